This is an optimization exercise on Yosys and OpenROAD, whose aim is small area, not a production implementation. At most, simulation tests tie the RTL to the original design; equivalence was not proved. Runs are listed by start time; runs that overlapped did not see each other's results, and the first one shown may already differ from the original design. Some runs may be left out. An edit can pass the tests and still lose a function that they never use. For runs 1 and 7, only the layout was checked, not whether the RTL still works.

[flow/design.v]
`timescale 1ns / 1ps
module Buzzer(input clk, input rst, input en, output reg speaker);
    parameter clkdivider = 12;
    reg [7:0] tone;
    always @(posedge clk, posedge rst) if (rst) tone <= 0; else tone <= tone+1;
    reg [14:0] counter;
    always @(posedge clk, posedge rst) if (rst) counter <= 0; else if (counter == 0) counter <= (tone[7] ? clkdivider-1 : clkdivider/2-1); else counter <= counter-1;
    always @(posedge clk, posedge rst) begin
        if (rst) speaker <= 0;
        else if (!en) speaker <= 0;
        else if (counter == 0) speaker <= ~speaker;
    end
endmodule
`timescale 1ns / 1ps
module ClockDivider #(parameter n = 50000000) (input clk, rst, output reg clk_out, output tick);
    reg [31:0] count;  
    always @ (posedge clk, posedge rst) begin
        if (rst == 1'b1)  
            count <= 32'b0;
        else if (count == n-1)
            count <= 32'b0;
        else
            count <= count + 1;
    end
    always @ (posedge clk, posedge rst) begin
        if (rst)  
            clk_out <= 0;
        else if (count == n-1)
            clk_out <= ~clk_out;    
    end
    assign tick = (count == n-1) & ~clk_out;
endmodule
`timescale 1ns / 1ps
module CounterModN #(parameter x = 3,parameter  n = 5) (input clk, rst, ce, clr, enable, load, input[x-1:0] data, output reg [x-1:0] count);
  always @(posedge clk, posedge rst) begin
    if (rst)
        count <= 0;
    else if (!ce)
        count <= count;
    else if (clr)
        count <= 0;
    else if (load) 
        count <= data;
    else if (enable & count == n-1)    
        count <= 0;
    else if (enable) 
        count <= count + 1;
  end
endmodule
`timescale 1ns / 1ps
module CounterModNUpDown #(parameter x = 3,parameter  n = 5) (input clk, reset, up, down, load, input[x-1:0] data, output reg [x-1:0] count);
  always @(posedge clk, posedge reset) begin
    if (reset)
        count <= 0;
    else if (load) 
        count <= data;
    else if (up & count == n-1)  
        count <= 0;
    else if (down & count == 0)  
        count <= n-1;
    else if (up) 
        count <= count + 1;
    else if (down)
        count <= count - 1;
  end
endmodule
`timescale 1ns / 1ps
module DeBouncer(input clk, reset, in, output out);
    reg q1,q2,q3;
    always@(posedge clk, posedge reset) begin
        if(reset == 1'b1) begin
            q1 <= 0;
            q2 <= 0;
            q3 <= 0;
        end
        else begin
            q1 <= in;
            q2 <= q1;
            q3 <= q2;
        end
    end
    assign out = (reset) ? 0 : q1 & q2 & q3;
endmodule
`timescale 1ns / 1ps
module Synchronizer(input clk, reset, in, output reg out);
    reg q1;
    always@(posedge clk, posedge reset) begin
         if(reset == 1'b1) begin
            q1 <= 0;
            out <= 0;
         end
         else begin
             q1 <= in;
             out <= q1;
         end
    end
endmodule
`timescale 1ns / 1ps
module RisingEdgeDetector(input clk, rst, w, output z);
  reg[1:0] state, nextState;
  parameter[1:0] A = 2'b00, B = 2'b01, C = 2'b10;
  always @(w or state)
    case(state)
      A: if (w==0) nextState = A;
          else nextState = B;
      B: if (w==0) nextState = A;
          else nextState = C;
      C: if (w==0) nextState = A;
          else nextState = C;
      default: nextState = A;
  endcase
  always @ (posedge clk or posedge rst) begin
    if(rst) state <= A;
    else state <= nextState;
  end
  assign z = (state == B);
endmodule
`timescale 1ns / 1ps
module PushButtonDetector(input clk, rst, in, output out);
    wire debouncer_out, sync_out;
    DeBouncer deb(clk, rst, in, debouncer_out);
    Synchronizer syn(clk, rst, debouncer_out, sync_out);
    RisingEdgeDetector rising(clk, rst, sync_out, out);  
endmodule
`timescale 1ns / 1ps
module RisingEdgeDetectorExt #(parameter n = 2) (input clk, rst, in, output reg out);
    reg[1:0] shiftReg;
    reg[31:0] count;
    always @(posedge clk) begin
        if (rst) begin 
            shiftReg <= 0;
            count <= 0;
            out <= 0;
        end
        else begin 
            shiftReg <= (shiftReg << 1) + in;
            if (count == n - 1) begin
                count <= 0;
                out <= 0;
            end
            else count <= count + 1;
            if (shiftReg == 1) begin
                count <= 0;
                out <= 1;
            end
        end
    end    
endmodule
`timescale 1ns / 1ps
module SegmentDisplay(input[3:0] x, input[1:0] sw, input dec, input enable, output reg[0:6] segment, output reg[3:0] anodes, output reg decimal_point);  
    always @ (x, sw, enable, dec) 
    begin
        if (sw == 2'b10) decimal_point = dec;
        else decimal_point = 1;
        if(!enable) anodes = 4'b1111;
        else if (sw == 2'b00) anodes = 4'b1110;
        else if (sw == 2'b01) anodes = 4'b1101;
        else if (sw == 2'b10) anodes = 4'b1011;
        else anodes = 4'b0111;
        case(x)
            0: segment = 7'b0000001;
            1: segment = 7'b1001111;
            2: segment = 7'b0010010;
            3: segment = 7'b0000110;
            4: segment = 7'b1001100;
            5: segment = 7'b0100100;
            6: segment = 7'b0100000;
            7: segment = 7'b0001111;
            8: segment = 7'b0000000;
            9: segment = 7'b0000100;
            default: segment = 7'b0110000;  
        endcase
    end
endmodule
`timescale 1ns / 1ps
module SystemCounter #(parameter div = 50) (input clk, reset, enable, load, input [5:0] time_minutes, input [4:0] time_hours, output [3:0] sec_units, min_units, hour_units, output [2:0] sec_tens, min_tens, hour_tens);
    wire clk_out;  
    wire tick;     
    reg reset_counter;
    wire wrap = (sec_units == 9 && sec_tens == 5 && min_units == 9 && min_tens == 5 && hour_units == 3 && hour_tens == 2);
    ClockDivider #(div) ck(clk, reset, clk_out, tick);
    always @(posedge clk, posedge reset) begin
        if (reset) reset_counter <= 0;
        else if (tick) reset_counter <= wrap;
    end
    wire clr = wrap | reset_counter;
    CounterModN #(4, 10) sec_mod_10(clk, reset, tick, clr, enable, 1'b0, 4'd0, sec_units);
    CounterModN #(3, 6) sec_mod_6(clk, reset, tick, clr, sec_units == 9, 1'b0, 3'd0, sec_tens);
    CounterModN #(4, 10) min_mod_10(clk, reset, tick, clr, (sec_units == 9 && sec_tens == 5), load, time_minutes % 10 ,min_units);
    CounterModN #(3, 6) min_mod_6(clk, reset, tick, clr, (sec_units == 9 && sec_tens == 5 && min_units == 9), load, time_minutes / 10, min_tens);
    CounterModN #(4, 10) hour_mod_10(clk, reset, tick, clr, (sec_units == 9 && sec_tens == 5 && min_units == 9 && min_tens == 5), load, time_hours % 10, hour_units);
    CounterModN #(3, 3) hour_mod_6(clk, reset, tick, clr, (sec_units == 9 && sec_tens == 5 && min_units == 9 && min_tens == 5 && hour_units == 9), load, time_hours / 10, hour_tens);
endmodule
`timescale 1ns / 1ps
module SystemAdjust( input clk, reset, enable, input[4:0] button_out, 
                     input[4:0] input_time_hours, input_alarm_hours, input[5:0] input_time_minutes, input_alarm_minutes,
                     output[3:0] adj_minutes_units, adj_hours_units, output[2:0] adj_minutes_tens, adj_hours_tens, output[1:0] adjusted,
                     output[4:0] time_hours_out, alarm_hours_out, output[5:0] time_minutes_out, alarm_minutes_out, output reg[3:0] LED);   
    wire[5:0] clk_time[1:0], alarm_time[1:0];  
    reg[5:0] adj_time[1:0];
    wire[4:0] clk_hours, alarm_hours;  
    reg[2:0] state, nextstate;
    parameter[2:0] Initial = 3'b000, TimeHours = 3'b001, TimeMin = 3'b010, AlarmHours = 3'b011, AlarmMin = 3'b100;
    integer i;
    always @(*) begin
        LED = 4'b0000;
        case(state)
            Initial: nextstate = TimeHours;
            TimeHours:
                begin
                    LED = 4'b1000; 
                    if(button_out[2]) nextstate = TimeMin;  
                    else if(button_out[1]) nextstate = AlarmMin;  
                    else nextstate = TimeHours;  
                end   
            TimeMin:
                begin
                    LED = 4'b0100; 
                    if(button_out[2]) nextstate = AlarmHours;  
                    else if(button_out[1]) nextstate = TimeHours;  
                    else nextstate = TimeMin;  
                end
            AlarmHours:
                begin
                    LED = 4'b0010;
                    if(button_out[2]) nextstate = AlarmMin;  
                    else if(button_out[1]) nextstate = TimeMin;  
                    else nextstate = AlarmHours;  
                end
            AlarmMin:
                begin
                    LED = 4'b0001;
                    if(button_out[2]) nextstate = TimeHours;  
                    else if(button_out[1]) nextstate = AlarmHours;  
                    else nextstate = AlarmMin;  
                end
            default: nextstate = TimeHours;
        endcase
        if (state == AlarmHours || state == AlarmMin) 
            for (i = 0; i < 2; i = i + 1)
                adj_time[i] = alarm_time[i];
        else
            for (i = 0; i < 2; i = i + 1)
                adj_time[i] = clk_time[i];
    end
    always @(posedge clk, posedge reset) begin
        if(reset) state <= Initial;
        else if(button_out[0]) state <= Initial;
        else state <= nextstate;    
    end
    CounterModNUpDown #(6, 60) time_min_mod_10(clk, reset, (state == TimeMin && button_out[3]==1), (state == TimeMin && button_out[4]==1), 
                                              (state == Initial), input_time_minutes , clk_time[0]);
    CounterModNUpDown #(5, 24) time_hour_mod_10(clk, reset, (state == TimeHours && button_out[3]==1), (state == TimeHours  && button_out[4]==1),
                                               (state == Initial), input_time_hours, clk_hours);
    CounterModNUpDown #(6, 60) alarm_min_mod_10(clk, reset, (state == AlarmMin && button_out[3]==1), (state == AlarmMin && button_out[4]==1), 
                                               (state == Initial), input_alarm_minutes, alarm_time[0]);
    CounterModNUpDown #(5, 24) alarm_hour_mod_10(clk, reset, (state == AlarmHours  && button_out[3]==1), (state == AlarmHours  && button_out[4]==1),
                                                (state == Initial), input_alarm_hours, alarm_hours);
    assign clk_time[1] = {1'b0, clk_hours};
    assign alarm_time[1] = {1'b0, alarm_hours};
    assign adj_minutes_units = adj_time[0] % 10;
    assign adj_minutes_tens = adj_time[0] / 10;
    assign adj_hours_units = adj_time[1] % 10;
    assign adj_hours_tens = adj_time[1] / 10;
    assign time_hours_out = clk_time[1];
    assign time_minutes_out = clk_time[0];
    assign alarm_hours_out = alarm_time[1];
    assign alarm_minutes_out = alarm_time[0];
    assign adjusted = {(input_alarm_hours != alarm_hours_out || input_alarm_minutes != alarm_minutes_out), 
                       (input_time_hours != time_hours_out || input_time_minutes != time_minutes_out)};
endmodule
`timescale 1ns / 1ps
module System(input clk, rst, enable, input[4:0] button_in, output[0:6] segment, output[3:0] anodes, output decimal_point, output [3:0] LEDs, output mode_led, output alarm_led, output speaker);
    reg load, mode, nextMode, alarm, alarm_flag;  
    reg[3:0] num_displayed;
    reg[4:0] alarm_hours, clk_load_time_hours;
    reg[5:0] alarm_minutes, clk_load_time_minutes; 
    wire[4:0] adjusted_alarm_hours, adjusted_time_hours, button_out; 
    wire[5:0] adjusted_alarm_minutes, adjusted_time_minutes;
    wire[1:0] adjusted, sw;
    wire[3:0] adj_leds;
    wire clk_load_reset, clk_out, clk_sec, load_out;
    wire sec_tick, disp_tick;  
    wire[3:0] clk_time0, clk_time2, adj_time0, adj_time2;
    wire[2:0] clk_time1, clk_time3, adj_time1, adj_time3;
    wire[3:0] sec_time0;
    wire[2:0] sec_time1;
    wire[5:0] clk_minutes = clk_time1 * 10 + clk_time0;
    wire[4:0] clk_hours = clk_time3 * 10 + clk_time2;
    genvar i;
    generate for (i = 0; i < 5; i = i + 1) begin: block1
        PushButtonDetector btn(clk, rst, button_in[i], button_out[i]);
    end endgenerate
    ClockDivider #(50) ckDecimal(clk, rst, clk_sec, sec_tick);
    SystemCounter #(50) counter(clk, rst, enable, load_out, clk_load_time_minutes, clk_load_time_hours, sec_time0, clk_time0, clk_time2, sec_time1, clk_time1, clk_time3);
    SystemAdjust adjust(clk, rst, enable, button_out,
                        clk_hours, alarm_hours, clk_minutes, alarm_minutes,
                        adj_time0, adj_time2, adj_time1, adj_time3, adjusted, 
                        adjusted_time_hours, adjusted_alarm_hours, adjusted_time_minutes, adjusted_alarm_minutes, adj_leds);
    SegmentDisplay seg(num_displayed, sw, clk_sec, enable, segment, anodes, decimal_point);
    ClockDivider #(5) ck(clk, rst, clk_out, disp_tick);
    CounterModN #(2, 4) cntModN(clk, rst, disp_tick, 1'b0, enable, 1'b0, 2'd0, sw);
    wire[3:0] clk_digit = (sw == 2'd0) ? clk_time0 : (sw == 2'd1) ? {1'b0, clk_time1} : (sw == 2'd2) ? clk_time2 : {1'b0, clk_time3};
    wire[3:0] adj_digit = (sw == 2'd0) ? adj_time0 : (sw == 2'd1) ? {1'b0, adj_time1} : (sw == 2'd2) ? adj_time2 : {1'b0, adj_time3};
    always @(posedge clk) begin
        if (rst) begin
            {load, mode, alarm_hours, alarm_minutes} <= 0;
            num_displayed <= 0;
            {clk_load_time_minutes, clk_load_time_hours} <= 0;
        end
        else begin
            num_displayed <= mode ? adj_digit : clk_digit;
            mode <= nextMode;
            if(button_out[0]) begin
                if(mode) begin
                    if(adjusted[0]) 
                        {clk_load_time_minutes, clk_load_time_hours} <= {adjusted_time_minutes, adjusted_time_hours};
                    if(adjusted[1]) 
                        {alarm_minutes, alarm_hours} <= {adjusted_alarm_minutes, adjusted_alarm_hours};
                end
            end        
        end
    end
    always @(*) begin
        case(button_out[0])
            0: nextMode = mode;
            1: nextMode = ~mode;
            default: nextMode = mode;
        endcase
    end
    RisingEdgeDetectorExt #(100) rising1(clk, rst, button_out[0] && mode && adjusted[0], load_out);  
    always @(posedge clk) begin
        if (rst) alarm_flag <= 0;
        else if (button_out != 0) alarm_flag <= 0;
        else if (mode == 0 && clk_minutes == alarm_minutes && clk_hours == alarm_hours && {sec_time0, sec_time1} == 0) 
            alarm_flag <= 1;    
    end
    always @(posedge clk, posedge rst) begin
        if (rst) alarm <= 0;
        else if (sec_tick) alarm <= ~alarm;
    end
    Buzzer buz(clk, rst, (alarm_flag && alarm), speaker);
    assign LEDs = (mode == 0) ? 0 : adj_leds;
    assign mode_led = mode;
    assign alarm_led = (alarm_flag && alarm);
endmodule
[flow/run.sh]
#!/bin/bash
# synth_recipe.tcl (not shown) runs the flow's synth.tcl, then flattens the netlist and writes it again
# the make line also repeats each setting of config.mk as NAME=value (left out here)
make -C /OpenROAD-flow-scripts/flow DESIGN_CONFIG=/design/flow/config.mk WORK_HOME=/design/flow/orfs CLKGATE_MAP_FILE= SYNTH_SCRIPT=/design/flow/synth_recipe.tcl finish
[flow/config.mk]
export PLATFORM = sky130hd
export DESIGN_NAME = System
export DESIGN_NICKNAME = System
export VERILOG_FILES = /design/flow/design.v
export SDC_FILE = /design/flow/constraint.sdc
export NUM_CORES = 4
export LEC_CHECK = 0
export CAP_MARGIN = 20
export CORE_MARGIN = 2
export CORE_UTILIZATION = 40
export PLACE_DENSITY = 0.6
export SLEW_MARGIN = 20
[flow/constraint.sdc]
create_clock -name core_clock -period 10.0 [get_ports {clk}]
set_input_delay 2.0000 -clock core_clock [delete_from_list [all_inputs] [get_ports {clk}]]
set_output_delay 2.0000 -clock core_clock [all_outputs]
set_load 0.01 [all_outputs]
==> results of run 1 <==
## cells in the mapped netlist (9+ instances only)
cell        n
and4_1     16
mux2i_1    23
a21oi_1    95
and2_1     19
ha_1       81
dfxtp_1    66
nand2b_1    9
o21ai_0    49
or3_1      13
nor2_1    157
xor2_1     59
xnor2_1   134
nand4_1    32
nor4_1     36
and3_1     36
dfrtp_1   208
nand2_1   138
nor3_1     43
inv_1      54
buf_2       9
nor2b_1    16
nor3b_1    11
clkbuf_1   40
a21o_1     11
a221o_1     9
nand3_1    71
## worst max-delay path, cell delays in order
cell and delay, ns:
clkdlybuf4s50_1 0.58, nand2_1 0.15, clkdlybuf4s50_1 0.54
## layout make-up
type | instances | area (µm²)
clock inverter | 18 | 278
clock buffer | 38 | 811
tap | 468 | 586
inverter | 57 | 221
timing repair buffer | 34 | 320
fill | 3443 | 20000
sequential | 274 | 6530
multi-input combinational | 1192 | 7950
## flip-flops by register name, summed over array words and instances (netlist names), 6 cells and up
name,flops
ck.count,32
ckDecimal.count,32
counter.ck.count,32
rising1.count,32
buz.counter,15
block1.btn.rising.state,10
buz.tone,8
segment,7
adjust.alarm_min_mod_10.count,6
adjust.time_min_mod_10.count,6
alarm_minutes,6
clk_load_time_minutes,6
## through the flow
| stage | util | worst slack, ns | cells |
|---|---|---|---|
| detailed placement | 0.425 | 4.70 | 2025 |
| CTS | 0.455 | 4.70 | 2081 |
| finish | 0.455 | 4.73 | 2081 |
| floorplan | - | 2.07 | 1579 |
| global placement | 0.425 | 4.72 | 2025 |
| global route | 0.455 | 4.65 | 2081 |
## cells in the final DEF, fill, tap and decap left out, types with 42 or more instances in the layout
master / count
xnor2_1: 134
dfrtp_1: 208
ha_1: 81
a21oi_1: 95
dfxtp_1: 66
inv_1: 53
xor2_1: 59
nand2_1: 138
nor3_1: 42
o21ai_0: 49
nand3_1: 71
nor2_1: 157
## metal layers
metal / part of all wire / wire length [µm] / up-vias / track usage
met3: 0.044 / 1410 / 67 / 0.0256
met5: 0.00040 / 13 / - / 0
met2: 0.44 / 14300 / 214 / 0.269
li1: - / - / 5563 / -
met1: 0.49 / 15700 / 5375 / 0.236
met4: 0.025 / 809 / 2 / 0.0529
## cell families (layout without fill, tap and decap cells)
logic type               after synthesis  count (layout)  share of synthesized area
adder cells (fa/ha/maj)               89              89                     0.0773
XOR/XNOR                             193             193                      0.113
flip-flops                           274             274                      0.438
AO/OA/AOI/OAI                        248             248                      0.107
AND/OR/NAND/NOR                      636             636                      0.216
multiplexers                          26              26                     0.0180
buffers and inverters                113             147                     0.0304
## final timing paths
| path | start | cells after the start | slack [ns] | to |
|---|---|---|---|---|
| max | enable | 3 | 4.73 | anodes[0] |
| min | block1[2].btn.syn.q1$_DFF_PP0_ | 0 | 0.35 | block1[2].btn.syn.out$_DFF_PP0_ |
| max reg2reg | adjust.state[0]$_DFF_PP0_ | 15 | 5.27 | segment[3]$_SDFF_PP0_ |
| min reg2reg | block1[2].btn.syn.q1$_DFF_PP0_ | 0 | 0.35 | block1[2].btn.syn.out$_DFF_PP0_ |
| max in group asynchronous | rst | 4 | 6.53 | buz.tone[1]$_DFF_PP0_ |
| min in group asynchronous | rst | 3 | 2.19 | counter.ck.count[3]$_DFF_PP0_ |
==> out/qor.txt, run 1 <==
Die ar.: 38900 µm²
placed cell areas: 15600 µm²
post-synthesis cell count: 1579
Worst Clk Skew: 0.00988 ns
outcome: timing/DRC/antenna clean
WP data required: 8.00 ns
drt drc: 0
vias per cell: 5.39
DIE HEIGHT: 197 µm
layout net count: 1684
Post-Syn Area: 14900 µm²
Hold-fix buffers, CTS: 0
CP max FO: 9
vias in the first global route: 11000
Synth Flop Type: dfrtp_1
max_slew headroom: 0.340
Ant. Diodes: 0
I/O pin total: 27
WL/cell: 15.5 µm
min cycle time layout: 5.27 ns
global-route wire length before repair: 54700 µm
post-CTS resize count: 0
Initial Util: 0.406
Root Buffer: clkbuf_16
Antenna Nets Post-Route: 0
final slew viol count: 0
fmax: 0.190 GHz
Clock Tree Buf Depth: 3
RSZ-0062 raised after global routing: no
Hold Path Class: reg -> reg
Critical Path AT: 3.27 ns
die width: 197 µm
type of origin of the critical path: input pin
CP Class: in -> out
Row Count: 70
Post-synth EDFFs: 0
DRT iter0 DRCs: 849
synth warn: 23
WHS: 0.346 ns
TritonCTS clock tree: done
H-tree depth: 1
Worst setup EP type: output pin
area leader, netlist: dfrtp_1
Post-CTS Setup Bufs: 0
Synth top area share: 0.349
vias post-DR: 11200
Synth cell types: 86
GRT overflow: 0
setup_tns: 0 ns
Syn Nets: 1674
CTS buffer count: 30
register area share after synthesis: 0.438
DRT Wirelength: 32300 µm
Maximum Capacitance Violations: 0
share of layout cells above drive strength 1: 0.0527
worst slew pin tran: 0.988 ns
Overall Global Routing Usage: 0.169
gpl congestion: 0.836
top area cells in the synthesized netlist: dfrtp_1 35%, dfxtp_1 8.9%, xnor2_1 7.9%, ha_1 6.8%, nor2_1 4.0%
fraction of registers with async set/reset: 0.759
Worst-path clk slew: 0.06 ns
largest net degree at the start of global routing: 112
Clock Sinks: 274
Area Overhead vs Synth: 11.9%
worst skew pair latency: 0.57 ns
total core area: 36700 µm²
1st-pass router iterations: 7
hpwl dp: 22100 µm
Fin. Hold Viols: 0
Design Area, Final: 16700 µm²
initial antenna violation count: 1
I/O Buffers: 26
synthesized area per cell: 9.45 µm²
Yosys reg bits: 274
# setup viols final: 0
Period Utilization, post-route: 0.527
Power of run 1 is not shown: the default activity estimate is doubtful for this run.
==> run 2: changes to the inputs <==
==> flow/design.v (replaced) <==
`timescale 1ns / 1ps
`timescale 1ns / 1ps
`timescale 1ns / 1ps
`timescale 1ns / 1ps
`timescale 1ns / 1ps
`timescale 1ns / 1ps
`timescale 1ns / 1ps
`timescale 1ns / 1ps
`timescale 1ns / 1ps
`timescale 1ns / 1ps
`timescale 1ns / 1ps
`timescale 1ns / 1ps
`timescale 1ns / 1ps
module System(input clk, rst, enable, input[4:0] button_in, output[0:6] segment, output[3:0] anodes,
              output decimal_point, output [3:0] LEDs, output mode_led, output alarm_led, output speaker);
    reg [7:0] tone;    
    reg [2:0] d5;      
    reg [2:0] a5;      
    reg csec;          
    reg alarm;         
    wire m10_9 = tone[0] & d5[2];         
    wire disp_tick = ~tone[0] & d5[2];    
    wire m50 = m10_9 & a5[2];             
    wire tick = m50 & ~csec;              
    always @(posedge clk) begin
        if (rst) begin
            tone <= 0; d5 <= 0; a5 <= 0; csec <= 0; alarm <= 0;
        end else begin
            tone <= tone + 1'b1;
            d5 <= d5[2] ? 3'd0 : d5 + 1'b1;
            if (m10_9) a5 <= a5[2] ? 3'd0 : a5 + 1'b1;
            if (m50) csec <= ~csec;
            if (tick) alarm <= ~alarm;
        end
    end
    wire [4:0] press;
    genvar i;
    generate for (i = 0; i < 5; i = i + 1) begin: btn
        reg [1:0] r, T;
        wire x = button_in[i];
        wire special = (r == 2'd2) & (T == 2'd3);
        wire ev = x & (r == 2'd2) & ~T[1];
        always @(posedge clk) begin
            if (rst) begin
                r <= 0; T <= 0;
            end else if (ev) begin
                r <= 2'd2; T <= 2'd3;
            end else if (special) begin
                r <= x ? 2'd3 : 2'd0; T <= 2'd3;
            end else begin
                r <= x ? ((r == 2'd3) ? 2'd3 : r + 1'b1) : 2'd0;
                T <= (T == 2'd0) ? 2'd0 : T - 1'b1;
            end
        end
        assign press[i] = (T == 2'd1);
    end endgenerate
    reg [3:0] su, mu, hu;
    reg [2:0] sn, mt;      
    reg [1:0] ht;
    reg p;                 
    reg [3:0] Emu, Ehu;    
    reg [2:0] Emt;
    reg [1:0] Eht;
    wire rcs = sn[2] & sn[1];
    wire c_s = (su == 4'd9);
    wire c_st = c_s & (sn == 3'd5);
    wire c_m = c_st & (mu == 4'd9);
    wire c_mt = c_m & (mt == 3'd5);
    wire c_h = c_mt & (hu == 4'd9);
    wire wrap = c_mt & (hu == 4'd3) & (ht == 2'd2);
    always @(posedge clk) begin
        if (rst) begin
            su <= 0; sn <= 0; mu <= 0; mt <= 0; hu <= 0; ht <= 0;
        end else if (tick) begin
            if (wrap | rcs) begin
                su <= 0; mu <= 0; mt <= 0; hu <= 0; ht <= 0;
                sn <= wrap ? 3'd6 : 3'd0;
            end else begin
                if (enable) su <= c_s ? 4'd0 : su + 1'b1;
                if (c_s) sn <= (sn == 3'd5) ? 3'd0 : sn + 1'b1;
                if (p) begin
                    mu <= Emu; mt <= Emt; hu <= Ehu; ht <= Eht;
                end else begin
                    if (c_st) mu <= (mu == 4'd9) ? 4'd0 : mu + 1'b1;
                    if (c_m) mt <= (mt == 3'd5) ? 3'd0 : mt + 1'b1;
                    if (c_mt) hu <= (hu == 4'd9) ? 4'd0 : hu + 1'b1;
                    if (c_h) ht <= ht + 1'b1;
                end
            end
        end
    end
    localparam [2:0] S_INIT = 3'd0, S_TH = 3'd1, S_TM = 3'd2, S_AH = 3'd3, S_AM = 3'd4;
    reg mode;
    reg [2:0] st;
    reg [3:0] Amu, Ahu, Lmu, Lhu;    
    reg [2:0] Amt, Lmt;
    reg [1:0] Aht, Lht;
    reg sr, alarm_flag;
    wire up = press[3], dn = press[4];
    wire s_th = (st == S_TH), s_tm = (st == S_TM), s_ah = (st == S_AH), s_am = (st == S_AM);
    wire adjusted = ({mu, mt, hu, ht} != {Amu, Amt, Ahu, Aht});
    wire trig = press[0] & mode & adjusted;
    always @(posedge clk) begin
        if (rst) begin
            mode <= 0; st <= S_INIT; sr <= 0; p <= 0;
        end else begin
            mode <= mode ^ press[0];
            if (press[0]) st <= S_INIT;
            else case (st)
                S_TH: st <= press[2] ? S_TM : press[1] ? S_AM : S_TH;
                S_TM: st <= press[2] ? S_AH : press[1] ? S_TH : S_TM;
                S_AH: st <= press[2] ? S_AM : press[1] ? S_TM : S_AH;
                S_AM: st <= press[2] ? S_TH : press[1] ? S_AH : S_AM;
                default: st <= S_TH;
            endcase
            sr <= trig;
            p <= sr | (p & ~tick);
        end
    end
    always @(posedge clk) if (trig) {Emu, Emt, Ehu, Eht} <= {Amu, Amt, Ahu, Aht};
    function [6:0] min_next(input [6:0] m, input u, input d);
        reg [2:0] t; reg [3:0] o;
        begin
            {t, o} = m;
            if (u & (m == {3'd5, 4'd9})) min_next = 0;
            else if (d & (m == 0)) min_next = {3'd5, 4'd9};
            else if (u) min_next = (o == 4'd9) ? {t + 3'd1, 4'd0} : {t, o + 4'd1};
            else if (d) min_next = (o == 4'd0) ? {t - 3'd1, 4'd9} : {t, o - 4'd1};
            else min_next = m;
        end
    endfunction
    function [5:0] hour_next(input [5:0] h, input u, input d);
        reg [1:0] t; reg [3:0] o;
        begin
            {t, o} = h;
            if (u & (h == {2'd2, 4'd3})) hour_next = 0;
            else if (d & (h == 0)) hour_next = {2'd2, 4'd3};
            else if (u) hour_next = (o == 4'd9) ? {t + 2'd1, 4'd0} : {t, o + 4'd1};
            else if (d) hour_next = (o == 4'd0) ? {t - 2'd1, 4'd9} : {t, o - 4'd1};
            else hour_next = h;
        end
    endfunction
    always @(posedge clk) begin
        if (st == S_INIT) begin
            {Amt, Amu} <= {mt, mu};
            {Aht, Ahu} <= {ht, hu};
        end else begin
            {Amt, Amu} <= min_next({Amt, Amu}, up & s_tm, dn & s_tm);
            {Aht, Ahu} <= hour_next({Aht, Ahu}, up & s_th, dn & s_th);
        end
    end
    wire l_en = mode & ~press[0];
    always @(posedge clk) begin
        if (rst) begin
            Lmu <= 0; Lmt <= 0; Lhu <= 0; Lht <= 0;
        end else begin
            {Lmt, Lmu} <= min_next({Lmt, Lmu}, up & s_am & l_en, dn & s_am & l_en);
            {Lht, Lhu} <= hour_next({Lht, Lhu}, up & s_ah & l_en, dn & s_ah & l_en);
        end
    end
    wire sec0 = (su == 4'd0) & ~sn[0] & (sn[2] == sn[1]);
    wire amatch = ({mu, mt, hu, ht} == {Lmu, Lmt, Lhu, Lht});
    always @(posedge clk) begin
        if (rst) alarm_flag <= 0;
        else if (press != 0) alarm_flag <= 0;
        else if (~mode & amatch & sec0) alarm_flag <= 1;
    end
    wire buz_en = alarm_flag & alarm;
    reg [3:0] bz;
    reg spk;
    always @(posedge clk) begin
        if (rst) begin
            bz <= 0; spk <= 0;
        end else begin
            if (bz == 0) bz <= tone[7] ? 4'd11 : 4'd5;
            else bz <= bz - 1'b1;
            if (!buz_en) spk <= 0;
            else if (bz == 0) spk <= ~spk;
        end
    end
    reg [1:0] sw;
    reg [3:0] num;
    wire alm = s_ah | s_am;
    wire [3:0] vmu = ~mode ? mu : alm ? Lmu : Amu;
    wire [2:0] vmt = ~mode ? mt : alm ? Lmt : Amt;
    wire [3:0] vhu = ~mode ? hu : alm ? Lhu : Ahu;
    wire [1:0] vht = ~mode ? ht : alm ? Lht : Aht;
    wire [3:0] digit = (sw == 2'd0) ? vmu : (sw == 2'd1) ? {1'b0, vmt} : (sw == 2'd2) ? vhu : {2'b0, vht};
    always @(posedge clk) begin
        if (rst) sw <= 0;
        else if (disp_tick & enable) sw <= sw + 1'b1;
        num <= digit;
    end
    reg [0:6] seg;
    always @(*) begin
        case (num)
            4'd0: seg = 7'b0000001;
            4'd1: seg = 7'b1001111;
            4'd2: seg = 7'b0010010;
            4'd3: seg = 7'b0000110;
            4'd4: seg = 7'b1001100;
            4'd5: seg = 7'b0100100;
            4'd6: seg = 7'b0100000;
            4'd7: seg = 7'b0001111;
            4'd8: seg = 7'b0000000;
            4'd9: seg = 7'b0000100;
            default: seg = 7'b0110000;
        endcase
    end
    assign segment = seg;
    assign anodes = ~enable ? 4'b1111 : ~(4'b0001 << sw);
    assign decimal_point = (sw == 2'd2) ? csec : 1'b1;
    assign LEDs = mode ? {s_th, s_tm, s_ah, s_am} : 4'b0000;
    assign mode_led = mode;
    assign alarm_led = buz_en;
    assign speaker = spk;
endmodule
==> run 2 against run 1 <==
  * Register-to-register slack gained 1.8 ns
  * Clock-buffer cell count shrank 14
  * Synthesized cell count shrank 45%
  * Via count shrank 47%
  * Critical path depth is the same
  * Worst hold slack gained 0.089 ns
  * Worst setup slack lost 0.036 ns
  * Sequential cell count shrank 158
  * Maximum frequency shrank 0.68%
  * Critical path type unchanged
  * Largest cell class unchanged
==> out/qor.txt, run 2 <==
Seq. cell area: 2580 µm² (-60%)
Worst-path clk slew: 0.05 ns (about the same)
vias per cell: 5.46 (+1.3%)
leading cell type in the layout, fill and taps excluded: nor2_1
H-tree depth: 4 (+3)
worst slew pin tran: 0.970 ns (-0.0182 ns)
share of layout cells above drive strength 1: 0.0680 (+0.0153)
worst skew pair latency: 0.43 ns (-0.14 ns)
Clock Tree Buf Depth: 2 (-1)
min cycle time layout: 5.30 ns (+0.0363 ns)
I/O pin total: 27 (unchanged)
most frequent cell after synthesis: nor2_1
vias post-DR: 5972 (-47%)
final slew viol count: 0 (unchanged)
Synth top area share: 0.253 (-0.0961)
post-CTS resize count: 0 (unchanged)
DIE HEIGHT: 137 µm (-30%)
I/O Buffers: 26 (unchanged)
DRT Wirelength: 16700 µm (-48%)
Yosys reg bits: 116 (-58%)
Antenna Nets Post-Route: 0 (unchanged)
gpl congestion: 0.844 (+1.1%)
vias in the first global route: 5390 (-51%)
hpwl dp: 11800 µm (-47%)
Period Utilization, post-route: 0.530 (+0.00363)
Syn Nets: 905 (-46%)
top area cells in the synthesized netlist: dfxtp_1 25%, edfxtp_1 11%, ha_1 5.8%, nor2_1 5.6%, a21oi_1 4.1%
Worst setup EP type: output pin
CTS buffer count: 17 (-43%)
layout net count: 896 (-47%)
Fin. Hold Viols: 0 (unchanged)
Commonest cells post-synth: 107 x nor2_1, 90 x dfxtp_1, 73 x nand2_1
DRT iter0 DRCs: 498 (-41%)
register area share after synthesis: 0.362 (-0.0751)
max_slew headroom: 0.349 (+0.00911)
Maximum Capacitance Violations: 0 (unchanged)
Initial Util: 0.410 (+0.00402)
Synth Flop Type: dfxtp_1
area leader, netlist: dfxtp_1
Synth cell types: 76 (-12%)
Critical Path AT: 3.30 ns (+0.03 ns)
Post-Syn Area: 7120 µm² (-52%)
GRT overflow: 0 (unchanged)
fmax: 0.189 GHz (-0.68%)
WP data required: 8.00 ns (about the same)
drt drc: 0 (unchanged)
outcome: timing/DRC/antenna clean
Post-synth EDFFs: 26 (+26)
Overall Global Routing Usage: 0.188 (+0.0199)
synthesized area per cell: 8.25 µm² (-13%)
Root Buffer: clkbuf_16
Row Count: 48 (-31%)
fillers: 1667 (-52%)
Area Overhead vs Synth: 12.6%
Ant. Diodes: 0 (unchanged)
global-route wire length before repair: 27600 µm (-50%)
Clock Sinks: 116 (-58%)
1st-pass router iterations: 5 (-2)
Hold-fix buffers, CTS: 0 (unchanged)
WL/cell: 15.3 µm (-1.4%)
CP Class: in -> out
most frequent cells in the layout: 107 x nor2_1, 90 x dfxtp_1, 73 x nand2_1
Top Registers: btn.T (10), btn.r (10), tone (8)
synth warn: 1 (-96%)
type of origin of the critical path: input pin
Hold Path Class: reg -> reg
RSZ-0062 raised after global routing: no
largest net degree at the start of global routing: 68 (-39%)
fraction of registers with async set/reset: 0 (-0.759)
TritonCTS clock tree: done
post-synthesis cell count: 864 (-45%)
# setup viols final: 0 (unchanged)
CP max FO: 11 (+2)
initial antenna violation count: 0 (-1)
die width: 137 µm (-30%)
Post-CTS Setup Bufs: 0 (unchanged)
Die ar.: 18900 µm² (-51%)
setup_tns: 0 ns (unchanged)
Multi-input gate area: 4160 µm² (-48%)
Worst Clk Skew: 0.0118 ns (+0.00188 ns)
total core area: 17400 µm² (-53%)
-- run 2: kinds of logic after synthesis --
| family | Yosys count | share of synthesized area |
|---|---|---|
| AND/OR/NAND/NOR | 363 | 0.265 |
| adder cells (fa/ha/maj) | 33 | 0.0580 |
| flip-flops | 116 | 0.362 |
| AO/OA/AOI/OAI | 198 | 0.175 |
| buffers and inverters | 90 | 0.0532 |
| XOR/XNOR | 45 | 0.0553 |
| multiplexers | 19 | 0.0313 |
-- run 2: worst paths after layout --
path	end	startpoint	cells past startpoint	slack [ns]
setup / recovery	anodes[2]	enable	3	4.70
hold / removal	d5[0]$_SDFF_PP0_	d5[0]$_SDFF_PP0_	1	0.43
setup reg to reg	segment[4]$_DFF_P_	sw[0]$_SDFFE_PP0P_	9	7.07
hold reg to reg	d5[0]$_SDFF_PP0_	d5[0]$_SDFF_PP0_	1	0.43
-- run 2: per-stage QoR --
step	util	setup slack [ns]	cells	hold slack, ns	cell area, µm²
finish	0.462	4.70	1093	0.434	8020
CTS	0.462	4.69	1093	0.440	8020
detailed placement	0.428	4.70	1061	0.428	7420
global route	0.462	4.59	1093	0.462	8020
floorplan	-	5.63	864	0.408	7120
global placement	0.428	4.69	1061	0.415	7420
-- run 2: area by class of cell --
| cell class | count | share of cell area |
|---|---|---|
| multi-input combinational | 658 | 0.519 |
| sequential | 116 | 0.322 |
| clock buffer | 24 | 0.0627 |
| tap | 225 | 0.0351 |
| timing repair buffer | 28 | 0.0337 |
| inverter | 34 | 0.0159 |
| clock inverter | 8 | 0.0120 |
-- run 2: layer usage --
layer,global-route usage,up-vias,share of wire
met1,0.257,2758,0.49
met4,0.0664,0,0.015
met3,0.0453,22,0.048
met2,0.291,146,0.45
met5,0,-,0
li1,-,3046,-
-- run 2: worst max-delay path, stage by stage --
cell	delay, ns
clkdlybuf4s50_1	0.71
nand2_1	0.10
clkdlybuf4s50_1	0.50
Power of run 2 is not shown: the default activity estimate is doubtful for this run.
==> run 3: changes to the inputs <==
==> flow/design.v (replaced) <==
`timescale 1ns / 1ps
`timescale 1ns / 1ps
`timescale 1ns / 1ps
`timescale 1ns / 1ps
`timescale 1ns / 1ps
`timescale 1ns / 1ps
`timescale 1ns / 1ps
`timescale 1ns / 1ps
`timescale 1ns / 1ps
`timescale 1ns / 1ps
`timescale 1ns / 1ps
`timescale 1ns / 1ps
`timescale 1ns / 1ps
module MinStep(input [2:0] t, input [3:0] o, input u, d, output [6:0] m);
    wire z = ~|{t, o};
    wire D = d & (~u | z);
    wire U = u & ~D;
    wire o9 = o[3] & o[0];
    wire o0 = ~|o;
    wire [3:0] ou = {o[0] & (o[3] | (o[1] & o[2])), o[0] & o[1], o[0] & ~o[3], 1'b1};
    wire [3:0] od = {~o[0] & ~o[1] & ~o[2], ~o[0] & ~o[1] & (o[2] | o[3]), ~o[0] & (o[1] | o[2] | o[3]), 1'b1};
    wire [2:0] tu = {t[0] & (t[1] | t[2]), t[0] & ~t[2], 1'b1};
    wire [2:0] td = {~t[0] & ~t[1], ~t[0] & (t[1] | t[2]), 1'b1};
    assign m[3:0] = ({4{U}} & ou) | ({4{D}} & od);
    assign m[6:4] = ({3{U & o9}} & tu) | ({3{D & o0}} & td);
endmodule
module HourStep(input [1:0] t, input [3:0] o, input u, d, output [5:0] m);
    wire z = ~|{t, o};
    wire D = d & (~u | z);
    wire U = u & ~D;
    wire h23 = t[1] & o[1] & o[0];
    wire o9 = o[3] & o[0];
    wire o0 = ~|o;
    wire [3:0] ou = h23 ? 4'b0011 : {o[0] & (o[3] | (o[1] & o[2])), o[0] & o[1], o[0] & ~o[3], 1'b1};
    wire [3:0] od = z ? 4'b0011 : {~o[0] & ~o[1] & ~o[2], ~o[0] & ~o[1] & (o[2] | o[3]), ~o[0] & (o[1] | o[2] | o[3]), 1'b1};
    wire [1:0] tu = h23 ? 2'b10 : o9 ? {t[0], 1'b1} : 2'b00;
    wire [1:0] td = z ? 2'b10 : o0 ? {t[1], 1'b1} : 2'b00;
    assign m[3:0] = ({4{U}} & ou) | ({4{D}} & od);
    assign m[5:4] = ({2{U}} & tu) | ({2{D}} & td);
endmodule
module Btn(input clk, rst, x, output press);
    reg [1:0] r, T;
    wire special = (r == 2'd2) & (T == 2'd3);
    wire ev = x & (r == 2'd2) & ~T[1];
    always @(posedge clk) begin
        if (rst) begin r <= 0; T <= 0; end
        else if (ev) begin r <= 2'd2; T <= 2'd3; end
        else if (special) begin r <= x ? 2'd3 : 2'd0; T <= 2'd3; end
        else begin r <= x ? ((r == 2'd3) ? 2'd3 : r + 1'b1) : 2'd0; T <= (T == 2'd0) ? 2'd0 : T - 1'b1; end
    end
    assign press = (T == 2'd1);
endmodule
module Tbase(input clk, rst, output reg [7:0] tone, output disp_tick, tick, output reg csec, alarm);
    reg [2:0] d5;      
    reg [2:0] a5;      
    wire m10_9 = tone[0] & d5[2];         
    assign disp_tick = ~tone[0] & d5[2];  
    wire m50 = m10_9 & a5[2];             
    assign tick = m50 & ~csec;            
    always @(posedge clk) begin
        if (rst) begin tone <= 0; d5 <= 0; a5 <= 0; csec <= 0; alarm <= 0; end
        else begin
            tone <= tone + 1'b1;
            d5 <= d5[2] ? 3'd0 : d5 + 1'b1;
            if (m10_9) a5 <= a5[2] ? 3'd0 : a5 + 1'b1;
            if (m50) csec <= ~csec;
            if (tick) alarm <= ~alarm;
        end
    end
endmodule
module Clk(input clk, rst, tick, enable, p, input [12:0] E, output reg [3:0] su, output reg [2:0] sn, output [12:0] R);
    wire T = tick;
    wire rcs = sn[2] & sn[1];
    wire c_s = su[3] & su[0];
    wire c_st = T & c_s & sn[2] & sn[0];
    wire c_m = c_st & mu[3] & mu[0];
    wire c_mt = c_m & mt[2] & mt[0];
    wire h23 = ht[1] & hu[1] & hu[0];
    wire wrap = c_mt & h23;
    wire ld = T & p & ~wrap & ~rcs;
    wire su_inc = T & ((enable & ~rcs) | wrap);
    wire [3:0] tsu = {su[0] & (su[3] | (su[1] & su[2])), su[0] & su[1], su[0] & ~su[3], 1'b1} & {4{su_inc}};
    wire [3:0] tmu = {mu[0] & (mu[3] | (mu[1] & mu[2])), mu[0] & mu[1], mu[0] & ~mu[3], 1'b1} & {4{c_st}};
    wire [2:0] tmt = {mt[0] & (mt[1] | mt[2]), mt[0] & ~mt[2], 1'b1} & {3{c_m}};
    wire [3:0] thu = {hu[0] & (hu[3] | (hu[1] & hu[2])), hu[0] & hu[1] & ~ht[1], hu[0] & ~hu[3], 1'b1} & {4{c_mt}};
    wire hu9 = hu[3] & hu[0];
    wire [1:0] tht = {(hu9 & ht[0]) | h23, hu9} & {2{c_mt}};
    reg [3:0] mu, hu; reg [2:0] mt; reg [1:0] ht;
    assign R = {mt, mu, ht, hu};
    always @(posedge clk) begin
        if (rst) begin su <= 0; sn <= 0; {mt, mu, ht, hu} <= 0; end
        else begin
            su <= su ^ tsu;
            if (T) sn <= rcs ? 3'd0 : wrap ? 3'd6 : c_s ? ((sn[2] & sn[0]) ? 3'd0 : sn + 1'b1) : sn;
            {mt, mu, ht, hu} <= ld ? E : {mt ^ tmt, mu ^ tmu, ht ^ tht, hu ^ thu};
        end
    end
endmodule
module System(input clk, rst, enable, input[4:0] button_in, output[0:6] segment, output[3:0] anodes,
              output decimal_point, output [3:0] LEDs, output mode_led, output alarm_led, output speaker);
    wire [7:0] tone;
    wire disp_tick, tick, csec, alarm;
    Tbase tb0(clk, rst, tone, disp_tick, tick, csec, alarm);
    wire [4:0] press;
    genvar i;
    generate for (i = 0; i < 5; i = i + 1) begin: btn
        Btn b(clk, rst, button_in[i], press[i]);
    end endgenerate
    reg p;               
    reg [12:0] E;        
    wire [3:0] su;
    wire [2:0] sn;
    wire [12:0] R;
    Clk ck(clk, rst, tick, enable, p, E, su, sn, R);
    localparam [2:0] S_INIT = 3'd0, S_TH = 3'd1, S_TM = 3'd2, S_AH = 3'd3, S_AM = 3'd4;
    reg mode, sr, alarm_flag;
    reg [2:0] st;
    reg [12:0] A, L;     
    wire s_init = (st == S_INIT), s_th = (st == S_TH), s_tm = (st == S_TM), s_ah = (st == S_AH), s_am = (st == S_AM);
    wire alm = s_ah | s_am;
    wire [12:0] dRA = R ^ A;
    wire trig = press[0] & mode & (|dRA);
    always @(posedge clk) begin
        if (rst) begin
            mode <= 0; st <= S_INIT; sr <= 0; p <= 0;
        end else begin
            mode <= mode ^ press[0];
            if (press[0]) st <= S_INIT;
            else case (st)
                S_TH: st <= press[2] ? S_TM : press[1] ? S_AM : S_TH;
                S_TM: st <= press[2] ? S_AH : press[1] ? S_TH : S_TM;
                S_AH: st <= press[2] ? S_AM : press[1] ? S_TM : S_AH;
                S_AM: st <= press[2] ? S_TH : press[1] ? S_AH : S_AM;
                default: st <= S_TH;
            endcase
            sr <= trig;
            p <= sr | (p & ~tick);
        end
    end
    always @(posedge clk) if (trig) E <= A;
    wire [12:0] v = alm ? L : A;
    wire ok = ~alm | (mode & ~press[0]);
    wire [6:0] mm;
    wire [5:0] hm;
    MinStep ms(v[12:10], v[9:6], press[3] & (s_tm | s_am) & ok, press[4] & (s_tm | s_am) & ok, mm);
    HourStep hs(v[5:4], v[3:0], press[3] & (s_th | s_ah) & ok, press[4] & (s_th | s_ah) & ok, hm);
    wire [12:0] msk = {mm, hm};
    always @(posedge clk) begin
        A <= A ^ (({13{s_init}} & dRA) | (msk & {13{~alm}}));    
        if (rst) L <= 0;
        else L <= L ^ (msk & {13{alm}});
    end
    wire sec0 = (su == 4'd0) & ~sn[0] & (sn[2] == sn[1]);
    always @(posedge clk) begin
        if (rst) alarm_flag <= 0;
        else if (press != 0) alarm_flag <= 0;
        else if (~mode & (R == L) & sec0) alarm_flag <= 1;
    end
    wire buz_en = alarm_flag & alarm;
    reg [3:0] bz;
    reg spk;
    always @(posedge clk) begin
        if (rst) begin
            bz <= 0; spk <= 0;
        end else begin
            if (bz == 0) bz <= tone[7] ? 4'd11 : 4'd5;
            else bz <= bz - 1'b1;
            if (!buz_en) spk <= 0;
            else if (bz == 0) spk <= ~spk;
        end
    end
    reg [1:0] g;    
    reg [3:0] n;
    wire p0 = ~g[1] & ~g[0], p1 = ~g[1] & g[0], p2 = g[1] & g[0], p3 = g[1] & ~g[0];
    wire [12:0] dv = mode ? v : R;
    wire [3:0] digit = ({4{p0}} & dv[9:6]) | ({4{p1}} & {1'b0, dv[12:10]}) | ({4{p2}} & dv[3:0]) | ({4{p3}} & {2'b0, dv[5:4]});
    always @(posedge clk) begin
        if (rst) g <= 0;
        else if (disp_tick & enable) g <= {g[0], ~g[1]};
        n <= digit;
    end
    assign segment[0] = (~n[3] & ~n[2] & ~n[1] & n[0]) | (n[2] & ~n[1] & ~n[0]);
    assign segment[1] = n[2] & (n[1] ^ n[0]);
    assign segment[2] = ~n[2] & n[1] & ~n[0];
    assign segment[3] = (~n[3] & ~n[2] & ~n[1] & n[0]) | (n[2] & ~n[1] & ~n[0]) | (n[2] & n[1] & n[0]);
    assign segment[4] = (n[2] & ~n[1]) | n[0];
    assign segment[5] = (~n[3] & ~n[2] & n[0]) | (~n[2] & n[1]) | (n[1] & n[0]);
    assign segment[6] = (~n[3] & ~n[2] & ~n[1]) | (n[2] & n[1] & n[0]);
    assign anodes = {~(enable & p3), ~(enable & p2), ~(enable & p1), ~(enable & p0)};
    assign decimal_point = ~p2 | csec;
    assign LEDs = mode ? {s_th, s_tm, s_ah, s_am} : 4'b0000;
    assign mode_led = mode;
    assign alarm_led = buz_en;
    assign speaker = spk;
endmodule
==> run 3 against run 2 <==
  * Clock-buffer cell count is 5 lower
  * Clock skew is 0.0023 ns lower
  * Highest routed layer unchanged
  * Still clean
  * Largest cell class unchanged
  * Global-route usage is 1.5 points higher
  * Critical endpoint is now anodes[0]
  * Final cell count is 11% lower
  * Sequential cell count is 3 lower
  * Critical path depth stayed put
  * Die area is 11% lower
  * Final area is 9.3% lower
  * Maximum frequency is 3.9% lower
  * Via count is 6.9% lower
  * Register-to-register slack worse by 0.34 ns
==> out/qor.txt, run 3 <==
# setup viols final: 0 (unchanged)
Synth top area share: 0.316 (+0.0634)
Area Overhead vs Synth: 14.9%
WL/cell: 16.9 µm (+11%)
WL met2: 7560 µm (+0.53%)
vias in the first global route: 5116 (-5.1%)
Fin. Hold Viols: 0 (unchanged)
wl on met1: 7650 µm (-5.8%)
largest net degree at the start of global routing: 82 (+21%)
Die ar.: 16800 µm² (-11%)
Design Area, Final: 7270 µm² (-9.3%)
Critical Path AT: 3.52 ns (+0.22 ns)
worst skew pair latency: 0.43 ns (about the same)
area leader, netlist: dfxtp_1
Worst setup EP type: output pin
pre-CTS WS: 4.48 ns (-0.218 ns)
hpwl dp: 11200 µm (-5.6%)
DRT Wirelength: 16400 µm (-1.7%)
die width: 130 µm (-5.6%)
TritonCTS clock tree: done
setup_tns: 0 ns (unchanged)
R2R depth: 7 (-2)
worst slew pin tran: 0.885 ns (-0.0855 ns)
CTS buffer count: 17 (unchanged)
H-tree depth: 4 (unchanged)
GRT overflow: 0 (unchanged)
CP dominant cell by count: clkdlybuf4s50_1
most frequent cell after synthesis: nor2_1
Period Utilization, post-route: 0.552 (+0.0214)
crit path to: anodes[0]
I/O pin total: 27 (unchanged)
total core area: 15300 µm² (-12%)
Row Count: 45 (-6.3%)
layout net count: 764 (-15%)
drt drc: 0 (unchanged)
type of origin of the critical path: input pin
WP data required: 8.00 ns (about the same)
vias per cell: 5.73 (+4.8%)
placed cell areas: 6640 µm² (-11%)
Post-Syn Area: 6330 µm² (-11%)
Hold Path Class: reg -> reg
global-route wire length before repair: 26600 µm (-3.7%)
I/O Buffers: 26 (unchanged)
min cycle time layout: 5.52 ns (+0.214 ns)
post-synthesis cell count: 751 (-13%)
Antenna Nets Post-Route: 0 (unchanged)
Top Registers: A (13), E (13), L (13)
Syn Nets: 768 (-15%)
share of layout cells above drive strength 1: 0.0829 (+0.0149)
Clock Sinks: 113 (-2.6%)
Worst Clk Skew: 0.00946 ns (-0.00230 ns)
RSZ-0062 raised after global routing: no
Routed met3 length: 858 µm (+6.7%)
DR top layer: met4
most frequent cells in the layout: 103 x nor2_1, 100 x dfxtp_1, 50 x nand2_1
gpl congestion: 0.901 (+6.7%)
outcome: timing/DRC/antenna clean
Ant. Diodes: 0 (unchanged)
FF-to-FF End: L[11]$_SDFF_PP0_
Worst-path clk slew: 0.06 ns (about the same)
DRT iter0 DRCs: 453 (-9.0%)
fmax: 0.181 GHz (-3.9%)
Clock Tree Buf Depth: 2 (unchanged)
Post-CTS Setup Bufs: 0 (unchanged)
synth warn: 4 (+3)
R2R setup slack: 6.73 ns (-0.34 ns)
DIE HEIGHT: 130 µm (-5.6%)
final slew viol count: 0 (unchanged)
synthesized area per cell: 8.43 µm² (+2.2%)
CP Class: in -> out
Overall Global Routing Usage: 0.203 (+0.0147)
Hold Crit Depth: 2 (+1)
vias post-DR: 5560 (-6.9%)
1st-pass router iterations: 5 (unchanged)
CP max FO: 6 (-5)
CP cell instances: clkdlybuf4s50_1 -> or3b_2 -> clkdlybuf4s50_1
Maximum Capacitance Violations: 0 (unchanged)
Post-synth EDFFs: 13 (-50%)
Commonest cells post-synth: 103 x nor2_1, 100 x dfxtp_1, 50 x nand2_1
slowest cell on the critical path: clkdlybuf4s50_1
Worst path max stage delay: 0.57 ns (-0.14 ns)
leading cell type in the layout, fill and taps excluded: nor2_1
reg2reg start: st[1]$_SDFF_PP0_
Hold-fix buffers, CTS: 0 (unchanged)
Root Buffer: clkbuf_16
Synth cell types: 72 (-5.3%)
register area share after synthesis: 0.378 (+0.0155)
fraction of registers with async set/reset: 0 (unchanged)
Initial Util: 0.413 (+0.00277)
crit path from: enable
Yosys reg bits: 113 (-2.6%)
WHS: 0.447 ns (+0.0123 ns)
Synth Flop Type: dfxtp_1
post-CTS resize count: 0 (unchanged)
top area cells in the synthesized netlist: dfxtp_1 32%, edfxtp_1 6.2%, nor2_1 6.1%, xnor2_1 3.7%, a21oi_1 3.6%
post-route setup slack: 4.48 ns (-0.214 ns)
initial antenna violation count: 0 (unchanged)
max_slew headroom: 0.410 (+0.0609)
run 3: cell types whose count changed after synthesis, moves of 8 or more:
cell	previous run	this run
nor3b_1	11	24
nor3_1	24	16
nand2_1	73	50
or3_1	4	12
a21oi_1	59	46
o21ai_0	55	35
ha_1	33	9
dfxtp_1	90	100
a211oi_1	6	15
inv_1	32	14
edfxtp_1	26	13
nand2b_1	28	16
run 3: routing by layer:
layer | track usage | up-vias
met5 | 0 | -
met4 | 0.0740 | 0
met3 | 0.0492 | 24
met2 | 0.315 | 160
met1 | 0.276 | 2678
li1 | - | 2698
run 3: layout make-up:
cell class | instances | area [µm²]
Multi-Input combinational cell | 569 | 3630
Clock inverter | 13 | 170
Timing Repair Buffer | 32 | 300
Fill cell | 1500 | 8040
Tap cell | 211 | 264
Clock buffer | 19 | 464
Sequential cell | 113 | 2390
Inverter | 14 | 52.6
run 3: worst min-delay path by stage:
stage          slack [ns]                 start                   end
2_1_floorplan        0.41         A[11]$_DFF_P_       E[11]$_DFFE_PP_
3_3_place_gp         0.42  tb0.d5[0]$_SDFF_PP0_  tb0.d5[0]$_SDFF_PP0_
3_5_place_dp         0.44         sr$_SDFF_PP0_          p$_SDFF_PP0_
4_1_cts              0.45         sr$_SDFF_PP0_          p$_SDFF_PP0_
5_1_grt              0.49  tb0.d5[0]$_SDFF_PP0_  tb0.d5[0]$_SDFF_PP0_
6_report             0.45         sr$_SDFF_PP0_          p$_SDFF_PP0_
run 3: cells by family after synthesis:
logic type | Yosys count | share of synthesized area
buf+inv | 69 | 0.0482
xor+xnor | 51 | 0.0706
mux | 16 | 0.0322
fa+ha+maj | 9 | 0.0178
simple gates | 320 | 0.264
compound gates | 173 | 0.189
flops | 113 | 0.378
run 3: through the flow:
| stage | cells | util |
|---|---|---|
| after floorplan | 751 | - |
| after global placement | 939 | 0.434 |
| after detailed placement | 939 | 0.434 |
| after CTS | 971 | 0.475 |
| after global routing | 971 | 0.475 |
| final | 971 | 0.475 |
run 3: critical path: cells and delay by family:
| kind | cells | cell delay [ns] |
|---|---|---|
| buf+inv | 2 | 1.06 |
| simple gates | 1 | 0.46 |
Power of run 3 is not shown: the default activity estimate is doubtful for this run.
==> run 4: changes to the inputs <==
--- a/flow/config.mk
+++ b/flow/config.mk
@@ -9,4 +9,7 @@
 export CORE_MARGIN = 2
 export CORE_UTILIZATION = 40
+export CTS_BUF_LIST = sky130_fd_sc_hd__clkbuf_4
+export CTS_CLUSTER_DIAMETER = 100
+export CTS_CLUSTER_SIZE = 30
 export PLACE_DENSITY = 0.6
 export SLEW_MARGIN = 20
==> run 4 against run 3 <==
  * Maximum frequency is 0.10% lower
  * Critical path depth is the same
  * Clock skew is 0.011 ns higher
  * Non-clock buffer count is the same
  * Critical endpoint unchanged
  * Worst setup slack worse by 0.0058 ns
  * Sequential cell count unchanged
  * Global-route usage fell by 0.33 points
  * Worst hold slack better by 0.017 ns
  * Final area down 4.1%
  * Critical path type unchanged
  * Still clean on timing, DRC and antenna
  * Wire length fell by 1.9%
  * Register-to-register slack hardly changed
  * Clock-buffer cell count decreased by 2
==> out/qor.txt, run 4 <==
WP buf/inv: 2 (unchanged)
Worst Clk Skew: 0.0202 ns (+0.0107 ns)
Finished Layout Cells: 972 (+0.10%)
GRT overflow: 0 (unchanged)
Clock Sinks: 113 (unchanged)
worst skew pair latency: 0.54 ns (+0.11 ns)
most frequent cells in the layout: 103 x nor2_1, 100 x dfxtp_1, 50 x nand2_1
max_slew headroom: 0.413 (+0.00249)
fillers: 1543 (+2.9%)
post-CTS resize count: 0 (unchanged)
Top Registers: A (13), E (13), L (13)
I/O Buffers: 26 (unchanged)
post-synthesis mux area share: 0.0322 (unchanged)
1st-pass router iterations: 5 (unchanged)
FF-to-FF End: L[11]$_SDFF_PP0_
TritonCTS clock tree: done
pre-CTS WS: 4.48 ns (unchanged)
Hold-fix buffers, CTS: 0 (unchanged)
Synth Area in Compound Gates: 0.189 (unchanged)
WP data required: 8.00 ns (about the same)
Post-CTS Setup Bufs: 0 (unchanged)
stages on the worst setup path: 3 (unchanged)
synthesized area per cell: 8.43 µm² (unchanged)
H-tree depth: 4 (unchanged)
CP Class: in -> out
Hold Crit Depth: 1 (-1)
die width: 130 µm (unchanged)
global-route wire length before repair: 26300 µm (-0.88%)
slowest cell on the critical path: clkdlybuf4s50_1
critical path's top delay family: buffers and inverters
gpl congestion: 0.901 (unchanged)
Hold Path Class: reg -> reg
final slew viol count: 0 (unchanged)
hpwl dp: 11200 µm (unchanged)
XOR/XNOR Fraction of Synth Area: 0.0706 (unchanged)
type of origin of the critical path: input pin
reg2reg start: st[1]$_SDFF_PP0_
Worst setup EP type: output pin
register area share after synthesis: 0.378 (unchanged)
layout net count: 764 (unchanged)
Fin. Hold Viols: 0 (unchanged)
vias per cell: 5.66 (-1.2%)
fraction of registers with async set/reset: 0 (unchanged)
Row Count: 45 (unchanged)
Synth Flop Type: dfxtp_1
Hold Startpoint: tb0.d5[0]$_SDFF_PP0_
outcome: timing/DRC/antenna clean
post-synthesis cell count: 751 (unchanged)
Clock Tree Buf Depth: 2 (unchanged)
Worst path max stage delay: 0.58 ns (about the same)
Area Overhead vs Synth: 10.2%
Synth Area in Adders: 0.0178 (unchanged)
vias post-DR: 5498 (-1.1%)
Period Utilization, post-route: 0.552 (+0.000578)
worst slew pin tran: 0.881 ns (-0.00374 ns)
leading cell type in the layout, fill and taps excluded: nor2_1
synth warn: 4 (unchanged)
Yosys reg bits: 113 (unchanged)
Commonest cells post-synth: 103 x nor2_1, 100 x dfxtp_1, 50 x nand2_1
share of layout cells above drive strength 1: 0.0816 (-0.00132)
Worst-path clk slew: 0.11 ns (+0.05 ns)
CP cell instances: clkdlybuf4s50_1 -> or3b_2 -> clkdlybuf4s50_1
largest net degree at the start of global routing: 82 (unchanged)
Critical Path AT: 3.52 ns (about the same)
fmax: 0.181 GHz (-0.10%)
WL/cell: 16.6 µm (-2.0%)
DIE HEIGHT: 130 µm (unchanged)
R2R setup slack: 6.74 ns (about the same)
post-route setup slack: 4.48 ns (-0.00578 ns)
Root Buffer: clkbuf_4
Initial Util: 0.413 (unchanged)
DRT Wirelength: 16100 µm (-1.9%)
total core area: 15300 µm² (unchanged)
Overall Global Routing Usage: 0.200 (-0.00328)
Maximum Capacitance Violations: 0 (unchanged)
top area cells in the synthesized netlist: dfxtp_1 32%, edfxtp_1 6.2%, nor2_1 6.1%, xnor2_1 3.7%, a21oi_1 3.6%
WHS: 0.463 ns (+0.0166 ns)
Placed Cells: 939 (unchanged)
vias in the first global route: 5112 (-0.078%)
Post-Syn Area: 6330 µm² (unchanged)
Post-synth EDFFs: 13 (unchanged)
Synth cell types: 72 (unchanged)
largest family of logic cells by synthesized area: simple AND/OR/NAND/NOR gates
DRT iter0 DRCs: 497 (+9.7%)
# setup viols final: 0 (unchanged)
I/O pin total: 27 (unchanged)
drt drc: 0 (unchanged)
CP dominant cell by count: clkdlybuf4s50_1
setup_tns: 0 ns (unchanged)
R2R depth: 7 (unchanged)
RSZ-0062 raised after global routing: no
area leader, netlist: dfxtp_1
initial antenna violation count: 1 (+1)
CTS buffer count: 17 (unchanged)
crit path from: enable
min cycle time layout: 5.52 ns (+0.00578 ns)
Die ar.: 16800 µm² (unchanged)
Syn Nets: 768 (unchanged)
most frequent cell after synthesis: nor2_1
Antenna Nets Post-Route: 0 (unchanged)
crit path to: anodes[0]
simple-gate area share of the yosys netlist: 0.264 (unchanged)
CP max FO: 6 (unchanged)
Synth top area share: 0.316 (unchanged)
-- run 4: cell counts after synthesis --
No cell type changed its count.
-- run 4: cells by family (layout without fill, tap and decap cells) --
family	count (synthesis)	count (layout)
compound gates	173	173
xor+xnor	51	51
fa+ha+maj	9	9
buf+inv	69	78
flops	113	113
mux	16	16
other cells	0	1
simple gates	320	320
-- run 4: worst min-delay path by stage --
stage	endpoint
floorplan	E[11]$_DFFE_PP_
global placement	tb0.d5[0]$_SDFF_PP0_
detailed placement	p$_SDFF_PP0_
CTS	p$_SDFF_PP0_
global route	tb0.d5[0]$_SDFF_PP0_
finish	tb0.d5[0]$_SDFF_PP0_
-- run 4: cell type report --
cell class                 count  area [µm²]  area share
clock buffer                  17         128      0.0183
antenna                        1        2.50    0.000359
clock inverter                15         204      0.0292
timing repair buffer          32         300      0.0431
multi-input combinational    569        3630       0.521
inverter                      14        52.6     0.00753
sequential                   113        2390       0.343
tap                          211         264      0.0379
-- run 4: through the flow --
step / utilization / instance area (µm²)
2_1_floorplan: - / 6330
3_3_place_gp: 0.434 / 6640
3_5_place_dp: 0.434 / 6640
4_1_cts: 0.455 / 6970
5_1_grt: 0.455 / 6970
6_report: 0.455 / 6970
-- run 4: layer usage --
layer | global-route usage | vias to the layer above | part of all wire
met5 | 0 | - | 0
met3 | 0.0451 | 21 | 0.050
li1 | - | 2707 | -
met2 | 0.315 | 144 | 0.46
met1 | 0.276 | 2626 | 0.47
met4 | 0.0582 | 0 | 0.014
Power of run 4 is not shown: the default activity estimate is doubtful for this run.
==> run 5: changes to the inputs <==
--- a/flow/config.mk
+++ b/flow/config.mk
@@ -9,7 +9,7 @@
 export CORE_MARGIN = 2
 export CORE_UTILIZATION = 40
-export CTS_BUF_LIST = sky130_fd_sc_hd__clkbuf_4
+export CTS_BUF_LIST = sky130_fd_sc_hd__clkbuf_8
 export CTS_CLUSTER_DIAMETER = 100
-export CTS_CLUSTER_SIZE = 30
+export CTS_CLUSTER_SIZE = 60
 export PLACE_DENSITY = 0.6
 export SLEW_MARGIN = 20
==> run 5 against run 4 <==
  * Still clean
  * Clock skew decreased by 0.0059 ns
  * Largest cell class unchanged
  * Global-route usage rose by 0.23 points
  * Wire length up 1.1%
  * Maximum frequency grew 0.15%
  * Core utilization increased by 0.74 points
  * Sequential cell count unchanged
  * Critical endpoint unchanged
  * Final area up 1.6%
  * Highest routed layer unchanged
==> out/qor.txt, run 5 <==
fillers: 1533 (-0.65%)
min cycle time layout: 5.52 ns (-0.00827 ns)
R2R depth: 7 (unchanged)
top area cells in the synthesized netlist: dfxtp_1 32%, edfxtp_1 6.2%, nor2_1 6.1%, xnor2_1 3.7%, a21oi_1 3.6%
Die ar.: 16800 µm² (unchanged)
area leader, netlist: dfxtp_1
Root Buffer: clkbuf_8
DRT iter0 DRCs: 481 (-3.2%)
layout net count: 764 (unchanged)
Synth cell types: 72 (unchanged)
Worst-path clk slew: 0.07 ns (-0.04 ns)
# setup viols final: 0 (unchanged)
Fin. Hold Viols: 0 (unchanged)
Hold Path Class: reg -> reg
Worst path max stage delay: 0.57 ns (about the same)
TritonCTS clock tree: done
I/O pin total: 27 (unchanged)
Critical Path AT: 3.52 ns (about the same)
Clock Tree Buf Depth: 2 (unchanged)
Overall Global Routing Usage: 0.202 (+0.00226)
RSZ-0062 raised after global routing: no
Synth Area in Compound Gates: 0.189 (unchanged)
fmax: 0.181 GHz (+0.15%)
DRT Wirelength: 16300 µm (+1.1%)
vias per cell: 5.70 (+0.83%)
Top Registers: A (13), E (13), L (13)
vias post-DR: 5538 (+0.73%)
synth warn: 4 (unchanged)
share of layout cells above drive strength 1: 0.0829 (+0.00132)
post-CTS resize count: 0 (unchanged)
largest family of logic cells by synthesized area: simple AND/OR/NAND/NOR gates
initial antenna violation count: 0 (-1)
Ant. Diodes: 0 (-1)
Post-CTS Setup Bufs: 0 (unchanged)
die width: 130 µm (unchanged)
stages on the worst setup path: 3 (unchanged)
XOR/XNOR Fraction of Synth Area: 0.0706 (unchanged)
1st-pass router iterations: 5 (unchanged)
vias in the first global route: 5094 (-0.35%)
max_slew headroom: 0.408 (-0.00443)
slowest cell on the critical path: clkdlybuf4s50_1
critical path's top delay family: buffers and inverters
Area Overhead vs Synth: 12.0%
worst skew pair latency: 0.46 ns (-0.08 ns)
Hold Crit Depth: 1 (unchanged)
Post-Syn Area: 6330 µm² (unchanged)
Finished Layout Cells: 971 (-0.10%)
largest net degree at the start of global routing: 82 (unchanged)
WL/cell: 16.8 µm (+1.2%)
Synth Area in Adders: 0.0178 (unchanged)
Hold-fix buffers, CTS: 0 (unchanged)
Row Count: 45 (unchanged)
outcome: timing/DRC/antenna clean
drt drc: 0 (unchanged)
Synth top area share: 0.316 (unchanged)
Clock Sinks: 113 (unchanged)
Syn Nets: 768 (unchanged)
Yosys reg bits: 113 (unchanged)
register area share after synthesis: 0.378 (unchanged)
gpl congestion: 0.901 (unchanged)
DIE HEIGHT: 130 µm (unchanged)
post-synthesis cell count: 751 (unchanged)
global-route wire length before repair: 26400 µm (+0.24%)
Initial Util: 0.413 (unchanged)
setup_tns: 0 ns (unchanged)
total core area: 15300 µm² (unchanged)
hpwl dp: 11200 µm (unchanged)
GRT overflow: 0 (unchanged)
CTS buffer count: 17 (unchanged)
Antenna Nets Post-Route: 0 (unchanged)
Period Utilization, post-route: 0.552 (-0.000827)
CP max FO: 6 (unchanged)
type of origin of the critical path: input pin
WP data required: 8.00 ns (about the same)
fraction of registers with async set/reset: 0 (unchanged)
CP Class: in -> out
simple-gate area share of the yosys netlist: 0.264 (unchanged)
Worst setup EP type: output pin
post-synthesis mux area share: 0.0322 (unchanged)
CP cell instances: clkdlybuf4s50_1 -> or3b_2 -> clkdlybuf4s50_1
most frequent cells in the layout: 103 x nor2_1, 100 x dfxtp_1, 50 x nand2_1
Commonest cells post-synth: 103 x nor2_1, 100 x dfxtp_1, 50 x nand2_1
Synth Flop Type: dfxtp_1
H-tree depth: 4 (unchanged)
Post-synth EDFFs: 13 (unchanged)
worst slew pin tran: 0.888 ns (+0.00665 ns)
Worst Clk Skew: 0.0143 ns (-0.00589 ns)
synthesized area per cell: 8.43 µm² (unchanged)
most frequent cell after synthesis: nor2_1
Maximum Capacitance Violations: 0 (unchanged)
Placed Cells: 939 (unchanged)
final slew viol count: 0 (unchanged)
leading cell type in the layout, fill and taps excluded: nor2_1
I/O Buffers: 26 (unchanged)
WP buf/inv: 2 (unchanged)
CP dominant cell by count: clkdlybuf4s50_1
-- run 5: cell counts after synthesis --
No cell type changed its count.
-- run 5: layout make-up --
class / count / area [µm²] / share of cell area
Clock buffer: 18 / 248 / 0.0350
Tap cell: 211 / 264 / 0.0372
Sequential cell: 113 / 2390 / 0.338
Timing Repair Buffer: 32 / 300 / 0.0424
Inverter: 14 / 52.6 / 0.00741
Clock inverter: 14 / 200 / 0.0282
Multi-Input combinational cell: 569 / 3630 / 0.512
-- run 5: final timing paths --
| check | startpoint | endpoint | slack, ns |
|---|---|---|---|
| worst max-delay path | enable | anodes[0] | 4.48 |
| worst max register to register | st[1]$_SDFF_PP0_ | A[9]$_DFF_P_ | 6.72 |
| worst min register to register | tb0.d5[0]$_SDFF_PP0_ | tb0.d5[0]$_SDFF_PP0_ | 0.46 |
| worst min-delay path | tb0.d5[0]$_SDFF_PP0_ | tb0.d5[0]$_SDFF_PP0_ | 0.46 |
-- run 5: kinds of logic (layout without fill, tap and decap cells) --
group	Yosys count	count (layout)
simple gates	320	320
compound gates	173	173
flops	113	113
buf+inv	69	78
xor+xnor	51	51
mux	16	16
fa+ha+maj	9	9
-- run 5: per-layer routing --
| metal | up-vias | routed length, µm | track usage |
|---|---|---|---|
| met2 | 161 | 7450 | 0.311 |
| met3 | 21 | 914 | 0.0525 |
| li1 | 2707 | - | - |
| met1 | 2649 | 7610 | 0.277 |
| met5 | - | 0 | 0 |
| met4 | 0 | 313 | 0.0670 |
-- run 5: stage by stage --
stage	setup slack (ns)	hold slack [ns]	instance area, µm²	util
floorplan	5.54	0.406	6330	-
global placement	4.50	0.417	6640	0.434
detailed placement	4.48	0.440	6640	0.434
CTS	4.48	0.456	7090	0.463
global route	4.43	0.488	7090	0.463
finish	4.48	0.461	7090	0.463
Power of run 5 is not shown: the default activity estimate is doubtful for this run.
==> run 6: changes to the inputs <==
--- a/flow/config.mk
+++ b/flow/config.mk
@@ -10,6 +10,6 @@
 export CORE_UTILIZATION = 40
 export CTS_BUF_LIST = sky130_fd_sc_hd__clkbuf_8
-export CTS_CLUSTER_DIAMETER = 100
-export CTS_CLUSTER_SIZE = 60
+export CTS_CLUSTER_DIAMETER = 200
+export CTS_CLUSTER_SIZE = 100
 export PLACE_DENSITY = 0.6
 export SLEW_MARGIN = 20
==> run 6 against run 5 <==
  * Maximum frequency unchanged
  * Highest routed layer unchanged
  * Largest cell class unchanged
  * Clock skew unchanged
  * Final area unchanged
  * Sequential cell count stayed put
  * Still clean
==> out/qor.txt, run 6 <==
setup_tns: 0 ns (unchanged)
fmax: 0.181 GHz (unchanged)
vias in the first global route: 5094 (unchanged)
Row Count: 45 (unchanged)
DRT iter0 DRCs: 481 (unchanged)
CP max FO: 6 (unchanged)
Top Registers: A (13), E (13), L (13)
CTS buffer count: 17 (unchanged)
Synth Area in Adders: 0.0178 (unchanged)
Initial Util: 0.413 (unchanged)
min cycle time layout: 5.52 ns (unchanged)
worst skew pair latency: 0.46 ns (about the same)
post-synthesis cell count: 751 (unchanged)
WL/cell: 16.8 µm (unchanged)
register area share after synthesis: 0.378 (unchanged)
simple-gate area share of the yosys netlist: 0.264 (unchanged)
Post-synth EDFFs: 13 (unchanged)
DIE HEIGHT: 130 µm (unchanged)
Root Buffer: clkbuf_8
WP data required: 8.00 ns (about the same)
final slew viol count: 0 (unchanged)
Period Utilization, post-route: 0.552 (unchanged)
CP Class: in -> out
XOR/XNOR Fraction of Synth Area: 0.0706 (unchanged)
Worst setup EP type: output pin
vias per cell: 5.70 (unchanged)
hpwl dp: 11200 µm (unchanged)
vias post-DR: 5538 (unchanged)
Fin. Hold Viols: 0 (unchanged)
worst slew pin tran: 0.888 ns (unchanged)
fillers: 1533 (unchanged)
# setup viols final: 0 (unchanged)
largest net degree at the start of global routing: 82 (unchanged)
synth warn: 4 (unchanged)
area leader, netlist: dfxtp_1
total core area: 15300 µm² (unchanged)
Synth Area in Compound Gates: 0.189 (unchanged)
1st-pass router iterations: 5 (unchanged)
Synth top area share: 0.316 (unchanged)
synthesized area per cell: 8.43 µm² (unchanged)
Yosys reg bits: 113 (unchanged)
fraction of registers with async set/reset: 0 (unchanged)
Syn Nets: 768 (unchanged)
Post-Syn Area: 6330 µm² (unchanged)
Maximum Capacitance Violations: 0 (unchanged)
Critical Path AT: 3.52 ns (about the same)
type of origin of the critical path: input pin
Die ar.: 16800 µm² (unchanged)
Synth Flop Type: dfxtp_1
RSZ-0062 raised after global routing: no
top area cells in the synthesized netlist: dfxtp_1 32%, edfxtp_1 6.2%, nor2_1 6.1%, xnor2_1 3.7%, a21oi_1 3.6%
Area Overhead vs Synth: 12.0% (unchanged)
layout net count: 764 (unchanged)
I/O Buffers: 26 (unchanged)
DRT Wirelength: 16300 µm (unchanged)
Commonest cells post-synth: 103 x nor2_1, 100 x dfxtp_1, 50 x nand2_1
drt drc: 0 (unchanged)
post-CTS resize count: 0 (unchanged)
Worst-path clk slew: 0.07 ns (about the same)
Antenna Nets Post-Route: 0 (unchanged)
Ant. Diodes: 0 (unchanged)
Worst Clk Skew: 0.0143 ns (unchanged)
Clock Sinks: 113 (unchanged)
max_slew headroom: 0.408 (unchanged)
most frequent cells in the layout: 103 x nor2_1, 100 x dfxtp_1, 50 x nand2_1
post-synthesis mux area share: 0.0322 (unchanged)
I/O pin total: 27 (unchanged)
global-route wire length before repair: 26400 µm (unchanged)
Clock Tree Buf Depth: 2 (unchanged)
outcome: timing/DRC/antenna clean
largest family of logic cells by synthesized area: simple AND/OR/NAND/NOR gates
Synth cell types: 72 (unchanged)
Hold-fix buffers, CTS: 0 (unchanged)
TritonCTS clock tree: done
share of layout cells above drive strength 1: 0.0829 (unchanged)
Hold Path Class: reg -> reg
gpl congestion: 0.901 (unchanged)
GRT overflow: 0 (unchanged)
Post-CTS Setup Bufs: 0 (unchanged)
initial antenna violation count: 0 (unchanged)
Overall Global Routing Usage: 0.202 (unchanged)
die width: 130 µm (unchanged)
leading cell type in the layout, fill and taps excluded: nor2_1
most frequent cell after synthesis: nor2_1
H-tree depth: 4 (unchanged)
-- run 6: critical path, cell delays in order --
cell,delay (ns)
clkdlybuf4s50_1,0.57
or3b_2,0.46
clkdlybuf4s50_1,0.49
-- run 6: kinds of logic (layout without fill, tap and decap cells) --
logic type,count (synthesis),count (layout)
AOI/OAI and AO/OA,173,173
xor gates and xnor gates,51,51
adders and majority gates,9,9
buffers and inverters,69,78
DFF,113,113
muxes,16,16
and+or+nand+nor,320,320
-- run 6: per-layer routing --
metal	vias up	track usage	wire length, µm
met2	161	0.311	7450
met3	21	0.0525	914
met1	2649	0.277	7610
li1	2707	-	-
met5	-	0	0
met4	0	0.0670	313
-- run 6: worst paths after layout --
check	startpoint	depth (start not counted)	slack (ns)	to
hold / removal	tb0.d5[0]$_SDFF_PP0_	1	0.46	tb0.d5[0]$_SDFF_PP0_
setup / recovery	enable	3	4.48	anodes[0]
hold reg to reg	tb0.d5[0]$_SDFF_PP0_	1	0.46	tb0.d5[0]$_SDFF_PP0_
setup reg to reg	st[1]$_SDFF_PP0_	7	6.72	A[9]$_DFF_P_
-- run 6: final cells by class --
class | instances | area, µm² | share of cell area
clock buffer | 18 | 248 | 0.0350
sequential | 113 | 2390 | 0.338
timing repair buffer | 32 | 300 | 0.0424
multi-input combinational | 569 | 3630 | 0.512
inverter | 14 | 52.6 | 0.00741
tap | 211 | 264 | 0.0372
clock inverter | 14 | 200 | 0.0282
-- run 6: through the flow --
stage | hold slack (ns) | cells | utilization | worst slack (ns) | area [µm²]
after floorplan | 0.406 | 751 | - | 5.54 | 6330
after CTS | 0.456 | 971 | 0.463 | 4.48 | 7090
after global routing | 0.488 | 971 | 0.463 | 4.43 | 7090
after detailed placement | 0.440 | 939 | 0.434 | 4.48 | 6640
final | 0.461 | 971 | 0.463 | 4.48 | 7090
after global placement | 0.417 | 939 | 0.434 | 4.50 | 6640
Power of run 6 is not shown: the default activity estimate is doubtful for this run.
==> run 7: changes to the inputs <==
--- a/flow/design.v
+++ b/flow/design.v
@@ -113,10 +113,10 @@
     wire [12:0] R;
     Clk ck(clk, rst, tick, enable, p, E, su, sn, R);
-    localparam [2:0] S_INIT = 3'd0, S_TH = 3'd1, S_TM = 3'd2, S_AH = 3'd3, S_AM = 3'd4;
+    localparam [2:0] S_INIT = 3'd0, S_TH = 3'd4, S_TM = 3'd5, S_AH = 3'd6, S_AM = 3'd7;
     reg mode, sr, alarm_flag;
     reg [2:0] st;
     reg [12:0] A, L;     
-    wire s_init = (st == S_INIT), s_th = (st == S_TH), s_tm = (st == S_TM), s_ah = (st == S_AH), s_am = (st == S_AM);
-    wire alm = s_ah | s_am;
+    wire s_init = ~st[2], s_th = (st == S_TH), s_tm = (st == S_TM), s_ah = (st == S_AH), s_am = (st == S_AM);
+    wire alm = st[2] & st[1];
     wire [12:0] dRA = R ^ A;
     wire trig = press[0] & mode & (|dRA);
@@ -127,11 +127,7 @@
             mode <= mode ^ press[0];
             if (press[0]) st <= S_INIT;
-            else case (st)
-                S_TH: st <= press[2] ? S_TM : press[1] ? S_AM : S_TH;
-                S_TM: st <= press[2] ? S_AH : press[1] ? S_TH : S_TM;
-                S_AH: st <= press[2] ? S_AM : press[1] ? S_TM : S_AH;
-                S_AM: st <= press[2] ? S_TH : press[1] ? S_AH : S_AM;
-                default: st <= S_TH;
-            endcase
+            else if (~st[2]) st <= S_TH;
+            else if (press[2]) st[1:0] <= st[1:0] + 1'b1;
+            else if (press[1]) st[1:0] <= st[1:0] - 1'b1;
             sr <= trig;
             p <= sr | (p & ~tick);
@@ -143,6 +139,6 @@
     wire [6:0] mm;
     wire [5:0] hm;
-    MinStep ms(v[12:10], v[9:6], press[3] & (s_tm | s_am) & ok, press[4] & (s_tm | s_am) & ok, mm);
-    HourStep hs(v[5:4], v[3:0], press[3] & (s_th | s_ah) & ok, press[4] & (s_th | s_ah) & ok, hm);
+    MinStep ms(v[12:10], v[9:6], press[3] & st[2] & st[0] & ok, press[4] & st[2] & st[0] & ok, mm);
+    HourStep hs(v[5:4], v[3:0], press[3] & st[2] & ~st[0] & ok, press[4] & st[2] & ~st[0] & ok, hm);
     wire [12:0] msk = {mm, hm};
     always @(posedge clk) begin
@@ -160,12 +156,12 @@
     reg [3:0] bz;
     reg spk;
+    wire bz_end = &bz;
     always @(posedge clk) begin
         if (rst) begin
-            bz <= 0; spk <= 0;
+            bz <= 4'd15; spk <= 0;
         end else begin
-            if (bz == 0) bz <= tone[7] ? 4'd11 : 4'd5;
-            else bz <= bz - 1'b1;
+            bz <= bz_end ? (tone[7] ? 4'd5 : 4'd4) : {bz[2:0], bz[3] ^ bz[0]};
             if (!buz_en) spk <= 0;
-            else if (bz == 0) spk <= ~spk;
+            else if (bz_end) spk <= ~spk;
         end
     end
--- a/flow/config.mk
+++ b/flow/config.mk
@@ -6,10 +6,9 @@
 export NUM_CORES = 4
 export LEC_CHECK = 0
+export ABC_AREA = 1
 export CAP_MARGIN = 20
 export CORE_MARGIN = 2
 export CORE_UTILIZATION = 40
 export CTS_BUF_LIST = sky130_fd_sc_hd__clkbuf_8
-export CTS_CLUSTER_DIAMETER = 200
-export CTS_CLUSTER_SIZE = 100
 export PLACE_DENSITY = 0.6
 export SLEW_MARGIN = 20
==> run 7 against run 6 <==
  * Still clean on timing, DRC and antenna
  * Area after synthesis is 5.4% lower
  * Final area is 4.2% lower
  * Maximum frequency is 7.7% higher
  * Clock skew is 0.0012 ns lower
  * Final cell count is 10% higher
  * Wire length is 13% lower
  * Die area is 5.2% lower
  * Global-route usage is 1.3 points lower
  * Via count is 3.6% lower
  * First-iteration DRC count is 28% lower
  * Critical endpoint is now anodes[1]
  * Largest cell class unchanged
==> out/qor.txt, run 7 <==
Hold Crit Depth: 1 (unchanged)
WL/cell: 13.3 µm (-21%)
WHS: 0.419 ns (-0.0420 ns)
Top Registers: A (13), E (13), L (13)
type of origin of the critical path: input pin
Multi-input gate area: 3040 µm² (-16%)
Root Buffer: clkbuf_8
Worst Clk Skew: 0.0131 ns (-0.00119 ns)
Hold Path Class: reg -> reg
initial antenna violation count: 0 (unchanged)
largest net degree at the start of global routing: 51 (-38%)
Die ar.: 16000 µm² (-5.2%)
min cycle time layout: 5.12 ns (-0.394 ns)
DIE HEIGHT: 126 µm (-2.7%)
Finished Layout Cells: 1071 (+10%)
fillers: 1446 (-5.7%)
synthesized area per cell: 7.04 µm² (-17%)
fmax: 0.195 GHz (+7.7%)
drt drc: 0 (unchanged)
CP Class: in -> out
TritonCTS clock tree: done
register area share after synthesis: 0.400 (+0.0216)
I/O Buffers: 26 (unchanged)
Synth Flop Type: dfxtp_1
Yosys reg bits: 113 (unchanged)
Synth top area share: 0.334 (+0.0180)
Worst setup EP type: output pin
gpl congestion: 0.908 (+0.83%)
setup_tns: 0 ns (unchanged)
share of layout cells above drive strength 1: 0.0902 (+0.00730)
GRT overflow: 0 (unchanged)
# setup viols final: 0 (unchanged)
Area Overhead vs Synth: 13.4%
RSZ-0062 raised after global routing: no
CP max FO: 6 (unchanged)
vias in the first global route: 4818 (-5.4%)
Synth Area in Adders: 0.0167 (-0.00107)
leading cell type in the layout, fill and taps excluded: nand2_1
DRT iter0 DRCs: 347 (-28%)
die width: 126 µm (-2.7%)
H-tree depth: 4 (unchanged)
vias per cell: 4.98 (-13%)
Placed Cells: 1039 (+11%)
fraction of registers with async set/reset: 0 (unchanged)
post-synthesis mux area share: 0 (-0.0322)
largest family of logic cells by synthesized area: simple AND/OR/NAND/NOR gates
max_slew headroom: 0.454 (+0.0459)
hpwl dp: 10200 µm (-8.4%)
outcome: timing/DRC/antenna clean
area leader, netlist: dfxtp_1
Post-Syn Area: 5990 µm² (-5.4%)
Row Count: 44 (-2.2%)
Fin. Hold Viols: 0 (unchanged)
WP data required: 8.00 ns (about the same)
most frequent cells in the layout: 177 x nand2_1, 108 x inv_1, 100 x dfxtp_1
Post-CTS Setup Bufs: 0 (unchanged)
Maximum Capacitance Violations: 0 (unchanged)
worst skew pair latency: 0.46 ns (about the same)
Syn Nets: 867 (+13%)
synth warn: 4 (unchanged)
Critical Path AT: 3.12 ns (-0.40 ns)
Seq. cell area: 2390 µm² (unchanged)
simple-gate area share of the yosys netlist: 0.319 (+0.0544)
Initial Util: 0.410 (-0.00286)
Commonest cells post-synth: 177 x nand2_1, 107 x inv_1, 100 x dfxtp_1
Synth cell types: 44 (-39%)
top area cells in the synthesized netlist: dfxtp_1 33%, nand2_1 11%, inv_1 6.7%, edfxtp_1 6.5%, a21oi_1 5.9%
Synth Area in Compound Gates: 0.128 (-0.0607)
Hold-fix buffers, CTS: 0 (unchanged)
worst slew pin tran: 0.818 ns (-0.0697 ns)
Post-synth EDFFs: 13 (unchanged)
global-route wire length before repair: 24100 µm (-8.7%)
Antenna Nets Post-Route: 0 (unchanged)
post-synthesis cell count: 851 (+13%)
CTS buffer count: 17 (unchanged)
layout net count: 890 (+16%)
Clock Tree Buf Depth: 2 (unchanged)
total core area: 14600 µm² (-4.7%)
Overall Global Routing Usage: 0.189 (-0.0129)
Ant. Diodes: 0 (unchanged)
post-CTS resize count: 0 (unchanged)
Clock Sinks: 113 (unchanged)
XOR/XNOR Fraction of Synth Area: 0.0439 (-0.0267)
Period Utilization, post-route: 0.512 (-0.0394)
vias post-DR: 5337 (-3.6%)
most frequent cell after synthesis: nand2_1
Worst-path clk slew: 0.06 ns (about the same)
R2R depth: 13 (+6)
final slew viol count: 0 (unchanged)
DRT Wirelength: 14200 µm (-13%)
I/O pin total: 27 (unchanged)
1st-pass router iterations: 5 (unchanged)
run 7: changes by cell type after synthesis, moves of 16 or more:
cell | before | now
a21oi_1 | 46 | 71
nand2_1 | 50 | 177
nor3b_1 | 24 | 0
xnor2_1 | 27 | 9
inv_1 | 14 | 107
o21ai_0 | 35 | 56
clkbuf_1 | 38 | 12
nand3_1 | 19 | 68
nand2b_1 | 16 | 0
run 7: metal layers:
| metal | routed length (µm) | vias to the layer above | share of wire | global-route usage |
|---|---|---|---|---|
| met5 | 0 | - | 0 | 0 |
| met1 | 7350 | 2382 | 0.52 | 0.274 |
| met4 | 320 | 0 | 0.023 | 0.0698 |
| met2 | 5850 | 112 | 0.41 | 0.270 |
| li1 | - | 2816 | - | - |
| met3 | 685 | 27 | 0.048 | 0.0489 |
run 7: path summary, 6_finish.rpt:
check                                           from              endpoint  slack [ns]
worst max register to register      st[2]$_SDFF_PP0_          A[5]$_DFF_P_        7.31
worst max-delay path                          enable             anodes[1]        4.88
worst min register to register  tb0.d5[0]$_SDFF_PP0_  tb0.d5[0]$_SDFF_PP0_        0.42
worst min-delay path            tb0.d5[0]$_SDFF_PP0_  tb0.d5[0]$_SDFF_PP0_        0.42
run 7: stage by stage:
step / instance area, µm² / setup WS, ns / utilization
after global placement: 6370 / 4.89 / 0.437
final: 6790 / 4.88 / 0.465
after global routing: 6790 / 4.78 / 0.465
after detailed placement: 6370 / 4.87 / 0.437
after floorplan: 5990 / 5.91 / -
after CTS: 6790 / 4.87 / 0.465
run 7: kinds of logic after synthesis:
logic type,Yosys count
buf+inv,138
flops,113
compound gates,144
simple gates,418
fa+ha+maj,8
xor+xnor,30
run 7: final cells by class:
cell class                 count  area share
multi-input combinational    600       0.448
sequential                   113       0.352
clock inverter                12      0.0206
tap                          184      0.0339
inverter                     113      0.0632
timing repair buffer          29      0.0417
clock buffer                  20      0.0406
run 7: critical path, cell delays in order:
cell and delay [ns]:
clkdlybuf4s50_1 0.49, nand2_1 0.10, clkdlybuf4s50_1 0.53
Power of run 7 is not shown: the default activity estimate is doubtful for this run.
==> run 8: changes to the inputs <==
--- a/flow/design.v
+++ b/flow/design.v
@@ -154,14 +154,14 @@
     end
     wire buz_en = alarm_flag & alarm;
-    reg [3:0] bz;
+    reg [2:0] bz;
     reg spk;
-    wire bz_end = &bz;
+    wire bz_end = (bz == 3'd3);
     always @(posedge clk) begin
         if (rst) begin
-            bz <= 4'd15; spk <= 0;
+            bz <= 3'd3; spk <= 0;
         end else begin
-            bz <= bz_end ? (tone[7] ? 4'd5 : 4'd4) : {bz[2:0], bz[3] ^ bz[0]};
+            if (~tone[0]) bz <= bz_end ? (tone[7] ? 3'd6 : 3'd2) : {bz[1:0], bz[2] ^ bz[1]};
             if (!buz_en) spk <= 0;
-            else if (bz_end) spk <= ~spk;
+            else if (bz_end & ~tone[0]) spk <= ~spk;
         end
     end
==> run 8 against run 7 <==
  * Still clean on timing, DRC and antenna
  * Final cell count is 1.8% lower
  * Area after synthesis is 0.75% higher
  * Maximum frequency is 0.22% lower
  * Worst hold slack better by 0.017 ns
  * Final area is 2.2% lower
  * Global-route usage is 0.52 points lower
  * Clock skew is 0.0018 ns higher
  * Sequential cell count is 1 lower
  * Largest cell class unchanged
==> out/qor.txt, run 8 <==
largest net degree at the start of global routing: 50 (-2.0%)
fillers: 1504 (+4.0%)
layout net count: 879 (-1.2%)
CP dominant cell by count: clkdlybuf4s50_1
final slew viol count: 0 (unchanged)
Synth cell types: 45 (+2.3%)
worst slew pin tran: 0.799 ns (-0.0187 ns)
Maximum Capacitance Violations: 0 (unchanged)
Placed Cells: 1036 (-0.29%)
CP max FO: 6 (unchanged)
XOR/XNOR Fraction of Synth Area: 0.0508 (+0.00693)
synth warn: 4 (unchanged)
Ant. Diodes: 0 (unchanged)
DIE HEIGHT: 127 µm (+0.36%)
register area share after synthesis: 0.393 (-0.00630)
Worst setup EP type: output pin
Fin. Hold Viols: 0 (unchanged)
Synth Area in Compound Gates: 0.126 (-0.00179)
drt drc: 0 (unchanged)
WL/cell: 13.4 µm (+1.3%)
Synth top area share: 0.329 (-0.00582)
Clock Tree Buf Depth: 2 (unchanged)
WP data required: 8.00 ns (about the same)
Worst-path clk slew: 0.13 ns (+0.07 ns)
setup_tns: 0 ns (unchanged)
synthesized area per cell: 7.11 µm² (+1.1%)
Hold-fix buffers, CTS: 0 (unchanged)
Post-Syn Area: 6030 µm² (+0.75%)
most frequent cell after synthesis: nand2_1
CP Class: in -> out
vias post-DR: 5220 (-2.2%)
vias per cell: 4.96 (-0.43%)
hpwl dp: 10500 µm (+2.4%)
1st-pass router iterations: 5 (unchanged)
Syn Nets: 864 (-0.35%)
WP buf/inv: 2 (unchanged)
Root Buffer: clkbuf_8
Die ar.: 16100 µm² (+0.73%)
post-synthesis cell count: 848 (-0.35%)
Clock Sinks: 112 (-0.88%)
max_slew headroom: 0.467 (+0.0125)
global-route wire length before repair: 23500 µm (-2.4%)
DRT Wirelength: 14100 µm (-0.53%)
# setup viols final: 0 (unchanged)
total core area: 14600 µm² (+0.38%)
Antenna Nets Post-Route: 0 (unchanged)
Top Registers: A (13), E (13), L (13)
Critical Path AT: 3.13 ns (about the same)
area leader, netlist: dfxtp_1
die width: 127 µm (+0.36%)
gpl congestion: 0.891 (-1.9%)
initial antenna violation count: 0 (unchanged)
vias in the first global route: 4728 (-1.9%)
min cycle time layout: 5.13 ns (+0.0114 ns)
fraction of registers with async set/reset: 0 (unchanged)
CP cell instances: clkdlybuf4s50_1 -> nand2_1 -> clkdlybuf4s50_1
H-tree depth: 3 (-1)
worst skew pair latency: 0.42 ns (-0.04 ns)
top area cells in the synthesized netlist: dfxtp_1 33%, nand2_1 10%, nor2_1 6.7%, edfxtp_1 6.5%, inv_1 6.4%
Worst Clk Skew: 0.0149 ns (+0.00182 ns)
post-CTS resize count: 0 (unchanged)
Period Utilization, post-route: 0.513 (+0.00114)
critical path's top delay family: buffers and inverters
post-synthesis mux area share: 0 (unchanged)
Row Count: 44 (unchanged)
most frequent cells in the layout: 167 x nand2_1, 108 x nor2_1, 103 x inv_1
Worst path max stage delay: 0.53 ns (about the same)
Area Overhead vs Synth: 10.1%
GRT overflow: 0 (unchanged)
fmax: 0.195 GHz (-0.22%)
Synth Flop Type: dfxtp_1
simple-gate area share of the yosys netlist: 0.322 (+0.00322)
Synth Area in Adders: 0.0166 (-0.000125)
Commonest cells post-synth: 167 x nand2_1, 108 x nor2_1, 103 x inv_1
leading cell type in the layout, fill and taps excluded: nand2_1
type of origin of the critical path: input pin
DRT iter0 DRCs: 384 (+11%)
Finished Layout Cells: 1052 (-1.8%)
outcome: timing/DRC/antenna clean
TritonCTS clock tree: done
Overall Global Routing Usage: 0.184 (-0.00522)
Yosys reg bits: 112 (-0.88%)
CTS buffer count: 9 (-8)
RSZ-0062 raised after global routing: no
Post-CTS Setup Bufs: 0 (unchanged)
Initial Util: 0.412 (+0.00153)
share of layout cells above drive strength 1: 0.0737 (-0.0165)
I/O pin total: 27 (unchanged)
Post-synth EDFFs: 13 (unchanged)
largest family of logic cells by synthesized area: simple AND/OR/NAND/NOR gates
Hold Path Class: reg -> reg
slowest cell on the critical path: clkdlybuf4s50_1
I/O Buffers: 26 (unchanged)
## run 8: layout make-up
type                            count  area, µm²  share of cell area
Timing Repair Buffer               29        283              0.0426
Multi-Input combinational cell    602       3110               0.469
Clock buffer                        9        124              0.0187
Inverter                          109        414              0.0624
Tap cell                          184        230              0.0347
Sequential cell                   112       2370               0.357
Clock inverter                      7        105              0.0158
## run 8: path summary, 6_finish.rpt
| kind | cells after the start | startpoint | to | slack (ns) |
|---|---|---|---|---|
| max reg2reg | 13 | st[2]$_SDFF_PP0_ | L[5]$_SDFF_PP0_ | 7.18 |
| min reg2reg | 1 | tb0.d5[0]$_SDFF_PP0_ | tb0.d5[0]$_SDFF_PP0_ | 0.44 |
| min | 1 | tb0.d5[0]$_SDFF_PP0_ | tb0.d5[0]$_SDFF_PP0_ | 0.44 |
| max | 3 | enable | anodes[3] | 4.87 |
## run 8: kinds of logic (layout without fill, tap and decap cells)
group	count (synthesis)	after routing
adders and majority gates	8	8
buffers and inverters	134	154
DFF	112	112
and+or+nand+nor	417	417
AOI/OAI and AO/OA	142	142
xor gates and xnor gates	35	35
## run 8: per-layer routing
metal	global-route usage	vias to the layer above	wire length, µm
met4	0.0446	0	151
met1	0.265	2346	7300
met3	0.0418	12	578
li1	-	2785	-
met5	0	-	0
met2	0.280	77	6100
## run 8: stage by stage
step                      hold slack [ns]   util  instance area (µm²)  setup slack, ns
after global placement              0.414  0.438                 6410             4.88
after detailed placement            0.415  0.438                 6410             4.86
after CTS                           0.433  0.453                 6640             4.85
after floorplan                     0.397      -                 6030             5.91
after global routing                0.457  0.453                 6640             4.78
final                               0.436  0.453                 6640             4.87
Power of run 8 is not shown: the default activity estimate is doubtful for this run.
==> run 9: changes to the inputs <==
--- a/flow/config.mk
+++ b/flow/config.mk
@@ -10,5 +10,5 @@
 export CORE_MARGIN = 2
 export CORE_UTILIZATION = 40
-export CTS_BUF_LIST = sky130_fd_sc_hd__clkbuf_8
+export CTS_BUF_LIST = sky130_fd_sc_hd__clkbuf_8 sky130_fd_sc_hd__clkbuf_16
 export PLACE_DENSITY = 0.6
 export SLEW_MARGIN = 20
==> run 9 against run 8 <==
  * Critical path type unchanged
  * Largest cell class unchanged
  * Clock skew decreased by 0.0051 ns
  * Sequential cell count unchanged
  * Sequential share of layout area decreased by 0.51 points
  * Critical endpoint unchanged
  * Highest routed layer unchanged
  * Worst hold slack got worse by 0.0050 ns
  * Still clean on timing, DRC and antenna
==> out/qor.txt, run 9 <==
vias post-DR: 5284 (+1.2%)
R2R depth: 13 (unchanged)
global-route wire length before repair: 23500 µm (about the same)
Synth Area in Adders: 0.0166 (unchanged)
top area cells in the synthesized netlist: dfxtp_1 33%, nand2_1 10%, nor2_1 6.7%, edfxtp_1 6.5%, inv_1 6.4%
fraction of registers with async set/reset: 0 (unchanged)
GRT overflow: 0 (unchanged)
share of layout cells above drive strength 1: 0.0737 (unchanged)
Clock Sinks: 112 (unchanged)
RSZ-0062 raised after global routing: no
post-synthesis mux area share: 0 (unchanged)
post-synthesis cell count: 848 (unchanged)
DIE HEIGHT: 127 µm (unchanged)
H-tree depth: 3 (unchanged)
Commonest cells post-synth: 167 x nand2_1, 108 x nor2_1, 103 x inv_1
CP max FO: 6 (unchanged)
worst skew pair latency: 0.36 ns (-0.06 ns)
CP dominant cell by count: clkdlybuf4s50_1
final slew viol count: 0 (unchanged)
Antenna Nets Post-Route: 0 (unchanged)
max_slew headroom: 0.457 (-0.00949)
leading cell type in the layout, fill and taps excluded: nand2_1
min cycle time layout: 5.13 ns (unchanged)
TritonCTS clock tree: done
initial antenna violation count: 0 (unchanged)
Fin. Hold Viols: 0 (unchanged)
Row Count: 44 (unchanged)
CTS buffer count: 9 (unchanged)
Hold-fix buffers, CTS: 0 (unchanged)
Hold Path End: tb0.d5[0]$_SDFF_PP0_
most frequent cells in the layout: 167 x nand2_1, 108 x nor2_1, 103 x inv_1
Synth cell types: 45 (unchanged)
I/O pin total: 27 (unchanged)
largest family of logic cells by synthesized area: simple AND/OR/NAND/NOR gates
drt drc: 0 (unchanged)
R2R setup slack: 7.20 ns (+0.02 ns)
Synth Area in Compound Gates: 0.126 (unchanged)
synth warn: 4 (unchanged)
Period Utilization, post-route: 0.513 (unchanged)
CP cell instances: clkdlybuf4s50_1 -> nand2_1 -> clkdlybuf4s50_1
Overall Global Routing Usage: 0.184 (about the same)
Synth top area share: 0.329 (unchanged)
CP Class: in -> out
vias per cell: 5.02 (+1.2%)
Hold Crit Depth: 1 (unchanged)
fmax: 0.195 GHz (unchanged)
1st-pass router iterations: 6 (+1)
Hold Startpoint: tb0.d5[0]$_SDFF_PP0_
hpwl dp: 10500 µm (unchanged)
Maximum Capacitance Violations: 0 (unchanged)
WL/cell: 13.5 µm (+0.47%)
Worst path max stage delay: 0.53 ns (about the same)
XOR/XNOR Fraction of Synth Area: 0.0508 (unchanged)
Synth Flop Type: dfxtp_1
Critical Path AT: 3.13 ns (about the same)
Root Buffer: clkbuf_16
largest net degree at the start of global routing: 50 (unchanged)
Post-CTS Setup Bufs: 0 (unchanged)
DRT Wirelength: 14200 µm (+0.47%)
WP buf/inv: 2 (unchanged)
# setup viols final: 0 (unchanged)
Yosys reg bits: 112 (unchanged)
gpl congestion: 0.891 (unchanged)
Die ar.: 16100 µm² (unchanged)
critical path's top delay family: buffers and inverters
Worst-path clk slew: 0.08 ns (-0.05 ns)
layout net count: 879 (unchanged)
Worst Clk Skew: 0.00977 ns (-0.00513 ns)
type of origin of the critical path: input pin
FF-to-FF End: L[5]$_SDFF_PP0_
Top Registers: A (13), E (13), L (13)
area leader, netlist: dfxtp_1
Initial Util: 0.412 (unchanged)
die width: 127 µm (unchanged)
register area share after synthesis: 0.393 (unchanged)
reg2reg start: st[2]$_SDFF_PP0_
post-CTS resize count: 0 (unchanged)
Hold Path Class: reg -> reg
Syn Nets: 864 (unchanged)
Area Overhead vs Synth: 11.7%
outcome: timing/DRC/antenna clean
most frequent cell after synthesis: nand2_1
simple-gate area share of the yosys netlist: 0.322 (unchanged)
DRT iter0 DRCs: 424 (+10%)
Ant. Diodes: 0 (unchanged)
slowest cell on the critical path: clkdlybuf4s50_1
WP data required: 8.00 ns (about the same)
Post-synth EDFFs: 13 (unchanged)
I/O Buffers: 26 (unchanged)
synthesized area per cell: 7.11 µm² (unchanged)
worst slew pin tran: 0.813 ns (+0.0142 ns)
total core area: 14600 µm² (unchanged)
Clock Tree Buf Depth: 2 (unchanged)
vias in the first global route: 4734 (+0.13%)
setup_tns: 0 ns (unchanged)
Worst setup EP type: output pin
Post-Syn Area: 6030 µm² (unchanged)
[run 9: cell counts after synthesis]
No cell type changed its count.
[run 9: layout make-up]
cell class                      instances  area, µm²
Clock buffer                           10        250
Clock inverter                          6       75.1
Fill cell                            1493       7910
Inverter                              109        414
Sequential cell                       112       2370
Timing Repair Buffer                   29        283
Tap cell                              184        230
Multi-Input combinational cell        602       3110
[run 9: cells by family after synthesis]
kind of cell    after synthesis
fa+ha+maj                     8
flops                       112
buf+inv                     134
xor+xnor                     35
compound gates              142
simple gates                417
[run 9: metal layers]
| metal | vias up | wire length, µm | global-route usage |
|---|---|---|---|
| met3 | 12 | 645 | 0.0384 |
| li1 | 2789 | - | - |
| met4 | 0 | 187 | 0.0517 |
| met5 | - | 0 | 0 |
| met1 | 2390 | 7300 | 0.265 |
| met2 | 93 | 6070 | 0.278 |
[run 9: metrics by stage]
step	setup slack (ns)	util	std cells	cell area (µm²)	hold slack, ns
after floorplan	5.91	-	848	6030	0.397
after global routing	4.78	0.460	1052	6740	0.451
after global placement	4.88	0.438	1036	6410	0.414
after CTS	4.85	0.460	1052	6740	0.427
final	4.87	0.460	1052	6740	0.431
after detailed placement	4.86	0.438	1036	6410	0.415
[run 9: worst max-delay path by stage]
stage | slack [ns] | end | start | cells after the start
global route | 4.78 | anodes[2] | enable | 3
detailed placement | 4.86 | anodes[0] | enable | 3
CTS | 4.85 | anodes[0] | enable | 3
global placement | 4.88 | anodes[3] | enable | 3
finish | 4.87 | anodes[3] | enable | 3
floorplan | 5.91 | anodes[0] | enable | 1
Power of run 9 is not shown: the default activity estimate is doubtful for this run.
==> run 10: changes to the inputs <==
--- a/flow/config.mk
+++ b/flow/config.mk
@@ -10,5 +10,4 @@
 export CORE_MARGIN = 2
 export CORE_UTILIZATION = 40
-export CTS_BUF_LIST = sky130_fd_sc_hd__clkbuf_8 sky130_fd_sc_hd__clkbuf_16
 export PLACE_DENSITY = 0.6
 export SLEW_MARGIN = 20
==> run 10 against run 9 <==
  * Largest cell class unchanged
  * Non-clock buffer count unchanged
  * Worst setup slack unchanged
  * Clock-buffer cell count stayed put
==> out/qor.txt, run 10 <==
Worst-path clk slew: 0.08 ns (about the same)
Top Registers: A (13), E (13), L (13)
fmax: 0.195 GHz (unchanged)
Row Count: 44 (unchanged)
Maximum Capacitance Violations: 0 (unchanged)
CP Class: in -> out
Hold-fix buffers, CTS: 0 (unchanged)
Placed Cells: 1036 (unchanged)
DRT iter0 DRCs: 424 (unchanged)
setup_tns: 0 ns (unchanged)
busiest layer in global routing: met2
# setup viols final: 0 (unchanged)
Worst setup EP type: output pin
post-synthesis cell count: 848 (unchanged)
Antenna Nets Post-Route: 0 (unchanged)
drt drc: 0 (unchanged)
R2R depth: 13 (unchanged)
R2R setup slack: 7.20 ns (about the same)
Ant. Diodes: 0 (unchanged)
DRT Wirelength: 14200 µm (unchanged)
hpwl dp: 10500 µm (unchanged)
worst skew pair latency: 0.36 ns (about the same)
Critical Path AT: 3.13 ns (about the same)
post-CTS resize count: 0 (unchanged)
type of origin of the critical path: input pin
DIE HEIGHT: 127 µm (unchanged)
gpl congestion: 0.891 (unchanged)
grt met1 use: 0.265 (unchanged)
register area share after synthesis: 0.393 (unchanged)
H-tree depth: 3 (unchanged)
Overall Global Routing Usage: 0.184 (unchanged)
1st-pass router iterations: 6 (unchanged)
CTS buffer count: 9 (unchanged)
Synth cell types: 45 (unchanged)
Root Buffer: clkbuf_16
Finished Layout Cells: 1052 (unchanged)
Area Overhead vs Synth: 11.7% (unchanged)
initial antenna violation count: 0 (unchanged)
synthesized area per cell: 7.11 µm² (unchanged)
I/O pin total: 27 (unchanged)
Hold Path Class: reg -> reg
largest net degree at the start of global routing: 50 (unchanged)
CP max FO: 6 (unchanged)
FF-to-FF End: L[5]$_SDFF_PP0_
share of layout cells above drive strength 1: 0.0737 (unchanged)
RSZ-0062 raised after global routing: no
total core area: 14600 µm² (unchanged)
TritonCTS clock tree: done
Hold Path End: tb0.d5[0]$_SDFF_PP0_
WL/cell: 13.5 µm (unchanged)
area leader, netlist: dfxtp_1
die width: 127 µm (unchanged)
reg2reg start: st[2]$_SDFF_PP0_
Yosys reg bits: 112 (unchanged)
Initial Util: 0.412 (unchanged)
min cycle time layout: 5.13 ns (unchanged)
I/O Buffers: 26 (unchanged)
synth warn: 4 (unchanged)
final slew viol count: 0 (unchanged)
global-route wire length before repair: 23500 µm (unchanged)
met3 usage: 0.0384 (unchanged)
Post-synth EDFFs: 13 (unchanged)
top area cells in the synthesized netlist: dfxtp_1 33%, nand2_1 10%, nor2_1 6.7%, edfxtp_1 6.5%, inv_1 6.4%
vias in the first global route: 4734 (unchanged)
Clock Sinks: 112 (unchanged)
Synth top area share: 0.329 (unchanged)
max_slew headroom: 0.457 (unchanged)
Period Utilization, post-route: 0.513 (unchanged)
Fin. Hold Viols: 0 (unchanged)
most frequent cells in the layout: 167 x nand2_1, 108 x nor2_1, 103 x inv_1
WP data required: 8.00 ns (about the same)
Worst Clk Skew: 0.00977 ns (unchanged)
leading cell type in the layout, fill and taps excluded: nand2_1
Post-Syn Area: 6030 µm² (unchanged)
Syn Nets: 864 (unchanged)
Die ar.: 16100 µm² (unchanged)
Synth Flop Type: dfxtp_1
Commonest cells post-synth: 167 x nand2_1, 108 x nor2_1, 103 x inv_1
Hold Crit Depth: 1 (unchanged)
outcome: timing/DRC/antenna clean
GRT overflow: 0 (unchanged)
Hold Startpoint: tb0.d5[0]$_SDFF_PP0_
fraction of registers with async set/reset: 0 (unchanged)
vias post-DR: 5284 (unchanged)
most frequent cell after synthesis: nand2_1
Post-CTS Setup Bufs: 0 (unchanged)
Clock Tree Buf Depth: 2 (unchanged)
worst slew pin tran: 0.813 ns (unchanged)
vias per cell: 5.02 (unchanged)
WHS: 0.431 ns (unchanged)
Finished Core Util: 0.460 (unchanged)
M2 GR Usage: 0.278 (unchanged)
layout net count: 879 (unchanged)
-- run 10: worst max path at each step --
stage / end / cells after the start / from
3_5_place_dp: anodes[0] / 3 / enable
2_1_floorplan: anodes[0] / 1 / enable
6_report: anodes[3] / 3 / enable
3_3_place_gp: anodes[3] / 3 / enable
4_1_cts: anodes[0] / 3 / enable
5_1_grt: anodes[2] / 3 / enable
-- run 10: kinds of logic after synthesis --
logic type | Yosys count | share of synthesized area
and+or+nand+nor | 417 | 0.322
AOI/OAI and AO/OA | 142 | 0.126
buffers and inverters | 134 | 0.0911
DFF | 112 | 0.393
xor gates and xnor gates | 35 | 0.0508
adders and majority gates | 8 | 0.0166
-- run 10: cell type report --
cell class | instances | area (µm²)
clock buffer | 10 | 250
clock inverter | 6 | 75.1
fill | 1493 | 7910
inverter | 109 | 414
multi-input combinational | 602 | 3110
sequential | 112 | 2370
tap | 184 | 230
timing repair buffer | 29 | 283
-- run 10: layer usage --
layer,routed length [µm],vias to the layer above
li1,-,2789
met1,7300,2390
met2,6070,93
met3,645,12
met4,187,0
met5,0,-
-- run 10: stage by stage --
stage / setup slack (ns) / area, µm²
after floorplan: 5.91 / 6030
after global placement: 4.88 / 6410
after detailed placement: 4.86 / 6410
after CTS: 4.85 / 6740
after global routing: 4.78 / 6740
final: 4.87 / 6740
-- run 10: critical path: stages --
cell and delay [ns]:
clkdlybuf4s50_1 0.50, nand2_1 0.11, clkdlybuf4s50_1 0.53
Power of run 10 is not shown: the default activity estimate is doubtful for this run.
==> run 11: changes to the inputs <==
==> flow/flow/run.sh (new file) <==
#!/bin/bash
# Own layout flow: the standard flow (standard.sh, standard synthesis unchanged) with two
# changes to how the layout is made: the clock tree is built without dummy loads from
# clkbuf_8 buffers, and ports are buffered with buf_1 cells. Each step's output goes to its own log.
set -euo pipefail
export CTS_ARGS="-sink_clustering_enable -repair_clock_nets -dont_use_dummy_load -buf_list sky130_fd_sc_hd__clkbuf_8"
export BUFFER_PORTS_ARGS="-buffer_cell sky130_fd_sc_hd__buf_1"
for step in synth floorplan place cts route finish; do
  bash standard.sh $step > log_$step.txt 2>&1
done
==> flow/standard.sh (new file) <==
#!/bin/bash
# synth_recipe.tcl (not shown) runs the flow's synth.tcl, then flattens the netlist and writes it again
# the make line also repeats each setting of config.mk as NAME=value (left out here)
make -C /OpenROAD-flow-scripts/flow DESIGN_CONFIG=/design/flow/config.mk WORK_HOME=/design/flow/orfs CLKGATE_MAP_FILE= SYNTH_SCRIPT=/design/flow/synth_recipe.tcl "${@:-finish}"
removed: flow/run.sh
==> run 11 against run 10 <==
  * Die area is the same
  * Sequential share of layout area is 2.0 points higher
  * Clock-buffer cell count fell by 1
  * Wire length rose by 1.0%
  * Clock skew rose by 0.036 ns
  * Maximum frequency is 16% higher
  * Worst setup slack better by 0.73 ns
  * Final cell count decreased by 0.67%
  * Highest routed layer unchanged
==> out/qor.txt, run 11 <==
outcome: timing/DRC/antenna clean
min cycle time layout: 4.41 ns (-0.725 ns)
synth warn: 4 (unchanged)
global-route wire length before repair: 23500 µm (about the same)
Period Utilization, post-route: 0.441 (-0.0725)
Initial Util: 0.412 (unchanged)
vias in the first global route: 4671 (-1.3%)
most frequent cells in the layout: 167 x nand2_1, 108 x nor2_1, 103 x inv_1
Top Registers: A (13), E (13), L (13)
Fin. Hold Viols: 0 (unchanged)
CP dominant cell by count: buf_1
type of origin of the critical path: input pin
TritonCTS clock tree: done
Row Count: 44 (unchanged)
register area share after synthesis: 0.393 (unchanged)
DRT Wirelength: 14300 µm (+1.0%)
Synth Area in Adders: 0.0166 (unchanged)
area leader, netlist: dfxtp_1
Worst setup EP type: output pin
post-CTS resize count: 0 (unchanged)
setup_tns: 0 ns (unchanged)
worst slew pin tran: 0.799 ns (-0.0144 ns)
largest net degree at the start of global routing: 50 (unchanged)
most frequent cell after synthesis: nand2_1
I/O Buffers: 26 (unchanged)
worst skew pair latency: 0.40 ns (+0.04 ns)
fmax: 0.227 GHz (+16%)
XOR/XNOR Fraction of Synth Area: 0.0508 (unchanged)
initial antenna violation count: 0 (unchanged)
Clock Tree Buf Depth: 2 (unchanged)
share of layout cells above drive strength 1: 0.0662 (-0.00753)
Yosys reg bits: 112 (unchanged)
hpwl dp: 10500 µm (+0.46%)
Synth cell types: 45 (unchanged)
largest family of logic cells by synthesized area: simple AND/OR/NAND/NOR gates
Synth Flop Type: dfxtp_1
RSZ-0062 raised after global routing: no
Hold Startpoint: btn[1].b.T[0]$_SDFF_PP0_
Post-Syn Area: 6030 µm² (unchanged)
gpl congestion: 0.923 (+3.6%)
Worst-path clk slew: 0.07 ns (about the same)
1st-pass router iterations: 5 (-1)
WP data required: 8.00 ns (about the same)
total core area: 14600 µm² (unchanged)
critical path's top delay family: buffers and inverters
final slew viol count: 0 (unchanged)
layout net count: 879 (unchanged)
drt drc: 0 (unchanged)
post-synthesis mux area share: 0 (unchanged)
synthesized area per cell: 7.11 µm² (unchanged)
WL/cell: 13.7 µm (+1.7%)
Commonest cells post-synth: 167 x nand2_1, 108 x nor2_1, 103 x inv_1
vias per cell: 5.05 (+0.54%)
Maximum Capacitance Violations: 0 (unchanged)
Overall Global Routing Usage: 0.184 (about the same)
Worst path max stage delay: 0.20 ns (-0.33 ns)
fraction of registers with async set/reset: 0 (unchanged)
Finished Layout Cells: 1045 (-0.67%)
WHS: 0.427 ns (-0.00414 ns)
Worst Clk Skew: 0.0453 ns (+0.0356 ns)
DRT iter0 DRCs: 430 (+1.4%)
CTS buffer count: 9 (unchanged)
Synth top area share: 0.329 (unchanged)
FF-to-FF End: L[9]$_SDFF_PP0_
I/O pin total: 27 (unchanged)
WP buf/inv: 2 (unchanged)
Post-synth EDFFs: 13 (unchanged)
slowest cell on the critical path: buf_1
Hold-fix buffers, CTS: 0 (unchanged)
Root Buffer: clkbuf_8
Die ar.: 16100 µm² (unchanged)
CP max FO: 6 (unchanged)
Hold Crit Depth: 1 (unchanged)
Hold Path End: btn[1].b.T[0]$_SDFF_PP0_
Ant. Diodes: 0 (unchanged)
die width: 127 µm (unchanged)
CP Class: in -> out
post-synthesis cell count: 848 (unchanged)
R2R setup slack: 7.15 ns (-0.05 ns)
H-tree depth: 3 (unchanged)
CP cell instances: buf_1 -> nand2_1 -> buf_1
Hold Path Class: reg -> reg
reg2reg start: st[2]$_SDFF_PP0_
R2R depth: 13 (unchanged)
Antenna Nets Post-Route: 0 (unchanged)
top area cells in the synthesized netlist: dfxtp_1 33%, nand2_1 10%, nor2_1 6.7%, edfxtp_1 6.5%, inv_1 6.4%
max_slew headroom: 0.467 (+0.00959)
Area Overhead vs Synth: 5.62%
Placed Cells: 1036 (unchanged)
Clock Sinks: 112 (unchanged)
leading cell type in the layout, fill and taps excluded: nand2_1
vias post-DR: 5277 (-0.13%)
Critical Path AT: 2.41 ns (-0.72 ns)
simple-gate area share of the yosys netlist: 0.322 (unchanged)
# setup viols final: 0 (unchanged)
Post-CTS Setup Bufs: 0 (unchanged)
Synth Area in Compound Gates: 0.126 (unchanged)
GRT overflow: 0 (unchanged)
Finished Core Util: 0.435 (-0.0249)
Syn Nets: 864 (unchanged)
DIE HEIGHT: 127 µm (unchanged)
==> run 11: final cells by class <==
| type | instances | area, µm² |
|---|---|---|
| tap | 184 | 230 |
| multi-input combinational | 602 | 3110 |
| clock buffer | 9 | 124 |
| inverter | 109 | 414 |
| fill | 1539 | 8270 |
| timing repair buffer | 29 | 120 |
| sequential | 112 | 2370 |
==> run 11: metrics by stage <==
stage | worst slack, ns | cell area [µm²]
final | 5.59 | 6370
after global routing | 5.52 | 6370
after CTS | 5.57 | 6370
after detailed placement | 5.57 | 6250
after global placement | 5.61 | 6250
after floorplan | 5.91 | 6030
==> run 11: worst reg2reg max path: cells and delay by family, from the launching register on <==
family,cells,cell delay [ns]
DFF,1,0.80
and+or+nand+nor,11,1.59
AOI/OAI and AO/OA,1,0.28
buffers and inverters,1,0.09
==> run 11: logic make-up after synthesis <==
group / Yosys count
and+or+nand+nor: 417
AOI/OAI and AO/OA: 142
buffers and inverters: 134
DFF: 112
xor gates and xnor gates: 35
adders and majority gates: 8
==> run 11: layer usage <==
metal / vias up / routed length, µm / share of wire / track usage
met5: - / 0 / 0 / 0
met4: 0 / 148 / 0.010 / 0.0478
met3: 12 / 750 / 0.052 / 0.0418
met2: 120 / 6090 / 0.42 / 0.276
met1: 2370 / 7360 / 0.51 / 0.267
li1: 2775 / - / - / -
==> run 11: how the worst max path moves through the flow <==
stage / start / end / slack, ns / depth (start not counted)
finish: enable / anodes[2] / 5.59 / 3
global placement: enable / anodes[3] / 5.61 / 3
CTS: enable / anodes[2] / 5.57 / 3
floorplan: enable / anodes[0] / 5.91 / 1
detailed placement: enable / anodes[2] / 5.57 / 3
global route: enable / anodes[1] / 5.52 / 3
Power of run 11 is not shown: the default activity estimate is doubtful for this run.
==> run 12: changes to the inputs <==
==> flow/flow/run.sh (replaced) <==
#!/bin/bash
# Own layout flow: the standard flow (standard.sh, standard synthesis unchanged) with two
# changes to how the layout is made: the clock tree is built without dummy loads from
# clkbuf_16 buffers, and ports are buffered with buf_1 cells. Each step's output goes to its own log.
set -euo pipefail
export CTS_ARGS="-sink_clustering_enable -repair_clock_nets -dont_use_dummy_load -buf_list sky130_fd_sc_hd__clkbuf_16"
export BUFFER_PORTS_ARGS="-buffer_cell sky130_fd_sc_hd__buf_1"
for step in synth floorplan place cts route finish; do
  bash standard.sh $step > log_$step.txt 2>&1
done
==> run 12 against run 11 <==
  * Core utilization grew 0.69 points
  * Clock-buffer cell count is the same
  * Sequential share of layout area shrank 0.58 points
  * Final area grew 1.6%
  * Worst hold slack lost 0.0023 ns
  * Synthesized cell count is the same
  * Non-clock buffer count is the same
  * Wire length grew 0.60%
  * Critical path depth is the same
  * Clock skew shrank 0.016 ns
  * Largest cell class unchanged
  * Highest routed layer unchanged
==> out/qor.txt, run 12 <==
outcome: timing/DRC/antenna clean
simple-gate area share of the yosys netlist: 0.322 (unchanged)
Worst Clk Skew: 0.0289 ns (-0.0164 ns)
fillers: 1522 (-1.1%)
Hold-fix buffers, CTS: 0 (unchanged)
Root Buffer: clkbuf_16
share of layout cells above drive strength 1: 0.0662 (unchanged)
Die ar.: 16100 µm² (unchanged)
leading cell type in the layout, fill and taps excluded: nand2_1
min cycle time layout: 4.41 ns (-0.000130 ns)
Critical Path AT: 2.41 ns (about the same)
initial antenna violation count: 0 (unchanged)
drt drc: 0 (unchanged)
CTS buffer count: 9 (unchanged)
Synth Area in Compound Gates: 0.126 (unchanged)
area leader, netlist: dfxtp_1
Antenna Nets Post-Route: 0 (unchanged)
Row Count: 44 (unchanged)
synth warn: 4 (unchanged)
Ant. Diodes: 0 (unchanged)
total core area: 14600 µm² (unchanged)
gpl congestion: 0.923 (unchanged)
register area share after synthesis: 0.393 (unchanged)
setup_tns: 0 ns (unchanged)
CP Class: in -> out
Worst setup EP type: output pin
worst skew pair latency: 0.37 ns (-0.03 ns)
Placed Cells: 1036 (unchanged)
WP data required: 8.00 ns (about the same)
CP max FO: 6 (unchanged)
vias in the first global route: 4689 (+0.39%)
worst slew pin tran: 0.798 ns (-0.000694 ns)
largest family of logic cells by synthesized area: simple AND/OR/NAND/NOR gates
most frequent cells in the layout: 167 x nand2_1, 108 x nor2_1, 103 x inv_1
Synth top area share: 0.329 (unchanged)
vias per cell: 5.04 (-0.19%)
slowest cell on the critical path: buf_1
synthesized area per cell: 7.11 µm² (unchanged)
Top Registers: A (13), E (13), L (13)
I/O Buffers: 26 (unchanged)
final slew viol count: 0 (unchanged)
fraction of registers with async set/reset: 0 (unchanged)
RSZ-0062 raised after global routing: no
Period Utilization, post-route: 0.441 (about the same)
XOR/XNOR Fraction of Synth Area: 0.0508 (unchanged)
1st-pass router iterations: 5 (unchanged)
Overall Global Routing Usage: 0.185 (+0.00107)
most frequent cell after synthesis: nand2_1
Initial Util: 0.412 (unchanged)
CP cell instances: buf_1 -> nand2_1 -> buf_1
Area Overhead vs Synth: 7.30%
Hold Path Class: reg -> reg
Post-CTS Setup Bufs: 0 (unchanged)
Finished Layout Cells: 1045 (unchanged)
top area cells in the synthesized netlist: dfxtp_1 33%, nand2_1 10%, nor2_1 6.7%, edfxtp_1 6.5%, inv_1 6.4%
WHS: 0.425 ns (-0.00230 ns)
DRT Wirelength: 14400 µm (+0.60%)
Synth Area in Adders: 0.0166 (unchanged)
die width: 127 µm (unchanged)
DRT iter0 DRCs: 388 (-9.8%)
H-tree depth: 3 (unchanged)
TritonCTS clock tree: done
global-route wire length before repair: 23600 µm (+0.53%)
post-synthesis mux area share: 0 (unchanged)
CP dominant cell by count: buf_1
Worst-path clk slew: 0.05 ns (-0.02 ns)
Fin. Hold Viols: 0 (unchanged)
GRT overflow: 0 (unchanged)
Yosys reg bits: 112 (unchanged)
fmax: 0.227 GHz (about the same)
Commonest cells post-synth: 167 x nand2_1, 108 x nor2_1, 103 x inv_1
max_slew headroom: 0.467 (about the same)
Clock Sinks: 112 (unchanged)
post-synthesis cell count: 848 (unchanged)
I/O pin total: 27 (unchanged)
layout net count: 879 (unchanged)
DIE HEIGHT: 127 µm (unchanged)
Syn Nets: 864 (unchanged)
Synth Flop Type: dfxtp_1
Post-synth EDFFs: 13 (unchanged)
Post-Syn Area: 6030 µm² (unchanged)
hpwl dp: 10500 µm (unchanged)
Maximum Capacitance Violations: 0 (unchanged)
# setup viols final: 0 (unchanged)
WL/cell: 13.8 µm (+0.60%)
vias post-DR: 5267 (-0.19%)
Synth cell types: 45 (unchanged)
Worst path max stage delay: 0.20 ns (about the same)
post-CTS resize count: 0 (unchanged)
Seq. cell area: 2370 µm² (unchanged)
Clock Tree Buf Depth: 2 (unchanged)
type of origin of the critical path: input pin
Multi-input gate area: 3110 µm² (unchanged)
largest net degree at the start of global routing: 50 (unchanged)
run 12: stage by stage:
step	utilization	setup slack, ns	instance area [µm²]
2_1_floorplan	-	5.91	6030
3_3_place_gp	0.427	5.61	6250
3_5_place_dp	0.427	5.57	6250
4_1_cts	0.442	5.57	6470
5_1_grt	0.442	5.52	6470
6_report	0.442	5.59	6470
run 12: final cells by class:
cell class | instances | area share
clock buffer | 9 | 0.0348
inverter | 109 | 0.0640
multi-input combinational | 602 | 0.481
sequential | 112 | 0.367
tap | 184 | 0.0356
timing repair buffer | 29 | 0.0186
run 12: metal layers:
metal | track usage | share of wire | up-vias
met5 | 0 | 0 | -
met4 | 0.0459 | 0.012 | 0
met3 | 0.0396 | 0.054 | 18
met2 | 0.281 | 0.42 | 113
met1 | 0.269 | 0.51 | 2366
li1 | - | - | 2770
run 12: kinds of logic after synthesis:
kind of cell / count (synthesis)
buffers and inverters: 134
AOI/OAI and AO/OA: 142
adders and majority gates: 8
and+or+nand+nor: 417
xor gates and xnor gates: 35
DFF: 112
run 12: worst max-delay path, delay by kind of cell:
kind / cells / cell delay, ns
buffers and inverters: 2 / 0.33
and+or+nand+nor: 1 / 0.08
run 12: final timing paths:
check | start | endpoint | slack [ns] | cells after the start
min | btn[1].b.T[0]$_SDFF_PP0_ | btn[1].b.T[0]$_SDFF_PP0_ | 0.42 | 1
max | enable | anodes[2] | 5.59 | 3
min reg2reg | btn[1].b.T[0]$_SDFF_PP0_ | btn[1].b.T[0]$_SDFF_PP0_ | 0.42 | 1
max reg2reg | st[2]$_SDFF_PP0_ | L[9]$_SDFF_PP0_ | 7.16 | 13
Power of run 12 is not shown: the default activity estimate is doubtful for this run.

==> static timing again, ports no longer ideal <==
The flow's constraints put no driver on any port. The routed layouts listed below were extracted and timed again, unchanged, in two steps.
Step 1 (the two cells are an assumption about what drives the block):
set clk [get_ports {clk}]
set_driving_cell -lib_cell sky130_fd_sc_hd__clkbuf_16 $clk
set_driving_cell -lib_cell sky130_fd_sc_hd__buf_2 [delete_from_list [all_inputs] $clk]
Step 2 times the ports against the registers' clock, not the clock port: input delays grow and output delays shrink by t, the midpoint of the rising clock arrivals with the driver on.
Slacks: ideal ports / drivers / drivers and shift; pairs: ideal ports / drivers.
run	shift t [ns]	setup WS [ns]	worst setup path at the end	worst data-port slew with drivers (ns)	pins driven straight from the clock port
run 1	0.621	4.732 / 4.663 / 4.663	input to output	0.07	1
run 2	0.464	4.696 / 4.662 / 4.662	input to output	0.04	1
run 3	0.468	4.482 / 4.456 / 4.456	input to output	0.03	1
run 4	0.573	4.476 / 4.450 / 4.450	input to output	0.03	1
run 5	0.485	4.484 / 4.459 / 4.459	input to output	0.03	1
run 6	0.485	4.484 / 4.459 / 4.459	input to output	0.03	1
run 7	0.488	4.878 / 4.854 / 4.854	input to output	0.03	1
run 8	0.445	4.867 / 4.844 / 4.844	input to output	0.03	1
run 9	0.399	4.867 / 4.844 / 4.844	input to output	0.03	1
run 10	0.399	4.867 / 4.844 / 4.844	input to output	0.03	1
run 11	0.416	5.592 / 5.570 / 5.570	input to output	0.04	1
run 12	0.392	5.592 / 5.570 / 5.570	input to output	0.04	1
After both steps setup and hold are still met in every run listed. For run 1, which loses most, drivers alone change the setup slack by -0.069 ns; drivers and shift together by -0.069 ns.
